Source: an optimization exercise on an open RTL-to-GDS flow (aim: small area and a short achievable clock period). Production flows keep margins and buffers that such runs may drop. At most, simulation tests tie the RTL to the original design; equivalence was not proved. Runs are listed by start time; runs that overlapped did not see each other's results, and the first one shown may already differ from the original design. Some runs may be left out. An edit can pass the tests and still lose a function that they never use. No functional check of the RTL was part of run 3. Power figures rest on the tool's default switching activity, not on a simulated workload.

--- flow/config.mk ---
export PLATFORM = sky130hd
export DESIGN_NAME = dataPath
export DESIGN_NICKNAME = dataPath
export VERILOG_FILES = /design/flow/design.v
export SDC_FILE = /design/flow/constraint.sdc
export NUM_CORES = 4
export LEC_CHECK = 0
export CAP_MARGIN = 20
export CORE_MARGIN = 2
export CORE_UTILIZATION = 40
export SLEW_MARGIN = 20
--- flow/constraint.sdc ---
create_clock -name core_clock -period 28.0 [get_ports {clk}]
set_input_delay 5.6000 -clock core_clock [delete_from_list [all_inputs] [get_ports {clk}]]
set_output_delay 5.6000 -clock core_clock [all_outputs]
set_load 0.01 [all_outputs]
--- flow/design.v ---
module RegisterFile (
    input  logic clk,         
    input  logic rst,         
    input  logic [3:0] A1,    
    input  logic [3:0] A2,    
    input  logic [3:0] A3,    
    input  logic        WE,   
    input  logic [31:0] WD3,  
    output logic [31:0] RD1,  
    output logic [31:0] RD2   
);
    logic [31:0] registers [0:15];
    always_ff @(posedge clk) begin
        if (rst) begin
            for (int i = 0; i < 16; i++) begin
                registers[i] <= 32'(i);
            end
            RD1 <= 32'h0;
            RD2 <= 32'h0;
        end else begin
            if (WE) begin
                registers[A3] <= WD3;
            end
            RD1 <= registers[A1];
            RD2 <= registers[A2];
        end
    end
endmodule
module fulladder(input logic signed a, b, cin,
				 output logic signed s, cout);
 assign s=a^b^cin;
 assign cout= a&b|b&cin|cin&a;
endmodule
module NbitFulladder (
    input logic [31:0] a, b,
    input logic cin,
    output logic [31:0] s,
    output logic cout
);
   logic [31:0] c;
    genvar i;
    generate
      for (i = 0; i < 32; i++) begin : fulladder_loop
            fulladder fulladder_inst (
                .a(a[i]),
                .b(b[i]),
                .cin(i == 0 ? cin : c[i-1]),
                .s(s[i]),
                .cout(c[i])
            );
        end
    endgenerate
    assign cout = c[31];
endmodule
module mux2(input logic [31:0] d0, d1,
			input logic s,
            output logic [31:0] y);
assign y = s ? d1 : d0;
endmodule
module mux4(input logic [31:0] d0, d1, d2, d3,
			input logic [1:0] s,
            output logic [31:0] y);
  assign y = s[1] ?
  (s[0] ? d3 : d2):
  (s[0] ? d1 : d0);
endmodule
module ALU (
    input logic [31:0] a,
    input logic [31:0] b,
    input logic [1:0] alu_control,
    output logic [31:0] result,
    output logic flag_zero,
    output logic flag_negative,
    output logic flag_carry,
    output logic flag_overflow
);
    logic [31:0] add_result;
    logic [31:0] and_result;
    logic [31:0] or_result;
    logic [31:0] selected_b;
    logic cout;
    NbitFulladder adder (
        .a(a),
        .b(selected_b),
        .cin(alu_control[0]),
        .s(add_result),
        .cout(cout)
    );
    mux2 select_b_mux (
        .d0(b),
        .d1(~b),
        .s(alu_control[0]), 
        .y(selected_b)
    );
    assign and_result = a & b;
    assign or_result = a | b;
    mux4 result_mux (
        .d0(add_result),
        .d1(add_result),
        .d2(and_result),
        .d3(or_result),
        .s(alu_control),
        .y(result)
    );
    assign flag_negative = result[31];
    assign flag_zero = (~|result);
    assign flag_carry = cout & ~alu_control[1];
    assign flag_overflow = ~(alu_control[0] ^ a[31] ^ b[31]) & 
           (a[31] ^ result[31]) & (~alu_control[1]);
endmodule
module dataPath (
  input logic [13:0] instruction,
  input logic clk,
  input logic rst,
  output logic flag_zero,
  output logic flag_negative,
  output logic flag_carry, 
  output logic flag_overflow
);
  logic WE;
  assign WE = 1'b1;
  wire [31:0] rd1, rd2;
  wire [31:0] add_result;
  RegisterFile registerfile (
      .clk(clk),
      .rst(rst),
      .A1(instruction[7:4]),
      .A2(instruction[3:0]),
      .A3(instruction[11:8]),
      .WE(WE),
      .WD3(add_result),
      .RD1(rd1),
      .RD2(rd2)
  );
  ALU alu (
        .a(rd1),
        .b(rd2),
        .alu_control(instruction[13:12]),
        .result(add_result),
        .flag_zero(flag_zero),
        .flag_negative(flag_negative),
        .flag_carry(flag_carry),
        .flag_overflow(flag_overflow)
  );
endmodule
--- flow/run.sh ---
#!/bin/bash
# synth_recipe.tcl (not shown) runs the flow's synth.tcl, then flattens the netlist and writes it again
# the make line also repeats each setting of config.mk as NAME=value (left out here)
make -C /OpenROAD-flow-scripts/flow DESIGN_CONFIG=/design/flow/config.mk WORK_HOME=/design/flow/orfs CLKGATE_MAP_FILE= SYNTH_SCRIPT=/design/flow/synth_recipe.tcl finish
==> results of run 1 <==
[kinds of logic after synthesis]
| kind of cell | after synthesis | share of synthesized area [%] |
|---|---|---|
| mux | 342 | 25.9 |
| xor+xnor | 31 | 0.927 |
| flops | 576 | 56.9 |
| fa+ha+maj | 53 | 2.90 |
| buf+inv | 240 | 3.33 |
| compound gates | 37 | 0.782 |
| simple gates | 649 | 9.23 |
[cell usage in the layout (no fill, tap or decap), types with 29 or more instances in the layout]
| master | count |
|---|---|
| edfxtp_1 | 512 |
| nor2_1 | 487 |
| mux4_2 | 320 |
| nor2b_1 | 69 |
| clkbuf_16 | 69 |
| dfxtp_1 | 64 |
| inv_1 | 63 |
| buf_4 | 56 |
| nand2_1 | 32 |
| fa_1 | 31 |
| xnor2_1 | 29 |
[cells in the mapped netlist, drive strengths merged]
| cell | number |
|---|---|
| xnor2 | 29 |
| o21ai | 19 |
| fa | 31 |
| inv | 64 |
| maj3 | 22 |
| clkbuf | 125 |
| nand3 | 26 |
| nand4b | 1 |
| a21oi | 1 |
| dfxtp | 64 |
| nor3 | 1 |
| and2 | 4 |
| nand2 | 47 |
| nor2 | 487 |
| nand4 | 6 |
| xor2 | 2 |
| a21o | 12 |
| mux4 | 320 |
| nand2b | 2 |
| buf | 51 |
| mux2i | 22 |
| and4 | 1 |
| or2 | 2 |
| or4 | 1 |
| a31o | 1 |
| edfxtp | 512 |
| o21bai | 3 |
| nor2b | 70 |
| o211ai | 1 |
| nor4 | 1 |
[metrics by stage]
step           total power, mW  worst slack [ps]  utilization (%)
6_report                  2.21               669             44.9
5_1_grt                   2.28              44.0             44.9
4_1_cts                   2.21               391             44.8
3_5_place_dp              1.35               412             41.9
3_3_place_gp              1.34               595             41.8
2_1_floorplan             1.24              1850                -
[critical path: cells and delay by family]
family / cells / cell delay [ps]
multiplexers: 1 / 470
buffers and inverters: 5 / 1140
AND/OR/NAND/NOR: 3 / 1270
AO/OA/AOI/OAI: 1 / 290
adder cells (fa/ha/maj): 30 / 12890
[worst max-delay path by stage]
| stage | end | cells past startpoint |
|---|---|---|
| floorplan | flag_zero | 42 |
| global placement | flag_zero | 40 |
| detailed placement | flag_zero | 40 |
| CTS | flag_zero | 40 |
| global route | flag_zero | 40 |
| finish | flag_zero | 40 |
[final cells by class]
| cell class | count | area [µm²] | share of cell area [%] |
|---|---|---|---|
| Clock inverter | 21 | 236 | 0.725 |
| Multi-Input combinational cell | 1112 | 11800 | 36.1 |
| Inverter | 64 | 240 | 0.737 |
| Tap cell | 959 | 1200 | 3.68 |
| Antenna cell | 1 | 2.50 | 0.00767 |
| Timing Repair Buffer | 72 | 577 | 1.77 |
| Sequential cell | 576 | 16700 | 51.1 |
| Clock buffer | 99 | 1920 | 5.89 |
[state kept, by name, indices dropped and copies added (netlist names)]
signal and cells:
registerfile.registers 512, registerfile.RD1 32, registerfile.RD2 32
[layer usage]
layer | global-route usage (%) | wire, µm
met5 | 0 | 0
met4 | 8.51 | 3200
met3 | 5.59 | 8730
met2 | 40.2 | 43900
met1 | 32.7 | 35000
[power by group]
group / total [mW] / leakage, nW / internal [mW] / switching [mW]
logic: 0.327 / 4.30 / 0.125 / 0.201
clock network: 0.875 / 1.05 / 0.520 / 0.355
registers: 1.01 / 5.76 / 0.981 / 0.0240
==> impl_metrics.py, run 1 <==
metrics = {
    "yosys": {
        "synth_area_um2": 29300,
        "syn_inst": 1928,
        "ys_warn_count": 1,
        "ys_seq_area_share_pct": 56.9,
        "synth_cell_types": 38,
        "synthTopCellsByArea": "edfxtp_1 (53%), mux4_2 (25%), nor2_1 (6.2%)",
        "synth_top_area_share_pct": 52.5,
        "yosys.area.top_type": "edfxtp_1",
        "synth_area_per_cell_um2": 15.2,
        "synth_seq_cells": 576,
    },
    "global_route": {
        "grt_pass1_vias": 18700,
        "grt_max_degree": 86,
        "grt_usage_pct": 24.7,
        "grt_overflow": 0,
        "grt_pass1_wl_um": 131000,
        "antenna_found_initial": 0,
    },
    "timing": {
        "relSlewSlack_pct": 27.9,
        "rsz0062_at_grt": "no",
        "finalHoldViolCount": 0,
        "hold-worst-slack_ps": 898,
        "finalSetupViolCount": 0,
        "finalClockSkew_ps": 30.4,
        "fin_tns_setup_ps": 0,
        "fin_crit_sh_pct": 97.6,
        "final-max-slew-violation-count": 0,
        "worstMarginPinSlew_ps": 1080,
        "fmax_mhz": 36.6,
        "fin_crit_ps": 27330,
    },
    "layout": {
        "final_nets": 1939,
        "drive_gt1_share_pct": 27.8,
        "fillCellCount": 6279,
        "finalNonFillerCells": 2904,
        "final_area_um2": 32600,
        "flow.area_growth_from_synthesis_pct": 11.4,
    },
    "route": {
        "wirelength_um": 90800,
        "drtIter0Drc": 2346,
        "ant_nets": 0,
        "via_per_inst": 6.14,
        "dr.pass1.iters": 7,
        "drcViolationCount": 0,
        "via_count": 17800,
        "wl_per_cell_um": 31.3,
    },
    "worst_setup_path": {
        "cp_common_cell": "fa_1",
        "worst_r2r_path_depth": 37,
        "crit_required_ps": 22400,
        "slowest_delay_ps": 650,
        "timing.rr.end": "registerfile.registers[4][31]",
        "r2r-start": "registerfile.RD2[0]",
        "startpoint": "instruction[12]",
        "start_kind": "primary input",
        "worstSetupPathType": "in -> out",
        "cp_slowest_cell": "clkdlybuf4s50_1",
        "r2r_slack_ps": 13070,
        "crit_path_end_kind": "primary output",
        "crit_fanout": 18,
        "cp.arrival_ps": 21730,
    },
    "power": {
        "p_leak_nw": 11.1,
        "ir_drop_mv": 0.0407,
        "powerDensity_nw_per_um2": 67.7,
    },
    "die": {
        "die_area_um2": 75400,
        "ios": 20,
        "die_w_um": 275,
        "coreArea_um2": 72700,
        "start_util_pct": 40.3,
        "row_count": 99,
        "die_y_um": 275,
    },
    "clock_tree": {
        "clk_pin_slew_ps": 60,
        "cts_tree": "built",
        "htree_levels": 3,
        "root_buffer": "clkbuf_16",
        "hold_buffers": 0,
        "cts_setup_buffers": 0,
        "clock_sinks": 576,
        "cts_buffer_depth": 3,
        "insertion_delay_ps": 620,
        "cts_buffers": 66,
        "post_cts_resized": 0,
    },
    "min_path": {
        "min_to": "registerfile.RD2[30]",
        "hold_start": "registerfile.registers[14][30]",
        "hold_class": "reg -> reg",
        "whs_path_depth": 3,
    },
    "place": {
        "place_area_um2": 30400,
        "placedCellCount": 2783,
        "numPortBuffers": 19,
        "dpl.hpwl_um": 47100,
        "place_congestion": 0.789,
    },
    "job": {
        "cap_violations": 0,
    },
    "status": {
        "outcome": "no timing/DRC/antenna violations",
    },
}
==> run 2, diff against run 1 <==
==> flow/design.v (replaced) <==
module dataPath (
  input  logic [13:0] instruction,
  input  logic        clk,
  input  logic        rst,
  output logic        flag_zero,
  output logic        flag_negative,
  output logic        flag_carry,
  output logic        flag_overflow
);
  logic [1:0] op;
  logic [3:0] wa, ra1, ra2;
  assign op  = instruction[13:12];
  assign wa  = instruction[11:8];
  assign ra1 = instruction[7:4];
  assign ra2 = instruction[3:0];
  logic [31:0] R [0:15];
  logic [31:0] a, b;           
  logic [15:0] s1, s2, we;
  always_comb begin
    for (int j = 0; j < 16; j++) begin
      s1[j] = ~rst & (ra1 == 4'(j));
      s2[j] = ~rst & (ra2 == 4'(j));
      we[j] =  rst | (wa  == 4'(j));
    end
  end
  logic [31:0] rd1_n, rd2_n;
  always_comb begin
    rd1_n = '0;
    rd2_n = '0;
    for (int j = 0; j < 16; j++) begin
      rd1_n = rd1_n | ({32{s1[j]}} & R[j]);
      rd2_n = rd2_n | ({32{s2[j]}} & R[j]);
    end
  end
  always_ff @(posedge clk) begin
    a <= rd1_n;
    b <= rd2_n;
  end
  logic [32:0] sum_add, sum_sub;
  assign sum_add = {1'b0, a} + {1'b0, b};
  assign sum_sub = {1'b0, a} + {1'b0, ~b} + 33'd1;
  logic [31:0] and_r, or_r, res;
  assign and_r = a & b;
  assign or_r  = a | b;
  always_comb begin
    case (op)
      2'b00:   res = sum_add[31:0];
      2'b01:   res = sum_sub[31:0];
      2'b10:   res = and_r;
      default: res = or_r;
    endcase
  end
  logic [31:0] p;
  assign p = a ^ b;
  logic z_add, z_sub, z_and, z_or;
  assign z_sub = ~|p;
  assign z_add = ~|(p ^ {or_r[30:0], 1'b0});
  assign z_and = ~|and_r;
  assign z_or  = ~|or_r;
  logic [3:0] fz, fn, fc, fv;
  assign fz = {z_or, z_and, z_sub, z_add};
  assign fn = {or_r[31], and_r[31], sum_sub[31], sum_add[31]};
  assign fc = {1'b0, 1'b0, sum_sub[32], sum_add[32]};
  assign fv = {1'b0, 1'b0,
               (a[31] != b[31]) & (sum_sub[31] != a[31]),
               (a[31] == b[31]) & (sum_add[31] != a[31])};
  assign flag_zero     = fz[op];
  assign flag_negative = fn[op];
  assign flag_carry    = fc[op];
  assign flag_overflow = fv[op];
  logic [31:0] wd_lo, wd_hi;    
  assign wd_lo = res & {32{~rst}};
  assign wd_hi = res | {32{rst}};
  always_ff @(posedge clk) begin
    for (int r = 0; r < 16; r++) begin
      logic [31:0] wd;
      for (int k = 0; k < 32; k++)
        wd[k] = (k < 4 && r[k]) ? wd_hi[k] : wd_lo[k];
      R[r] <= ({32{we[r]}} & wd) | ({32{~we[r]}} & R[r]);
    end
  end
endmodule
==> run 2 against run 1 <==
Effect of this change:
- utilization is 0.46 points higher
- highest routed layer is now met5
- critical endpoint unchanged
- largest cell class unchanged
- synthesized area is 5.0% lower
- critical path depth is 35 lower
- synthesized cell count is 13% higher
- register-to-register slack better by 10000 ps
- still clean
- routed wire length is 19% higher
- die area is 4.9% lower
- first-iteration DRC count is 41% higher
- non-clock buffer count is 12 higher
==> impl_metrics.py, run 2 <==
metrics = {
    "status": {
        "outcome": "no timing/DRC/antenna violations",
    },
    "global_route": {
        "grt_pass1_wl_um": 152000,
        "antenna_found_initial": 3,
        "grt_usage_pct": 29.5,
        "grt_max_degree": 79,
        "grt_overflow": 0,
        "grt_pass1_vias": 21700,
    },
    "clock_tree": {
        "cts_buffer_depth": 3,
        "clock_sinks": 576,
        "root_buffer": "clkbuf_16",
        "hold_buffers": 0,
        "post_cts_resized": 0,
        "cts_setup_buffers": 0,
        "clk_pin_slew_ps": 60,
        "cts_tree": "built",
        "insertion_delay_ps": 600,
        "cts_buffers": 55,
        "htree_levels": 2,
    },
    "power": {
        "powerDensity_nw_per_um2": 75.2,
        "p_leak_nw": 10.8,
        "p_total_mw": 2.34,
        "ir_drop_mv": 0.0509,
    },
    "layout": {
        "final_nets": 2287,
        "layout_common_cells": "edfxtp_1 (512), a221oi_1 (260), a22o_1 (258), inv_1 (100), ha_1 (96)",
        "fillCellCount": 6157,
        "flow.area_growth_from_synthesis_pct": 11.9,
        "drive_gt1_share_pct": 10.5,
        "diodes": 0,
        "final_common_cell": "edfxtp_1",
    },
    "route": {
        "ant_nets": 0,
        "drcViolationCount": 0,
        "wirelength_um": 108000,
        "wl_per_cell_um": 34.3,
        "dr.pass1.iters": 9,
        "via_count": 22100,
        "via_per_inst": 7.01,
        "drtIter0Drc": 3317,
    },
    "worst_setup_path": {
        "worstSetupPathType": "in -> out",
        "crit_fanout": 29,
        "r2r_slack_ps": 23190,
        "crit_required_ps": 22400,
        "start_kind": "primary input",
        "cp.arrival_ps": 8560,
        "crit_path_end_kind": "primary output",
    },
    "yosys": {
        "ys_async_sr_fraction_pct": 0,
        "synth.mux.area_fraction_pct": 0.418,
        "synth_cell_types": 74,
        "synth_area_um2": 27800,
        "syn_inst": 2186,
        "synth_xor_xnor_area_share_pct": 1.76,
        "yosys.area.top_type": "edfxtp_1",
        "synthFlopType": "edfxtp_1",
        "ys_seq_area_share_pct": 59.9,
        "synth_area_per_cell_um2": 12.7,
        "synth_most_common_cell": "edfxtp_1",
        "synthSimpleGateAreaFrac_pct": 7.20,
        "synth_top_area_share_pct": 55.3,
        "synthTopCellsByArea": "edfxtp_1 (55%), a221oi_1 (8.2%), a22o_1 (8.1%)",
        "synth_top_family_by_area": "compound AO/OA/AOI/OAI gates",
        "synth-compound-area-share_pct": 22.7,
        "synth_edf_count": 512,
        "ys_warn_count": 2,
        "ys_top_cells_by_count": "edfxtp_1 (512), a221oi_1 (260), a22o_1 (258)",
        "synth_adder_area_share_pct": 4.46,
        "synth_seq_cells": 576,
    },
    "die": {
        "row_count": 96,
        "die_area_um2": 71700,
        "die_y_um": 268,
        "ios": 20,
        "die_w_um": 268,
        "start_util_pct": 40.5,
        "coreArea_um2": 68700,
    },
    "timing": {
        "fin_crit_sh_pct": 50.6,
        "rsz0062_at_grt": "no",
        "final-max-slew-violation-count": 0,
        "worstMarginPinSlew_ps": 1020,
        "fin_tns_setup_ps": 0,
        "finalClockSkew_ps": 18.6,
        "relSlewSlack_pct": 32.1,
        "fmax_mhz": 70.6,
        "fin_crit_ps": 14160,
        "finalHoldViolCount": 0,
        "finalSetupViolCount": 0,
    },
    "place": {
        "dpl.hpwl_um": 59700,
        "place_congestion": 0.926,
        "numPortBuffers": 19,
    },
    "job": {
        "cap_violations": 0,
    },
    "min_path": {
        "hold_class": "reg -> reg",
    },
}
-- run 2: where the power goes --
group / switching [mW] / internal, mW / leakage, nW
logic: 0.310 / 0.134 / 4.19
clock network: 0.322 / 0.422 / 0.874
registers: 0.0697 / 1.08 / 5.76
total: 0.701 / 1.64 / 10.8
-- run 2: per-stage QoR --
step	hold WS [ps]	cell area, µm²	util (%)	std cells	worst slack (ps)
after floorplan	473	27800	-	2186	15420
after CTS	507	31100	45.3	3145	13920
after global routing	530	31100	45.3	3147	13740
final	504	31100	45.3	3147	13840
after global placement	494	29300	42.7	3045	13930
after detailed placement	492	29300	42.7	3045	13920
-- run 2: path summary, 6_finish.rpt --
check,startpoint,to,cells after the start
worst max-delay path,instruction[12],flag_zero,5
worst min-delay path,register,b[12],2
worst max register to register,a[9],register,11
worst min register to register,register,b[12],2
-- run 2: final cells by class --
cell class,instances,area (µm²),share of cell area [%]
multi-input combinational,1355,10500,33.6
clock buffer,74,1540,4.94
tap,931,1160,3.74
timing repair buffer,84,666,2.14
sequential,576,16700,53.5
clock inverter,26,254,0.816
inverter,101,379,1.22
-- run 2: logic make-up (layout without fill, tap and decap cells) --
kind of cell | after synthesis | after routing
AOI/OAI and AO/OA | 784 | 784
DFF | 576 | 576
xor gates and xnor gates | 56 | 56
adders and majority gates | 98 | 98
muxes | 11 | 11
buffers and inverters | 255 | 285
and+or+nand+nor | 406 | 406
-- run 2: worst max-delay path, stage by stage --
cell	delay [ps]
buf_4	270
clkinv_1	790
or4_1	750
o311ai_0	480
clkdlybuf4s50_1	640
-- run 2: routing by layer --
metal	track usage, %	share of wire, %
met1	38.4	36
met2	44.7	43
met3	8.26	14
met4	16.1	6.4
met5	0	0.020
==> run 3, diff against run 2 <==
==> flow/design.v (replaced) <==
module dataPath (
  input  logic [13:0] instruction,
  input  logic        clk,
  input  logic        rst,
  output logic        flag_zero,
  output logic        flag_negative,
  output logic        flag_carry,
  output logic        flag_overflow
);
  logic [1:0] op;
  logic [3:0] wa, ra1, ra2;
  assign op  = instruction[13:12];
  assign wa  = instruction[11:8];
  assign ra1 = instruction[7:4];
  assign ra2 = instruction[3:0];
  logic [31:0] R [0:15];
  logic [31:0] a, b;           
  logic [15:0] s1, s2, we;
  always_comb begin
    for (int j = 0; j < 16; j++) begin
      s1[j] = ~rst & (ra1 == 4'(j));
      s2[j] = ~rst & (ra2 == 4'(j));
      we[j] =  rst | (wa  == 4'(j));
    end
  end
  logic [31:0] rd1_n, rd2_n;
  always_comb begin
    rd1_n = '0;
    rd2_n = '0;
    for (int j = 0; j < 16; j++) begin
      rd1_n = rd1_n | ({32{s1[j]}} & R[j]);
      rd2_n = rd2_n | ({32{s2[j]}} & R[j]);
    end
  end
  always_ff @(posedge clk) begin
    a <= rd1_n;
    b <= rd2_n;
  end
  logic [31:0] p, g, o;
  assign p = a ^ b;
  assign g = a & b;
  assign o = a | b;
  logic [7:0] ga, pa, gs, ps;    
  always_comb begin
    for (int k = 0; k < 8; k++) begin
      logic ca, cs;
      ca = 1'b0;    
      cs = 1'b0;    
      for (int i = 4*k; i < 4*k + 4; i++) begin
        ca = p[i] ? ca : a[i];
        cs = p[i] ? a[i] : cs;
      end
      ga[k] = ca;
      gs[k] = cs;
      pa[k] = &p[4*k +: 4];
      ps[k] = ~|p[4*k +: 4];
    end
  end
  logic [8:0] CA, CS;
  always_comb begin
    CA[0] = 1'b0;
    CS[0] = 1'b1;
    for (int k = 0; k < 8; k++) begin
      CA[k+1] = ga[k] | (pa[k] & CA[k]);
      CS[k+1] = gs[k] | (ps[k] & CS[k]);
    end
  end
  logic [32:0] ca_b, cs_b;
  logic [31:0] sa, ss;
  always_comb begin
    for (int k = 0; k < 8; k++) begin
      ca_b[4*k] = CA[k];
      cs_b[4*k] = CS[k];
      for (int i = 4*k; i < 4*k + 4; i++) begin
        if (i % 4 != 3) begin
          ca_b[i+1] = p[i] ? ca_b[i] : a[i];
          cs_b[i+1] = p[i] ? a[i] : cs_b[i];
        end
      end
    end
    ca_b[32] = CA[8];
    cs_b[32] = CS[8];
    sa = p ^ ca_b[31:0];
    ss = ~p ^ cs_b[31:0];
  end
  logic z_add, z_sub, z_and, z_or;
  assign z_add = ~|sa;
  assign z_sub = ~|p;
  assign z_and = ~|g;
  assign z_or  = ~|o;
  logic [3:0] fz, fn;
  logic [1:0] fc, fv;
  assign fz = {z_or, z_and, z_sub, z_add};
  assign fn = {o[31], g[31], ss[31], sa[31]};
  assign fc = {cs_b[32], ca_b[32]};
  assign fv = {cs_b[32] ^ cs_b[31], ca_b[32] ^ ca_b[31]};
  flag_sel u_flag_sel (
    .op(op), .fz(fz), .fn(fn), .fc(fc), .fv(fv),
    .flag_zero(flag_zero), .flag_negative(flag_negative),
    .flag_carry(flag_carry), .flag_overflow(flag_overflow)
  );
  logic [3:0] os;     
  assign os[0] = ~rst & (op == 2'd0);
  assign os[1] = ~rst & (op == 2'd1);
  assign os[2] = ~rst & (op == 2'd2);
  assign os[3] = ~rst & (op == 2'd3);
  logic [31:0] wd_lo, wd_hi;    
  assign wd_lo = ({32{os[0]}} & sa) | ({32{os[1]}} & ss) |
                 ({32{os[2]}} & g)  | ({32{os[3]}} & o);
  assign wd_hi = wd_lo | {32{rst}};
  always_ff @(posedge clk) begin
    for (int r = 0; r < 16; r++) begin
      logic [31:0] wd;
      for (int k = 0; k < 32; k++)
        wd[k] = (k < 4 && r[k]) ? wd_hi[k] : wd_lo[k];
      R[r] <= ({32{we[r]}} & wd) | ({32{~we[r]}} & R[r]);
    end
  end
endmodule
module flag_sel (
  input  logic [1:0] op,
  input  logic [3:0] fz,
  input  logic [3:0] fn,
  input  logic [1:0] fc,
  input  logic [1:0] fv,
  output logic       flag_zero,
  output logic       flag_negative,
  output logic       flag_carry,
  output logic       flag_overflow
);
  assign flag_zero     = fz[op];
  assign flag_negative = fn[op];
  assign flag_carry    = ~op[1] & fc[op[0]];
  assign flag_overflow = ~op[1] & fv[op[0]];
endmodule
--- a/flow/config.mk
+++ b/flow/config.mk
@@ -8,4 +8,8 @@
 export CAP_MARGIN = 20
 export CORE_MARGIN = 2
-export CORE_UTILIZATION = 40
+export CORE_UTILIZATION = 60
+export CTS_BUF_LIST = sky130_fd_sc_hd__clkbuf_4 sky130_fd_sc_hd__clkbuf_8
+export CTS_CLUSTER_SIZE = 24
 export SLEW_MARGIN = 20
+export SYNTH_HIERARCHICAL = 1
+export SYNTH_MINIMUM_KEEP_SIZE = 0
==> run 3 against run 2 <==
Effect of this change:
- utilization up 22 points
- largest power group unchanged
- routed wire length fell by 6.0%
- global-route usage is 13 points higher
- still clean
- highest routed layer unchanged
==> impl_metrics.py, run 3 <==
metrics = {
    "clock_tree": {
        "cts_buffer_depth": 3,
        "post_cts_resized": 0,
        "hold_buffers": 0,
        "insertion_delay_ps": 690,
        "root_buffer": "clkbuf_8",
        "cts_buffers": 89,
        "htree_levels": 3,
        "clock_sinks": 576,
        "cts_tree": "built",
        "clk_pin_slew_ps": 60,
        "cts_setup_buffers": 0,
    },
    "yosys": {
        "synth_most_common_cell": "edfxtp_1",
        "synthFlopType": "edfxtp_1",
        "synth_area_per_cell_um2": 12.8,
        "synthTopCellsByArea": "edfxtp_1 (56%), a221oi_1 (6.1%), a22o_1 (5.8%)",
        "yosys.area.top_type": "edfxtp_1",
        "synth_edf_count": 512,
        "synth_area_um2": 27500,
        "synth_seq_cells": 576,
        "ys_warn_count": 8,
        "syn_inst": 2143,
        "ys_seq_area_share_pct": 60.5,
        "synth_top_area_share_pct": 55.9,
        "ys_async_sr_fraction_pct": 0,
        "ys_top_cells_by_count": "edfxtp_1 (512), a221oi_1 (191), a22o_1 (182)",
        "synth_cell_types": 79,
    },
    "global_route": {
        "grt_overflow": 0,
        "grt_pass1_vias": 21200,
        "grt_pass1_wl_um": 144000,
        "grt_max_degree": 84,
        "antenna_found_initial": 3,
        "grt_usage_pct": 42.6,
    },
    "layout": {
        "finalNonFillerCells": 2845,
        "drive_gt1_share_pct": 14.4,
        "final_common_cell": "edfxtp_1",
        "final_area_um2": 30500,
        "final_nets": 2263,
        "flow.area_growth_from_synthesis_pct": 10.8,
        "layout_common_cells": "edfxtp_1 (512), a221oi_1 (191), a22o_1 (182), nor2_1 (102), clkbuf_8 (96)",
        "fillCellCount": 3334,
    },
    "place": {
        "dpl.hpwl_um": 56200,
        "placedCellCount": 2676,
        "place_congestion": 0.918,
        "place_area_um2": 28600,
        "numPortBuffers": 19,
        "dp_slack_ps": 14890,
    },
    "timing": {
        "fmax_mhz": 76.3,
        "relSlewSlack_pct": 16.3,
        "fin_crit_ps": 13110,
        "finalClockSkew_ps": 35.2,
        "fin_ws_ps": 14890,
        "fin_crit_sh_pct": 46.8,
        "final-max-slew-violation-count": 0,
        "rsz0062_at_grt": "no",
        "fin_tns_setup_ps": 0,
        "finalHoldViolCount": 0,
        "finalSetupViolCount": 0,
        "hold-worst-slack_ps": 516,
        "worstMarginPinSlew_ps": 1250,
    },
    "worst_setup_path": {
        "crit_fanout": 83,
        "crit_required_ps": 22400,
        "worstSetupPathType": "in -> out",
        "cp.arrival_ps": 7510,
        "start_kind": "primary input",
        "crit_path_end_kind": "primary output",
    },
    "die": {
        "coreArea_um2": 45300,
        "row_count": 78,
        "ios": 20,
        "die_w_um": 218,
        "die_y_um": 218,
        "die_area_um2": 47600,
        "start_util_pct": 60.8,
    },
    "route": {
        "via_per_inst": 7.67,
        "drtIter0Drc": 3877,
        "dr.pass1.iters": 10,
        "via_count": 21800,
        "wl_per_cell_um": 35.7,
        "wirelength_um": 101000,
        "drcViolationCount": 0,
        "ant_nets": 0,
    },
    "power": {
        "power_frac_seq_pct": 50.0,
        "ir_drop_mv": 0.0560,
        "p_int_mw": 1.65,
        "powerDensity_nw_per_um2": 78.0,
        "combPwrFrac_pct": 19.9,
        "switching_power_uw": 727,
        "switching_share_pct": 30.6,
        "p_leak_nw": 10.9,
        "power_frac_clock_pct": 30.1,
    },
    "job": {
        "cap_violations": 0,
    },
    "min_path": {
        "hold_class": "reg -> reg",
    },
    "status": {
        "outcome": "no timing/DRC/antenna violations",
    },
}
==> run 3: cell types whose count changed after synthesis, moves of 34 or more <==
cell / before / now
a21oi_1: 93 / 57
mux2i_1: 9 / 43
a22oi_1: 2 / 43
a221oi_1: 260 / 191
a222oi_1: 0 / 46
a22o_1: 258 / 182
==> run 3: Yosys stat by module (local to each module, per instance) <==
module    cells  area (µm²)  copies in the design  flops+latches
flag_sel      6        80.1                     1              0
dataPath   2137       27400                     1            576
==> run 3: metrics by stage <==
step	total power [mW]	utilization, %
3_5_place_dp	1.65	63.2
3_3_place_gp	1.64	63.2
4_1_cts	2.36	67.3
2_1_floorplan	1.47	-
5_1_grt	2.46	67.3
6_report	2.38	67.3
==> run 3: cells by family (layout without fill, tap and decap cells) <==
family	after synthesis	in the layout	synth area share (%)
AOI/OAI and AO/OA	715	715	20.9
muxes	55	55	2.25
DFF	576	576	60.5
adders and majority gates	80	80	3.64
and+or+nand+nor	433	433	7.97
other	0	2	0
buffers and inverters	243	343	3.41
xor gates and xnor gates	41	41	1.30
==> run 3: per-layer routing <==
metal | track usage [%] | vias up | share of wire [%]
met5 | 0 | - | 0.15
met2 | 61.7 | 2038 | 42
met3 | 15.8 | 514 | 17
met4 | 22.4 | 4 | 6.1
met1 | 56.1 | 10400 | 35
li1 | - | 8826 | -
==> run 3: power groups by stage <==
stage               clock network [mW]  registers, mW  logic (mW)
floorplan                            0           1.17       0.302
global placement                     0           1.20       0.446
detailed placement                   0           1.20       0.453
CTS                              0.719           1.18       0.455
global route                     0.759           1.20       0.505
finish                           0.717           1.19       0.473
==> run 3: final cells by class <==
cell class	count	area, µm²	area share, %
repair buffers	94	733	2.40
inverters	82	308	1.01
diodes	2	5.00	0.0164
clock inverters	24	158	0.517
multi-input cells	1324	10200	33.5
flip-flops and latches	576	16700	54.6
clock buffers	143	1670	5.49
well taps	600	751	2.46
==> run 3: path summary, 6_finish.rpt <==
check	start	to	slack (ps)	depth (start not counted)
max	instruction[12]	flag_negative	14890	4
min	register	b[18]	520	2
max reg2reg	a[5]	register	23350	11
min reg2reg	register	b[18]	520	2
==> run 3: worst max-delay path: stages <==
cell	delay (ps)
buf_2	80
buf_4	660
mux4_1	660
clkdlybuf4s50_1	490
==> run 4, diff against run 3 <==
--- a/flow/design.v
+++ b/flow/design.v
@@ -41,47 +41,15 @@
   assign g = a & b;
   assign o = a | b;
-  logic [7:0] ga, pa, gs, ps;    
+  logic [32:0] ca_b, cs_b;
   always_comb begin
-    for (int k = 0; k < 8; k++) begin
-      logic ca, cs;
-      ca = 1'b0;    
-      cs = 1'b0;    
-      for (int i = 4*k; i < 4*k + 4; i++) begin
-        ca = p[i] ? ca : a[i];
-        cs = p[i] ? a[i] : cs;
-      end
-      ga[k] = ca;
-      gs[k] = cs;
-      pa[k] = &p[4*k +: 4];
-      ps[k] = ~|p[4*k +: 4];
+    ca_b[0] = 1'b0; cs_b[0] = 1'b1;
+    for (int i = 0; i < 32; i++) begin
+      ca_b[i+1] = p[i] ? ca_b[i] : a[i];
+      cs_b[i+1] = p[i] ? a[i] : cs_b[i];
     end
   end
-  logic [8:0] CA, CS;
-  always_comb begin
-    CA[0] = 1'b0;
-    CS[0] = 1'b1;
-    for (int k = 0; k < 8; k++) begin
-      CA[k+1] = ga[k] | (pa[k] & CA[k]);
-      CS[k+1] = gs[k] | (ps[k] & CS[k]);
-    end
-  end
-  logic [32:0] ca_b, cs_b;
   logic [31:0] sa, ss;
-  always_comb begin
-    for (int k = 0; k < 8; k++) begin
-      ca_b[4*k] = CA[k];
-      cs_b[4*k] = CS[k];
-      for (int i = 4*k; i < 4*k + 4; i++) begin
-        if (i % 4 != 3) begin
-          ca_b[i+1] = p[i] ? ca_b[i] : a[i];
-          cs_b[i+1] = p[i] ? a[i] : cs_b[i];
-        end
-      end
-    end
-    ca_b[32] = CA[8];
-    cs_b[32] = CS[8];
-    sa = p ^ ca_b[31:0];
-    ss = ~p ^ cs_b[31:0];
-  end
+  assign sa = p ^ ca_b[31:0];
+  assign ss = ~p ^ cs_b[31:0];
   logic z_add, z_sub, z_and, z_or;
   assign z_add = ~|sa;
@@ -101,8 +69,5 @@
   );
   logic [3:0] os;     
-  assign os[0] = ~rst & (op == 2'd0);
-  assign os[1] = ~rst & (op == 2'd1);
-  assign os[2] = ~rst & (op == 2'd2);
-  assign os[3] = ~rst & (op == 2'd3);
+  op_decode u_op_decode (.op(op), .rst(rst), .os(os));
   logic [31:0] wd_lo, wd_hi;    
   assign wd_lo = ({32{os[0]}} & sa) | ({32{os[1]}} & ss) |
@@ -129,7 +94,28 @@
   output logic       flag_overflow
 );
-  assign flag_zero     = fz[op];
-  assign flag_negative = fn[op];
-  assign flag_carry    = ~op[1] & fc[op[0]];
-  assign flag_overflow = ~op[1] & fv[op[0]];
+  logic [3:0] s;
+  op_onehot u_dec (.op(op), .s(s));
+  sel4 u_z (.s(s), .d(fz), .y(flag_zero));
+  sel4 u_n (.s(s), .d(fn), .y(flag_negative));
+  sel4 u_c (.s(s), .d({2'b00, fc}), .y(flag_carry));
+  sel4 u_v (.s(s), .d({2'b00, fv}), .y(flag_overflow));
 endmodule
+module op_onehot (input logic [1:0] op, output logic [3:0] s);
+  assign s[0] = (op == 2'd0);
+  assign s[1] = (op == 2'd1);
+  assign s[2] = (op == 2'd2);
+  assign s[3] = (op == 2'd3);
+endmodule
+module sel4 (input logic [3:0] s, input logic [3:0] d, output logic y);
+  assign y = |(s & d);
+endmodule
+module op_decode (
+  input  logic [1:0] op,
+  input  logic       rst,
+  output logic [3:0] os
+);
+  assign os[0] = ~rst & (op == 2'd0);
+  assign os[1] = ~rst & (op == 2'd1);
+  assign os[2] = ~rst & (op == 2'd2);
+  assign os[3] = ~rst & (op == 2'd3);
+endmodule
==> flow/flow/run.sh (new file) <==
#!/bin/bash
# Layout flow: the standard ORFS flow (standard.sh, synthesis unchanged)
# with two changes to how the layout is made:
#  - the port buffers that buffer_ports inserts on every input and output
#    are sky130_fd_sc_hd__buf_2 cells rather than the tool's default pick;
#  - clock tree synthesis runs without dummy loads.
# Each tool's full output stays in orfs/logs/; make's output goes to
# standard.log in this folder.
set -euo pipefail
export BUFFER_PORTS_ARGS="-buffer_cell sky130_fd_sc_hd__buf_2"
export CTS_ARGS="-sink_clustering_enable -repair_clock_nets -sink_clustering_size 30 -sink_clustering_max_diameter 60 -dont_use_dummy_load"
bash standard.sh > standard.log 2>&1
==> flow/standard.sh (new file) <==
#!/bin/bash
# synth_recipe.tcl (not shown) runs the flow's synth.tcl, then flattens the netlist and writes it again
# the make line also repeats each setting of config.mk as NAME=value (left out here)
make -C /OpenROAD-flow-scripts/flow DESIGN_CONFIG=/design/flow/config.mk WORK_HOME=/design/flow/orfs CLKGATE_MAP_FILE= SYNTH_SCRIPT=/design/flow/synth_recipe.tcl "${@:-finish}"
--- a/flow/config.mk
+++ b/flow/config.mk
@@ -8,7 +8,7 @@
 export CAP_MARGIN = 20
 export CORE_MARGIN = 2
-export CORE_UTILIZATION = 60
-export CTS_BUF_LIST = sky130_fd_sc_hd__clkbuf_4 sky130_fd_sc_hd__clkbuf_8
-export CTS_CLUSTER_SIZE = 24
+export CORE_UTILIZATION = 50
+export CTS_CLUSTER_DIAMETER = 100
+export CTS_CLUSTER_SIZE = 40
 export SLEW_MARGIN = 20
 export SYNTH_HIERARCHICAL = 1
removed: flow/run.sh
==> run 4 against run 3 <==
Effect of this change:
- clock-buffer cell count down 96
- clock power down 19%
- clock skew up 32 ps
- critical path depth up 1
- critical endpoint is now flag_zero
- highest routed layer is now met4
==> impl_metrics.py, run 4 <==
metrics = {
    "route": {
        "drcViolationCount": 0,
        "via_count": 20800,
        "via_per_inst": 7.60,
        "drtIter0Drc": 3314,
        "ant_nets": 0,
        "wl_per_cell_um": 36.8,
        "dr.pass1.iters": 9,
        "wirelength_um": 101000,
    },
    "layout": {
        "layout_common_cells": "edfxtp_1 (512), a221oi_1 (192), a22o_1 (190), a22oi_1 (124), nand2_1 (88)",
        "flow.area_growth_from_synthesis_pct": 8.46,
        "diodes": 0,
        "drive_gt1_share_pct": 11.6,
        "finalNonFillerCells": 2737,
        "final_common_cell": "edfxtp_1",
        "final_nets": 2125,
    },
    "die": {
        "die_w_um": 237,
        "row_count": 85,
        "die_area_um2": 56200,
        "die_y_um": 237,
        "start_util_pct": 50.5,
        "ios": 20,
        "coreArea_um2": 53700,
    },
    "power": {
        "power_frac_seq_pct": 53.4,
        "p_leak_nw": 10.1,
        "powerDensity_nw_per_um2": 78.9,
        "switching_share_pct": 30.4,
        "power_frac_clock_pct": 25.1,
        "switching_power_uw": 706,
        "combPwrFrac_pct": 21.5,
        "p_int_mw": 1.62,
        "ir_drop_mv": 0.0455,
    },
    "yosys": {
        "ys_warn_count": 8,
        "synth_edf_count": 512,
        "synth_top_area_share_pct": 56.6,
        "ys_async_sr_fraction_pct": 0,
        "yosys.area.top_type": "edfxtp_1",
        "synth_area_per_cell_um2": 13.2,
        "syn_inst": 2050,
        "ys_seq_area_share_pct": 61.4,
        "synthFlopType": "edfxtp_1",
        "synth_most_common_cell": "edfxtp_1",
        "synth_seq_cells": 576,
        "ys_top_cells_by_count": "edfxtp_1 (512), a221oi_1 (192), a22o_1 (190)",
        "synth_area_um2": 27100,
        "synth_cell_types": 90,
        "synthTopCellsByArea": "edfxtp_1 (57%), a221oi_1 (6.2%), a22o_1 (6.1%)",
    },
    "timing": {
        "fin_tns_setup_ps": 0,
        "finalClockSkew_ps": 67.2,
        "rsz0062_at_grt": "no",
        "fin_ws_ps": 15960,
        "worstMarginPinSlew_ps": 1100,
        "fin_crit_sh_pct": 43.0,
        "hold-worst-slack_ps": 492,
        "finalHoldViolCount": 0,
        "relSlewSlack_pct": 26.0,
        "fmax_mhz": 83.1,
        "fin_crit_ps": 12040,
        "finalSetupViolCount": 0,
        "final-max-slew-violation-count": 0,
    },
    "worst_setup_path": {
        "cp_num_buf_inv": 2,
        "start_kind": "primary input",
        "cp_slowest_cell": "nor2b_1",
        "path_cells": "buf_2 > nor2b_1 > a22oi_1 > nand2_1 > buf_2",
        "crit_path_end_kind": "primary output",
        "worstSetupPathType": "in -> out",
        "cp_common_cell": "buf_2",
        "cp.arrival_ps": 6440,
        "slowest_delay_ps": 300,
        "crit_family": "simple AND/OR/NAND/NOR gates",
        "crit_required_ps": 22400,
        "crit_fanout": 8,
    },
    "place": {
        "dp_slack_ps": 15970,
        "place_congestion": 0.947,
        "placedCellCount": 2687,
        "dpl.hpwl_um": 53000,
        "numPortBuffers": 19,
    },
    "clock_tree": {
        "cts_tree": "built",
        "cts_buffer_depth": 3,
        "clk_pin_slew_ps": 100,
        "cts_setup_buffers": 0,
        "htree_levels": 2,
        "insertion_delay_ps": 620,
        "hold_buffers": 0,
        "cts_buffers": 47,
        "root_buffer": "clkbuf_16",
        "clock_sinks": 576,
        "post_cts_resized": 0,
    },
    "global_route": {
        "grt_max_degree": 34,
        "grt_pass1_wl_um": 141000,
        "grt_pass1_vias": 19900,
        "grt_overflow": 0,
        "grt_usage_pct": 35.4,
        "antenna_found_initial": 2,
    },
    "job": {
        "cap_violations": 0,
    },
    "min_path": {
        "hold_class": "reg -> reg",
    },
    "status": {
        "outcome": "no timing/DRC/antenna violations",
    },
}
-- run 4: cell count changes after synthesis, moves of 14 or more --
| cell | previous run | this run |
|---|---|---|
| a22oi_1 | 43 | 124 |
| nor2_1 | 118 | 64 |
| a222oi_1 | 46 | 7 |
| a211oi_1 | 30 | 2 |
| mux2i_1 | 43 | 21 |
| xnor2_1 | 22 | 41 |
| a21oi_1 | 57 | 42 |
| and3_1 | 16 | 31 |
| clkbuf_1 | 132 | 117 |
| ha_1 | 80 | 66 |
-- run 4: layer usage --
layer	up-vias	share of wire [%]	global-route usage, %
met5	-	0	0
met1	10200	37	47.4
met3	411	14	10.4
met4	0	5.9	17.6
li1	8347	-	-
met2	1791	43	52.7
-- run 4: layout make-up --
cell class,count,area [µm²]
clock buffers,47,1180
flip-flops and latches,576,16700
inverters,73,288
repair buffers,84,583
multi-input cells,1261,9860
fillers,4363,24300
well taps,696,871
-- run 4: logic make-up (layout without fill, tap and decap cells) --
group                      count (synthesis)  count (layout)  share of synthesized area (%)
AOI/OAI and AO/OA                        723             723                           21.4
xor gates and xnor gates                  70              70                           2.33
adders and majority gates                 66              66                           3.04
buffers and inverters                    216             204                           3.38
DFF                                      576             576                           61.4
muxes                                     26              26                           1.05
other                                      1               4                         0.0138
and+or+nand+nor                          372             372                           7.37
-- run 4: tightest hold or removal path, stage by stage, from the launching register on --
cell and delay (ps):
edfxtp_1 350, a221oi_1 90, nand4_1 80
-- run 4: through the flow --
stage	utilization, %	instance area (µm²)	power (mW)
floorplan	-	27200	1.57
global placement	52.5	28200	1.73
detailed placement	52.5	28200	1.74
CTS	54.7	29400	2.31
global route	54.8	29400	2.41
finish	54.8	29400	2.32
-- run 4: power groups by stage --
stage          clock, mW  combinational [mW]  sequential [mW]
2_1_floorplan          0               0.351             1.22
3_3_place_gp           0               0.480             1.25
3_5_place_dp           0               0.485             1.25
4_1_cts            0.582               0.487             1.24
5_1_grt            0.614               0.540             1.26
6_report           0.583               0.500             1.24
-- run 4: final timing paths --
path / from / to / slack (ps) / cells after the start
max: instruction[12] / flag_zero / 15960 / 5
min: register / b[11] / 490 / 2
min reg2reg: register / b[11] / 490 / 2
max reg2reg: a[3] / register / 23780 / 12
-- run 4: per-module statistics from Yosys (local to each module, per instance) --
| module | cells inside | flip-flops and latches |
|---|---|---|
| dataPath | 2029 | 576 |
| op_decode | 4 | 0 |
| op_onehot | 4 | 0 |
| sel4 | 3 | 0 |
| flag_sel | 1 | 0 |
==> run 5, diff against run 4 <==
--- a/flow/flow/run.sh
+++ b/flow/flow/run.sh
@@ -9,4 +9,4 @@
 set -euo pipefail
 export BUFFER_PORTS_ARGS="-buffer_cell sky130_fd_sc_hd__buf_2"
-export CTS_ARGS="-sink_clustering_enable -repair_clock_nets -sink_clustering_size 30 -sink_clustering_max_diameter 60 -dont_use_dummy_load"
+export CTS_ARGS="-sink_clustering_enable -repair_clock_nets -sink_clustering_size 24 -sink_clustering_max_diameter 80 -dont_use_dummy_load"
 bash standard.sh > standard.log 2>&1
==> run 5 against run 4 <==
Effect of this change:
- still clean on timing, DRC and antenna
- clock-buffer cell count decreased by 13
- clock skew fell by 22 ps
- synthesized cell count is the same
- utilization shrank 0.60 points
==> impl_metrics.py, run 5 <==
metrics = {
    "status": {
        "outcome": "no timing/DRC/antenna violations",
    },
    "power": {
        "ir_drop_mv": 0.0452,
        "p_leak_nw": 9.96,
        "powerDensity_nw_per_um2": 76.5,
    },
    "yosys": {
        "syn_inst": 2050,
        "synth_top_area_share_pct": 56.6,
        "synth_area_per_cell_um2": 13.2,
        "ys_seq_area_share_pct": 61.4,
        "synth_area_um2": 27100,
        "synth_seq_cells": 576,
        "ys_warn_count": 8,
        "yosys.area.top_type": "edfxtp_1",
        "synth_edf_count": 512,
        "synthFlopType": "edfxtp_1",
        "ys_top_cells_by_count": "edfxtp_1 (512), a221oi_1 (192), a22o_1 (190)",
        "synthTopCellsByArea": "edfxtp_1 (57%), a221oi_1 (6.2%), a22o_1 (6.1%)",
        "ys_async_sr_fraction_pct": 0,
        "synth_cell_types": 90,
        "synth_most_common_cell": "edfxtp_1",
    },
    "worst_setup_path": {
        "slowest_delay_ps": 300,
        "crit_path_end_kind": "primary output",
        "crit_required_ps": 22400,
        "r2r-start": "a[3]",
        "cp.arrival_ps": 6430,
        "crit_fanout": 8,
        "cp_common_cell": "buf_2",
        "worst_r2r_path_depth": 12,
        "start_kind": "primary input",
        "path_cells": "buf_2 > nor2b_1 > a22oi_1 > nand2_1 > buf_2",
        "crit_family": "simple AND/OR/NAND/NOR gates",
        "cp_num_buf_inv": 2,
        "worstSetupPathType": "in -> out",
        "cp_slowest_cell": "nor2b_1",
        "r2r_slack_ps": 23790,
    },
    "timing": {
        "fin_ws_ps": 15970,
        "worstMarginPinSlew_ps": 991,
        "finalSetupViolCount": 0,
        "fin_crit_ps": 12030,
        "finalHoldViolCount": 0,
        "final-max-slew-violation-count": 0,
        "rsz0062_at_grt": "no",
        "finalClockSkew_ps": 45.3,
        "relSlewSlack_pct": 33.5,
        "fin_tns_setup_ps": 0,
        "fin_crit_sh_pct": 43.0,
        "fmax_mhz": 83.1,
    },
    "clock_tree": {
        "hold_buffers": 0,
        "clock_sinks": 576,
        "cts_buffer_depth": 3,
        "insertion_delay_ps": 580,
        "cts_buffers": 34,
        "cts_setup_buffers": 0,
        "htree_levels": 2,
        "post_cts_resized": 0,
        "clk_pin_slew_ps": 90,
        "root_buffer": "clkbuf_16",
        "cts_tree": "built",
    },
    "layout": {
        "drive_gt1_share_pct": 11.0,
        "fillCellCount": 4398,
        "finalNonFillerCells": 2725,
        "flow.area_growth_from_synthesis_pct": 7.28,
        "final_nets": 2113,
        "diodes": 0,
        "layout_common_cells": "edfxtp_1 (512), a221oi_1 (192), a22o_1 (190), a22oi_1 (124), nand2_1 (88)",
        "final_area_um2": 29100,
        "final_common_cell": "edfxtp_1",
    },
    "die": {
        "start_util_pct": 50.5,
        "row_count": 85,
        "die_area_um2": 56200,
        "coreArea_um2": 53700,
        "die_w_um": 237,
        "die_y_um": 237,
        "ios": 20,
    },
    "global_route": {
        "grt_pass1_vias": 19900,
        "grt_max_degree": 34,
        "grt_use_met1_pct": 47.4,
        "grt_usage_pct": 35.3,
        "grt_use_met2_pct": 52.7,
        "grt_pass1_wl_um": 141000,
        "antenna_found_initial": 2,
        "grt_overflow": 0,
        "grt_util_met3_pct": 10.4,
        "top_usage_layer": "met2",
    },
    "route": {
        "drtIter0Drc": 3460,
        "wl_per_cell_um": 36.9,
        "ant_nets": 0,
        "via_per_inst": 7.59,
        "dr.pass1.iters": 9,
        "drcViolationCount": 0,
        "via_count": 20700,
        "wirelength_um": 101000,
    },
    "min_path": {
        "min_to": "a[31]",
        "hold_class": "reg -> reg",
        "whs_path_depth": 2,
    },
    "job": {
        "cap_violations": 0,
    },
    "place": {
        "numPortBuffers": 19,
        "dpl.hpwl_um": 53000,
        "dp_slack_ps": 15970,
        "place_congestion": 0.947,
        "placedCellCount": 2687,
        "place_area_um2": 28200,
    },
}
run 5: routing by layer:
layer  part of all wire (%)  vias up
met3                     14      411
met1                     37    10100
met4                    5.8        2
li1                       -     8319
met2                     43     1843
met5                  0.012        -
run 5: through the flow:
| stage | power, mW | util, % | hold WS, ps |
|---|---|---|---|
| after global routing | 2.31 | 54.2 | 502 |
| after global placement | 1.73 | 52.5 | 498 |
| after detailed placement | 1.74 | 52.5 | 502 |
| after CTS | 2.21 | 54.1 | 495 |
| after floorplan | 1.57 | - | 445 |
| final | 2.23 | 54.2 | 508 |
run 5: cell families after synthesis:
group | Yosys count | share of synthesized area, %
compound gates | 723 | 21.4
flops | 576 | 61.4
other cells | 1 | 0.0138
buf+inv | 216 | 3.38
xor+xnor | 70 | 2.33
mux | 26 | 1.05
simple gates | 372 | 7.37
fa+ha+maj | 66 | 3.04
run 5: per-module statistics from Yosys (local to each module, per instance):
| module | copies in the design | flops+latches | cells |
|---|---|---|---|
| op_onehot | 1 | 0 | 4 |
| op_decode | 1 | 0 | 4 |
| dataPath | 1 | 576 | 2029 |
| sel4 | 4 | 0 | 3 |
| flag_sel | 1 | 0 | 1 |
run 5: worst max-delay path by stage:
stage / depth (start not counted) / end / start
3_3_place_gp: 5 / flag_negative / instruction[12]
3_5_place_dp: 5 / flag_zero / instruction[12]
5_1_grt: 5 / flag_zero / instruction[12]
6_report: 5 / flag_zero / instruction[12]
4_1_cts: 5 / flag_zero / instruction[12]
2_1_floorplan: 3 / flag_negative / instruction[12]
run 5: final cells by class:
type                            count  area (µm²)  share of cell area, %
Tap cell                          696         871                   2.99
Inverter                           73         288                  0.988
Sequential cell                   576       16700                   57.2
Timing Repair Buffer               85         591                   2.03
Clock buffer                       34         851                   2.92
Multi-Input combinational cell   1261        9860                   33.9
run 5: where the power goes:
| part | total [mW] | internal, mW | switching [mW] |
|---|---|---|---|
| clock | 0.487 | 0.217 | 0.270 |
| combinational | 0.500 | 0.176 | 0.324 |
| sequential | 1.24 | 1.15 | 0.0933 |
| total | 2.23 | 1.54 | 0.688 |
run 5: worst reg2reg max path, cell delays in order, from the launching register on:
cell       delay [ps]
dfxtp_1           440
bufinv_8          220
ha_1              500
nor2_1            280
o211ai_1          130
a22o_1            290
o2bb2ai_1         160
buf_4             180
a31o_2            290
o31a_1            310
a31oi_2           310
xor2_1            300
a221o_1           530
==> run 6, diff against run 5 <==
--- a/flow/design.v
+++ b/flow/design.v
@@ -94,19 +94,21 @@
   output logic       flag_overflow
 );
-  logic [3:0] s;
-  op_onehot u_dec (.op(op), .s(s));
-  sel4 u_z (.s(s), .d(fz), .y(flag_zero));
-  sel4 u_n (.s(s), .d(fn), .y(flag_negative));
-  sel4 u_c (.s(s), .d({2'b00, fc}), .y(flag_carry));
-  sel4 u_v (.s(s), .d({2'b00, fv}), .y(flag_overflow));
+  logic z_lo_n, z_hi_n, n_lo_n, n_hi_n, c_lo_n, v_lo_n;
+  mux2_n u_z0 (.s(op[0]), .a(fz[0]), .b(fz[1]), .y(z_lo_n));
+  mux2_n u_z1 (.s(op[0]), .a(fz[2]), .b(fz[3]), .y(z_hi_n));
+  mux2_n u_z  (.s(op[1]), .a(z_lo_n), .b(z_hi_n), .y(flag_zero));
+  mux2_n u_n0 (.s(op[0]), .a(fn[0]), .b(fn[1]), .y(n_lo_n));
+  mux2_n u_n1 (.s(op[0]), .a(fn[2]), .b(fn[3]), .y(n_hi_n));
+  mux2_n u_n  (.s(op[1]), .a(n_lo_n), .b(n_hi_n), .y(flag_negative));
+  mux2_n u_c0 (.s(op[0]), .a(fc[0]), .b(fc[1]), .y(c_lo_n));
+  mux2_n u_v0 (.s(op[0]), .a(fv[0]), .b(fv[1]), .y(v_lo_n));
+  nor2_k u_c (.a(op[1]), .b(c_lo_n), .y(flag_carry));
+  nor2_k u_v (.a(op[1]), .b(v_lo_n), .y(flag_overflow));
 endmodule
-module op_onehot (input logic [1:0] op, output logic [3:0] s);
-  assign s[0] = (op == 2'd0);
-  assign s[1] = (op == 2'd1);
-  assign s[2] = (op == 2'd2);
-  assign s[3] = (op == 2'd3);
+module mux2_n (input logic s, a, b, output logic y);
+  assign y = ~(s ? b : a);
 endmodule
-module sel4 (input logic [3:0] s, input logic [3:0] d, output logic y);
-  assign y = |(s & d);
+module nor2_k (input logic a, b, output logic y);
+  assign y = ~(a | b);
 endmodule
 module op_decode (
==> flow/flow/run.sh (replaced) <==
#!/bin/bash
# Layout flow: the standard ORFS flow (standard.sh, synthesis unchanged)
# with these changes to how the layout is made:
#  - the port buffers that buffer_ports inserts on every input and output
#    are sky130_fd_sc_hd__buf_2 cells rather than the tool's default pick;
#  - clock tree synthesis uses larger sink clusters and no dummy loads;
#  - before global routing, flow/tighten.tcl runs one more setup repair
#    pass with a larger setup margin.
# Each tool's full output stays in orfs/logs/ (one log per step); make's
# output goes to standard.log in this folder.
set -euo pipefail
here=$(pwd)
export BUFFER_PORTS_ARGS="-buffer_cell sky130_fd_sc_hd__buf_2"
export CTS_ARGS="-sink_clustering_enable -repair_clock_nets -sink_clustering_size 24 -sink_clustering_max_diameter 80 -dont_use_dummy_load"
export PRE_GLOBAL_ROUTE_TCL="$here/flow/tighten.tcl"
bash standard.sh > standard.log 2>&1
==> flow/flow/tighten.tcl (new file) <==
# Sourced by ORFS's global_route step (PRE_GLOBAL_ROUTE_TCL) before global
# routing: one more setup repair pass on the placed, clock-tree-synthesized
# design, asking for extra slack on the input-to-output flag paths so the
# resizer sizes their few cells up. The SDC is unchanged.
estimate_parasitics -placement
repair_timing -setup -setup_margin 16.8 -match_cell_footprint -verbose
detailed_placement
check_placement -verbose
estimate_parasitics -placement
report_checks -path_delay max -format end -group_path_count 4
==> run 6 against run 5 <==
Effect of this change:
- routed wire length fell by 0.99%
- setup slack better by 260 ps
- global-route usage shrank 0.29 points
- utilization decreased by 0.14 points
- clock power is 6.0% lower
- clock-buffer cell count down 3
- synthesized area about the same
- critical endpoint unchanged
- largest power group unchanged
- highest routed layer unchanged
==> impl_metrics.py, run 6 <==
metrics = {
    "status": {
        "outcome": "no timing/DRC/antenna violations",
    },
    "worst_setup_path": {
        "cp_common_cell": "mux2i_1",
        "slowest_delay_ps": 170,
        "crit_fanout": 7,
        "r2r_slack_ps": 23850,
        "path_cells": "buf_12 > mux2i_1 > mux2i_1 > buf_2",
        "worstSetupPathType": "in -> out",
        "crit_required_ps": 22400,
        "cp.arrival_ps": 6170,
        "start_kind": "primary input",
        "cp_slowest_cell": "mux2i_1",
        "crit_path_end_kind": "primary output",
    },
    "yosys": {
        "synth_seq_cells": 576,
        "synth_area_um2": 27100,
        "ys_top_cells_by_count": "edfxtp_1 (512), a221oi_1 (192), a22o_1 (190)",
        "syn_inst": 2043,
        "synthFlopType": "edfxtp_1",
        "synth_edf_count": 512,
        "ys_seq_area_share_pct": 61.4,
        "synth_cell_types": 88,
        "ys_async_sr_fraction_pct": 0,
        "synth_area_per_cell_um2": 13.3,
        "yosys.area.top_type": "edfxtp_1",
        "synth_top_area_share_pct": 56.7,
        "ys_warn_count": 8,
        "synth_most_common_cell": "edfxtp_1",
        "synthTopCellsByArea": "edfxtp_1 (57%), a221oi_1 (6.2%), a22o_1 (6.1%)",
    },
    "global_route": {
        "antenna_found_initial": 5,
        "grt_pass1_vias": 20000,
        "grt_max_degree": 34,
        "grt_overflow": 0,
        "grt_usage_pct": 35.0,
        "grt_pass1_wl_um": 141000,
    },
    "timing": {
        "rsz0062_at_grt": "yes",
        "fmax_mhz": 85.0,
        "final-max-slew-violation-count": 0,
        "finalHoldViolCount": 0,
        "relSlewSlack_pct": 33.5,
        "finalSetupViolCount": 0,
        "fin_tns_setup_ps": 0,
        "finalClockSkew_ps": 70.7,
        "hold-worst-slack_ps": 506,
        "fin_crit_ps": 11770,
        "fin_crit_sh_pct": 42.0,
        "worstMarginPinSlew_ps": 987,
    },
    "layout": {
        "final_common_cell": "edfxtp_1",
        "final_nets": 2103,
        "drive_gt1_share_pct": 10.9,
        "flow.area_growth_from_synthesis_pct": 7.08,
        "layout_common_cells": "edfxtp_1 (512), a221oi_1 (192), a22o_1 (190), a22oi_1 (116), nand2_1 (84)",
    },
    "clock_tree": {
        "insertion_delay_ps": 660,
        "cts_tree": "built",
        "clk_pin_slew_ps": 90,
        "root_buffer": "clkbuf_16",
        "htree_levels": 1,
        "cts_buffers": 31,
        "clock_sinks": 576,
        "hold_buffers": 0,
        "cts_buffer_depth": 3,
    },
    "route": {
        "wirelength_um": 99500,
        "ant_nets": 0,
        "dr.pass1.iters": 6,
        "drcViolationCount": 0,
        "via_per_inst": 7.58,
        "via_count": 20600,
        "drtIter0Drc": 3139,
        "wl_per_cell_um": 36.6,
    },
    "die": {
        "coreArea_um2": 53700,
        "die_y_um": 237,
        "die_w_um": 237,
        "start_util_pct": 50.5,
        "ios": 20,
        "row_count": 85,
        "die_area_um2": 56100,
    },
    "power": {
        "ir_drop_mv": 0.0481,
        "power_frac_seq_pct": 56.2,
        "power_frac_clock_pct": 20.7,
        "powerDensity_nw_per_um2": 76.0,
        "p_leak_nw": 9.93,
        "switching_power_uw": 691,
        "combPwrFrac_pct": 23.0,
        "p_int_mw": 1.52,
        "switching_share_pct": 31.3,
    },
    "place": {
        "dpl.hpwl_um": 54000,
        "numPortBuffers": 19,
        "place_congestion": 0.938,
    },
    "min_path": {
        "hold_class": "reg -> reg",
    },
    "job": {
        "cap_violations": 0,
    },
}
## run 6: through the flow
stage	util [%]	setup slack, ps	power (mW)	area (µm²)	std cells
4_1_cts	54.0	16070	2.20	29000	2714
2_1_floorplan	-	16480	1.57	27100	2043
3_3_place_gp	52.5	16110	1.74	28200	2683
3_5_place_dp	52.5	16070	1.75	28200	2683
6_report	54.1	16230	2.21	29000	2716
5_1_grt	54.1	16210	2.30	29000	2716
## run 6: cell type report
type | instances | area [µm²]
fill | 4432 | 24700
sequential | 576 | 16700
multi-input combinational | 1251 | 9820
tap | 696 | 871
clock buffer | 31 | 776
timing repair buffer | 88 | 631
inverter | 73 | 288
antenna | 1 | 2.50
## run 6: path summary, 6_finish.rpt
check                        from        end  cells past startpoint
setup / recovery  instruction[12]  flag_zero                      4
hold / removal           register      b[22]                      1
setup reg to reg             a[3]   register                     11
hold reg to reg          register      b[22]                      1
## run 6: per-module statistics from Yosys (local to each module, per instance), a selection
module | flops+latches | cells
op_decode | 0 | 4
nor2_k | 0 | 1
mux2_n | 0 | 1
dataPath | 576 | 2029
## run 6: cells by family after synthesis
kind of cell | Yosys count | share of synthesized area, %
AO/OA/AOI/OAI | 715 | 21.2
flip-flops | 576 | 61.4
AND/OR/NAND/NOR | 366 | 7.25
buffers and inverters | 216 | 3.39
XOR/XNOR | 70 | 2.33
adder cells (fa/ha/maj) | 66 | 3.04
multiplexers | 34 | 1.35
## run 6: worst max-delay path, delay by kind of cell
kind / cells / cell delay, ps
muxes: 2 / 300
buffers and inverters: 2 / 280
## run 6: metal layers
| layer | part of all wire [%] | wire length, µm | up-vias | global-route usage, % |
|---|---|---|---|---|
| met5 | 0.040 | 40 | - | 0 |
| met4 | 4.0 | 4030 | 6 | 12.8 |
| met3 | 15 | 14800 | 327 | 9.69 |
| met2 | 43 | 42400 | 1747 | 51.8 |
| met1 | 39 | 38300 | 10200 | 49.5 |
| li1 | - | - | 8310 | - |
## run 6: repair_timing
action                     in CTS  in global routing
buffers inserted                0                  1
setup endpoints to repair       0                  4
resized for setup               0                  5
## run 6: power groups by stage
stage	Clock [mW]	Combinational, mW	Sequential (mW)
3_3_place_gp	0	0.489	1.25
6_report	0.458	0.508	1.24
4_1_cts	0.460	0.496	1.24
5_1_grt	0.490	0.548	1.26
2_1_floorplan	0	0.352	1.22
3_5_place_dp	0	0.495	1.26
==> run 7, diff against run 6 <==
==> flow/config.mk (replaced) <==
export PLATFORM = sky130hd
export DESIGN_NAME = dataPath
export DESIGN_NICKNAME = dataPath
export VERILOG_FILES = /design/flow/design.v
export SDC_FILE = /design/flow/constraint.sdc
export NUM_CORES = 4
export LEC_CHECK = 0
export CAP_MARGIN = 5
export CORE_MARGIN = 2
export CORE_UTILIZATION = 60
export CTS_CLUSTER_DIAMETER = 80
export CTS_CLUSTER_SIZE = 24
export SLEW_MARGIN = 5
export SYNTH_HIERARCHICAL = 1
export SYNTH_MINIMUM_KEEP_SIZE = 0
==> run 7 against run 6 <==
Effect of this change:
- still clean
- critical path depth unchanged
- flip-flop and latch count unchanged
- register-to-register slack got worse by 200 ps
- critical endpoint unchanged
- largest cell class unchanged
- highest routed layer unchanged
==> impl_metrics.py, run 7 <==
metrics = {
    "power": {
        "power_frac_clock_pct": 20.5,
        "switching_power_uw": 683,
        "p_leak_nw": 9.91,
        "combPwrFrac_pct": 23.0,
        "p_int_mw": 1.51,
        "powerDensity_nw_per_um2": 76.0,
        "ir_drop_mv": 0.0651,
        "power_frac_seq_pct": 56.5,
        "switching_share_pct": 31.1,
    },
    "global_route": {
        "grt_max_degree": 34,
        "grt_pass1_vias": 19700,
        "grt_usage_pct": 40.8,
        "grt_overflow": 0,
        "antenna_found_initial": 2,
        "grt_pass1_wl_um": 137000,
    },
    "route": {
        "wirelength_um": 97400,
        "drcViolationCount": 0,
        "dr.pass1.iters": 6,
        "wl_per_cell_um": 37.3,
        "via_per_inst": 7.94,
        "drtIter0Drc": 3772,
        "ant_nets": 0,
        "via_count": 20700,
    },
    "yosys": {
        "ys_seq_area_share_pct": 61.4,
        "synth_area_per_cell_um2": 13.3,
        "ys_warn_count": 8,
        "syn_inst": 2043,
        "synth_most_common_cell": "edfxtp_1",
        "ys_top_cells_by_count": "edfxtp_1 (512), a221oi_1 (192), a22o_1 (190)",
        "synth_cell_types": 88,
        "synth_area_um2": 27100,
        "ys_async_sr_fraction_pct": 0,
        "synthTopCellsByArea": "edfxtp_1 (57%), a221oi_1 (6.2%), a22o_1 (6.1%)",
        "synthFlopType": "edfxtp_1",
        "yosys.area.top_type": "edfxtp_1",
        "synth_edf_count": 512,
        "synth_seq_cells": 576,
        "synth_top_area_share_pct": 56.7,
    },
    "clock_tree": {
        "cts_buffer_depth": 3,
        "htree_levels": 1,
        "root_buffer": "clkbuf_16",
        "insertion_delay_ps": 650,
        "clk_pin_slew_ps": 90,
        "cts_tree": "built",
        "hold_buffers": 0,
        "cts_buffers": 30,
        "clock_sinks": 576,
    },
    "worst_setup_path": {
        "cp.arrival_ps": 6140,
        "crit_required_ps": 22400,
        "start_kind": "primary input",
        "crit_path_end_kind": "primary output",
        "worstSetupPathType": "in -> out",
        "crit_fanout": 7,
    },
    "place": {
        "place_congestion": 0.984,
        "placedCellCount": 2579,
        "numPortBuffers": 19,
        "place_area_um2": 28100,
        "dpl.hpwl_um": 51600,
    },
    "status": {
        "outcome": "no timing/DRC/antenna violations",
    },
    "timing": {
        "fin_tns_setup_ps": 0,
        "rsz0062_at_grt": "yes",
        "fin_crit_sh_pct": 41.9,
        "finalClockSkew_ps": 92.5,
        "fin_crit_ps": 11740,
        "finalHoldViolCount": 0,
        "final-max-slew-violation-count": 0,
        "fmax_mhz": 85.2,
        "relSlewSlack_pct": 20.0,
        "finalSetupViolCount": 0,
        "worstMarginPinSlew_ps": 1190,
    },
    "die": {
        "die_area_um2": 46900,
        "die_y_um": 217,
        "die_w_um": 217,
        "start_util_pct": 61.1,
        "row_count": 77,
        "ios": 20,
        "coreArea_um2": 44400,
    },
    "layout": {
        "multi_input_area_um2": 9800,
        "layout_common_cells": "edfxtp_1 (512), a221oi_1 (192), a22o_1 (190), a22oi_1 (116), nand2_1 (84)",
        "final_area_um2": 28900,
        "flow.area_growth_from_synthesis_pct": 6.44,
        "finalNonFillerCells": 2612,
        "final_common_cell": "edfxtp_1",
        "fillCellCount": 3293,
        "regArea_um2": 16700,
        "drive_gt1_share_pct": 10.7,
        "final_nets": 2102,
    },
    "job": {
        "cap_violations": 0,
    },
    "min_path": {
        "hold_class": "reg -> reg",
    },
}
## run 7: repair_timing
action	in CTS	in global routing
setup endpoints to repair	0	4
gates resized for setup	0	5
setup buffers	0	1
## run 7: kinds of logic after synthesis
group	Yosys count	share of synthesized area (%)
AOI/OAI and AO/OA	715	21.2
xor gates and xnor gates	70	2.33
adders and majority gates	66	3.04
buffers and inverters	216	3.39
DFF	576	61.4
muxes	34	1.35
and+or+nand+nor	366	7.25
## run 7: worst paths after layout
path	cells past startpoint	slack (ps)	startpoint	endpoint
max	4	16260	instruction[12]	flag_zero
min	2	520	register	b[11]
max reg2reg	11	23650	a[3]	register
min reg2reg	2	520	register	b[11]
## run 7: critical path: stages
cell and delay (ps):
buf_12 100, mux2i_1 210, mux2i_1 90, buf_2 140
## run 7: routing by layer
| metal | wire, µm | vias to the layer above | track usage (%) | part of all wire, % |
|---|---|---|---|---|
| met5 | 13 | - | 0 | 0.013 |
| met4 | 5510 | 2 | 17.2 | 5.7 |
| met3 | 16000 | 454 | 13.8 | 16 |
| met2 | 40900 | 1945 | 59.7 | 42 |
| met1 | 35000 | 10000 | 56.1 | 36 |
| li1 | - | 8287 | - | - |
## run 7: modules after synthesis, one instance, submodules excluded, a selection
module     cells inside  times used
nor2_k                1           2
dataPath           2029           1
mux2_n                1           8
op_decode             4           1
## run 7: stage by stage
| step | hold slack [ps] | worst slack [ps] | util, % | total power, mW |
|---|---|---|---|---|
| final | 523 | 16260 | 65.0 | 2.20 |
| after global routing | 545 | 16220 | 65.0 | 2.27 |
| after CTS | 520 | 16090 | 64.9 | 2.17 |
| after detailed placement | 483 | 16090 | 63.2 | 1.74 |
| after global placement | 487 | 16130 | 63.2 | 1.74 |
| after floorplan | 445 | 16480 | - | 1.57 |
## run 7: final cells by class
type / count / area share (%)
Antenna cell: 2 / 0.0173
Clock buffer: 30 / 2.60
Inverter: 73 / 0.997
Multi-Input combinational cell: 1251 / 33.9
Sequential cell: 576 / 57.7
Tap cell: 592 / 2.57
Timing Repair Buffer: 88 / 2.18
## run 7: power groups by stage
stage	clock network (mW)	logic, mW	registers (mW)
final	0.449	0.505	1.24
after global routing	0.474	0.539	1.26
after CTS	0.446	0.492	1.24
after detailed placement	0	0.489	1.26
after global placement	0	0.484	1.25
after floorplan	0	0.352	1.22
==> run 8, diff against run 7 <==
--- a/flow/config.mk
+++ b/flow/config.mk
@@ -8,5 +8,5 @@
 export CAP_MARGIN = 5
 export CORE_MARGIN = 2
-export CORE_UTILIZATION = 60
+export CORE_UTILIZATION = 50
 export CTS_CLUSTER_DIAMETER = 80
 export CTS_CLUSTER_SIZE = 24
==> run 8 against run 7 <==
Effect of this change:
- still clean on timing, DRC and antenna
- critical path type unchanged
- via count decreased by 1.0%
- flip-flop and latch count unchanged
- final cell count grew 4.0%
==> impl_metrics.py, run 8 <==
metrics = {
    "route": {
        "ant_nets": 0,
        "drtIter0Drc": 3242,
        "wl_per_cell_um": 36.6,
        "via_count": 20500,
        "wirelength_um": 99500,
        "drcViolationCount": 0,
        "via_per_inst": 7.56,
        "dr.pass1.iters": 6,
    },
    "global_route": {
        "grt_max_degree": 34,
        "grt_pass1_wl_um": 141000,
        "antenna_found_initial": 5,
        "grt_overflow": 0,
        "grt_pass1_vias": 20000,
        "grt_usage_pct": 35.0,
    },
    "yosys": {
        "synth_area_um2": 27100,
        "synth_edf_count": 512,
        "ys_seq_area_share_pct": 61.4,
        "synth.mux.area_fraction_pct": 1.35,
        "synth_cell_types": 88,
        "ys_top_cells_by_count": "edfxtp_1 (512), a221oi_1 (192), a22o_1 (190)",
        "yosys.area.top_type": "edfxtp_1",
        "synth_most_common_cell": "edfxtp_1",
        "synth_adder_area_share_pct": 3.04,
        "synth-compound-area-share_pct": 21.2,
        "synth_xor_xnor_area_share_pct": 2.33,
        "synthFlopType": "edfxtp_1",
        "synth_top_area_share_pct": 56.7,
        "ys_warn_count": 8,
        "synth_area_per_cell_um2": 13.3,
        "syn_inst": 2043,
        "synth_seq_cells": 576,
        "ys_async_sr_fraction_pct": 0,
        "synthTopCellsByArea": "edfxtp_1 (57%), a221oi_1 (6.2%), a22o_1 (6.1%)",
        "synthSimpleGateAreaFrac_pct": 7.25,
        "synth_top_family_by_area": "compound AO/OA/AOI/OAI gates",
    },
    "worst_setup_path": {
        "crit_fanout": 7,
        "crit_family": "multiplexers",
        "worstSetupPathType": "in -> out",
        "cp.arrival_ps": 6170,
        "cp_slowest_cell": "mux2i_1",
        "start_kind": "primary input",
        "crit_required_ps": 22400,
        "cp_num_buf_inv": 2,
        "crit_path_end_kind": "primary output",
        "slowest_delay_ps": 170,
        "cp_common_cell": "mux2i_1",
        "path_cells": "buf_12 > mux2i_1 > mux2i_1 > buf_2",
    },
    "clock_tree": {
        "clk_pin_slew_ps": 100,
        "cts_buffers": 31,
        "htree_levels": 1,
        "clock_sinks": 576,
        "root_buffer": "clkbuf_16",
        "cts_buffer_depth": 3,
        "hold_buffers": 0,
        "cts_tree": "built",
        "insertion_delay_ps": 660,
    },
    "timing": {
        "rsz0062_at_grt": "yes",
        "fin_tns_setup_ps": 0,
        "worstMarginPinSlew_ps": 1190,
        "fmax_mhz": 85.0,
        "relSlewSlack_pct": 20.0,
        "fin_crit_ps": 11770,
        "final-max-slew-violation-count": 0,
        "finalClockSkew_ps": 75.4,
        "finalSetupViolCount": 0,
        "finalHoldViolCount": 0,
        "fin_crit_sh_pct": 42.0,
    },
    "layout": {
        "layout_common_cells": "edfxtp_1 (512), a221oi_1 (192), a22o_1 (190), a22oi_1 (116), nand2_1 (84)",
        "drive_gt1_share_pct": 10.7,
        "final_common_cell": "edfxtp_1",
        "flow.area_growth_from_synthesis_pct": 7.02,
        "final_nets": 2103,
        "finalNonFillerCells": 2717,
        "fin_util_pct": 54.0,
    },
    "die": {
        "ios": 20,
        "die_w_um": 237,
        "die_y_um": 237,
        "die_area_um2": 56100,
        "row_count": 85,
        "start_util_pct": 50.5,
        "coreArea_um2": 53700,
    },
    "power": {
        "powerDensity_nw_per_um2": 76.0,
        "ir_drop_mv": 0.0484,
        "p_leak_nw": 9.92,
    },
    "place": {
        "placedCellCount": 2683,
        "dpl.hpwl_um": 54000,
        "numPortBuffers": 19,
        "place_congestion": 0.938,
    },
    "job": {
        "cap_violations": 0,
    },
    "status": {
        "outcome": "no timing/DRC/antenna violations",
    },
    "min_path": {
        "hold_class": "reg -> reg",
    },
}
==> run 8: cells by family after synthesis <==
group                      after synthesis
and+or+nand+nor                        366
xor gates and xnor gates                70
DFF                                    576
muxes                                   34
AOI/OAI and AO/OA                      715
adders and majority gates               66
buffers and inverters                  216
==> run 8: layer usage <==
layer	vias to the layer above	GRT usage [%]	routed length, µm
met4	6	12.8	4050
met1	10200	49.5	38400
met2	1693	51.8	42300
li1	8302	-	-
met5	-	0	40
met3	326	9.69	14800
==> run 8: path summary, 6_finish.rpt <==
| path | startpoint | to | slack (ps) | depth (start not counted) |
|---|---|---|---|---|
| max | instruction[12] | flag_zero | 16230 | 4 |
| min | register | b[14] | 500 | 2 |
| max reg2reg | a[3] | register | 23760 | 11 |
| min reg2reg | register | b[14] | 500 | 2 |
==> run 8: cell type report <==
cell class	count	area, µm²
diodes	2	5.00
clock buffers	31	776
fillers	4436	24700
inverters	73	288
multi-input cells	1251	9800
flip-flops and latches	576	16700
well taps	696	871
repair buffers	88	631
==> run 8: per-module statistics from Yosys (local to each module, per instance), a selection <==
| module | cells | times used | flops+latches | area, µm² |
|---|---|---|---|---|
| mux2_n | 1 | 8 | 0 | 10.0 |
| nor2_k | 1 | 2 | 0 | 3.75 |
| op_decode | 4 | 1 | 0 | 30.0 |
| dataPath | 2029 | 1 | 576 | 27000 |
==> run 8: report_power, final <==
group / internal, mW / switching (mW) / leakage, nW
combinational: 0.176 / 0.330 / 3.74
clock: 0.196 / 0.263 / 0.382
sequential: 1.15 / 0.0965 / 5.80
total: 1.52 / 0.690 / 9.92
==> run 8: tightest hold or removal path: stages, from the launching register on <==
cell and delay [ps]:
edfxtp_1 350, a22oi_1 70, nand4_1 100
==> run 8: metrics by stage <==
| stage | hold slack [ps] | power, mW | cell area (µm²) | setup slack (ps) |
|---|---|---|---|---|
| 2_1_floorplan | 445 | 1.57 | 27100 | 16480 |
| 3_3_place_gp | 469 | 1.74 | 28200 | 16110 |
| 3_5_place_dp | 468 | 1.75 | 28200 | 16070 |
| 4_1_cts | 488 | 2.20 | 29000 | 16070 |
| 5_1_grt | 524 | 2.29 | 29000 | 16210 |
| 6_report | 499 | 2.21 | 29000 | 16230 |
==> run 8: repair_timing <==
action                                  CTS  global route
buffers inserted                          0             1
hold endpoints to repair                  0             0
endpoints found under the setup margin    0             4
resized for setup                         0             5
==> run 9, diff against run 8 <==
--- a/flow/design.v
+++ b/flow/design.v
@@ -25,12 +25,9 @@
   end
   logic [31:0] rd1_n, rd2_n;
-  always_comb begin
-    rd1_n = '0;
-    rd2_n = '0;
-    for (int j = 0; j < 16; j++) begin
-      rd1_n = rd1_n | ({32{s1[j]}} & R[j]);
-      rd2_n = rd2_n | ({32{s2[j]}} & R[j]);
-    end
-  end
+  logic [511:0] R_flat;
+  always_comb
+    for (int j = 0; j < 16; j++) R_flat[32*j +: 32] = R[j];
+  read_sel u_rs1 (.s(s1), .Rf(R_flat), .q(rd1_n));
+  read_sel u_rs2 (.s(s2), .Rf(R_flat), .q(rd2_n));
   always_ff @(posedge clk) begin
     a <= rd1_n;
@@ -122,2 +119,24 @@
   assign os[3] = ~rst & (op == 2'd3);
 endmodule
+module read_sel (
+  input  logic [15:0] s,
+  input  logic [511:0] Rf,
+  output logic [31:0] q
+);
+  for (genvar k = 0; k < 32; k++) begin : g_bit
+    logic [5:0] n;
+    aoi222 u0 (.a1(s[0]),  .a2(Rf[0*32+k]),  .b1(s[1]),  .b2(Rf[1*32+k]),  .c1(s[2]),  .c2(Rf[2*32+k]),  .y(n[0]));
+    aoi222 u1 (.a1(s[3]),  .a2(Rf[3*32+k]),  .b1(s[4]),  .b2(Rf[4*32+k]),  .c1(s[5]),  .c2(Rf[5*32+k]),  .y(n[1]));
+    aoi222 u2 (.a1(s[6]),  .a2(Rf[6*32+k]),  .b1(s[7]),  .b2(Rf[7*32+k]),  .c1(s[8]),  .c2(Rf[8*32+k]),  .y(n[2]));
+    aoi222 u3 (.a1(s[9]),  .a2(Rf[9*32+k]),  .b1(s[10]), .b2(Rf[10*32+k]), .c1(s[11]), .c2(Rf[11*32+k]), .y(n[3]));
+    aoi222 u4 (.a1(s[12]), .a2(Rf[12*32+k]), .b1(s[13]), .b2(Rf[13*32+k]), .c1(s[14]), .c2(Rf[14*32+k]), .y(n[4]));
+    nand2_k u5 (.a(s[15]), .b(Rf[15*32+k]), .y(n[5]));
+    assign q[k] = ~&n;
+  end
+endmodule
+module aoi222 (input logic a1, a2, b1, b2, c1, c2, output logic y);
+  assign y = ~((a1 & a2) | (b1 & b2) | (c1 & c2));
+endmodule
+module nand2_k (input logic a, b, output logic y);
+  assign y = ~(a & b);
+endmodule
==> run 9 against run 8 <==
Effect of this change:
- still clean on timing, DRC and antenna
- via count decreased by 4.3%
- final cell count decreased by 4.5%
- die area decreased by 3.6%
- synthesized cell count decreased by 9.6%
- register-to-register slack got worse by 450 ps
- largest power group unchanged
==> impl_metrics.py, run 9 <==
metrics = {
    "layout": {
        "final_common_cell": "edfxtp_1",
        "multi_input_area_um2": 9180,
        "fin_util_pct": 55.0,
        "drive_gt1_share_pct": 10.9,
        "final_area_um2": 28400,
        "layout_common_cells": "edfxtp_1 (512), a222oi_1 (320), nand2_1 (142), inv_1 (71), nand3_1 (71)",
        "final_nets": 1999,
        "regArea_um2": 16700,
        "flow.area_growth_from_synthesis_pct": 8.56,
        "fillCellCount": 4258,
    },
    "die": {
        "die_y_um": 233,
        "coreArea_um2": 51500,
        "row_count": 83,
        "ios": 20,
        "die_w_um": 233,
        "die_area_um2": 54100,
        "start_util_pct": 50.7,
    },
    "power": {
        "p_leak_nw": 9.45,
        "ir_drop_mv": 0.0485,
        "powerDensity_nw_per_um2": 76.5,
    },
    "global_route": {
        "grt_overflow": 0,
        "grt_usage_pct": 33.4,
        "grt_pass1_wl_um": 130000,
        "grt_pass1_vias": 18700,
        "grt_max_degree": 33,
        "antenna_found_initial": 0,
    },
    "timing": {
        "fin_crit_ps": 11750,
        "worstMarginPinSlew_ps": 1230,
        "fin_tns_setup_ps": 0,
        "rsz0062_at_grt": "yes",
        "relSlewSlack_pct": 17.8,
        "fmax_mhz": 85.1,
        "final-max-slew-violation-count": 0,
        "finalHoldViolCount": 0,
        "finalSetupViolCount": 0,
        "fin_crit_sh_pct": 42.0,
        "finalClockSkew_ps": 45.4,
    },
    "worst_setup_path": {
        "cp.arrival_ps": 6150,
        "cp_slowest_cell": "mux2i_1",
        "cp_num_buf_inv": 2,
        "cp_common_cell": "mux2i_1",
        "crit_path_end_kind": "primary output",
        "slowest_delay_ps": 170,
        "crit_family": "multiplexers",
        "worstSetupPathType": "in -> out",
        "start_kind": "primary input",
        "path_cells": "buf_12 > mux2i_1 > mux2i_1 > buf_2",
        "r2r_slack_ps": 23310,
        "crit_required_ps": 22400,
        "path_depth": 4,
        "crit_fanout": 5,
        "r2r-start": "a[3]",
        "worst_r2r_path_depth": 11,
    },
    "route": {
        "drtIter0Drc": 3877,
        "wirelength_um": 91300,
        "via_count": 19600,
        "drcViolationCount": 0,
        "via_per_inst": 7.56,
        "dr.pass1.iters": 14,
        "wl_per_cell_um": 35.2,
        "ant_nets": 0,
    },
    "yosys": {
        "ys_async_sr_fraction_pct": 0,
        "synth_area_per_cell_um2": 14.1,
        "synthTopCellsByArea": "edfxtp_1 (59%), a222oi_1 (12%), dfxtp_1 (4.9%)",
        "ys_top_cells_by_count": "edfxtp_1 (512), a222oi_1 (320), nand2_1 (142)",
        "synth_area_um2": 26100,
        "synth_seq_cells": 576,
        "syn_inst": 1846,
        "synth_cell_types": 87,
        "synth_most_common_cell": "edfxtp_1",
        "synth_edf_count": 512,
        "ys_seq_area_share_pct": 63.8,
        "yosys.area.top_type": "edfxtp_1",
        "ys_warn_count": 8,
        "synthFlopType": "edfxtp_1",
        "synth_top_area_share_pct": 58.9,
    },
    "place": {
        "place_congestion": 0.919,
        "dpl.hpwl_um": 47400,
        "place_area_um2": 27500,
        "numPortBuffers": 19,
    },
    "min_path": {
        "min_to": "b[8]",
        "hold_class": "reg -> reg",
        "whs_path_depth": 2,
    },
    "clock_tree": {
        "htree_levels": 1,
        "cts_tree": "built",
        "cts_buffers": 30,
        "hold_buffers": 0,
        "cts_buffer_depth": 3,
        "clock_sinks": 576,
        "insertion_delay_ps": 620,
        "root_buffer": "clkbuf_16",
        "clk_pin_slew_ps": 80,
    },
    "job": {
        "cap_violations": 0,
    },
    "status": {
        "outcome": "no timing/DRC/antenna violations",
    },
}
run 9: cell types whose count changed in the layout (fill, tap and decap cells not counted), moves of 58 or more:
cell | before | now
a222oi_1 | 7 | 320
a22o_1 | 190 | 3
and4_1 | 0 | 64
nand3_1 | 9 | 71
a221oi_1 | 192 | 1
nand2_1 | 84 | 142
nand4_1 | 74 | 11
a22oi_1 | 116 | 1
run 9: logic make-up (layout without fill, tap and decap cells):
kind of cell    after synthesis  count (layout)  synth area share [%]
compound gates              527             527                  17.8
other cells                   0               1                     0
simple gates                459             459                  9.46
flops                       576             576                  63.8
mux                          30              30                  1.25
buf+inv                     118             187                  2.11
xor+xnor                     70              70                  2.42
fa+ha+maj                    66              66                  3.16
run 9: report_power, final:
| group | switching [mW] | internal, mW |
|---|---|---|
| clock | 0.261 | 0.190 |
| sequential | 0.0834 | 1.14 |
| combinational | 0.313 | 0.176 |
run 9: cell type report:
| class | instances | share of cell area (%) |
|---|---|---|
| Timing Repair Buffer | 85 | 2.22 |
| Sequential cell | 576 | 58.7 |
| Multi-Input combinational cell | 1152 | 32.4 |
| Clock buffer | 30 | 2.65 |
| Inverter | 72 | 1.00 |
| Tap cell | 680 | 3.00 |
| Antenna cell | 1 | 0.00883 |
run 9: modules after synthesis, one instance, submodules excluded, a selection:
module,flip-flops and latches,cells
op_decode,0,4
mux2_n,0,1
aoi222,0,1
read_sel,0,64
dataPath,576,1320
nand2_k,0,1
nor2_k,0,1
run 9: tightest hold or removal path: cells and delay by family, from the launching register on:
kind / cells / cell delay, ps
DFF: 1 / 350
and+or+nand+nor: 1 / 70
AOI/OAI and AO/OA: 1 / 60
run 9: worst max path at each step:
| stage | startpoint | end | slack, ps |
|---|---|---|---|
| 2_1_floorplan | instruction[12] | flag_zero | 16480 |
| 3_3_place_gp | instruction[12] | flag_zero | 16140 |
| 3_5_place_dp | instruction[12] | flag_zero | 16080 |
| 4_1_cts | instruction[12] | flag_zero | 16080 |
| 5_1_grt | instruction[12] | flag_zero | 16190 |
| 6_report | instruction[12] | flag_zero | 16250 |
run 9: metrics by stage:
| step | cells | hold WS (ps) | worst slack (ps) | power (mW) |
|---|---|---|---|---|
| after global placement | 2562 | 488 | 16140 | 1.71 |
| after floorplan | 1846 | 468 | 16480 | 1.57 |
| final | 2596 | 511 | 16250 | 2.17 |
| after detailed placement | 2562 | 490 | 16080 | 1.72 |
| after CTS | 2592 | 512 | 16080 | 2.15 |
| after global routing | 2595 | 535 | 16190 | 2.25 |
run 9: per-layer routing:
| metal | routed length, µm | track usage (%) |
|---|---|---|
| met4 | 4160 | 13.8 |
| met2 | 40500 | 52.0 |
| met1 | 33800 | 44.9 |
| met5 | 0 | 0 |
| met3 | 12800 | 8.32 |
run 9: timing repair:
action	CTS	global route
buffers inserted	0	1
gates resized for setup	0	6
setup endpoints to repair	0	4
==> run 10, diff against run 9 <==
--- a/flow/design.v
+++ b/flow/design.v
@@ -71,11 +71,18 @@
                  ({32{os[2]}} & g)  | ({32{os[3]}} & o);
   assign wd_hi = wd_lo | {32{rst}};
+  logic [15:0] wen;
+  assign wen = ~we;
+  logic [31:0] R_n [0:15];
+  for (genvar r = 0; r < 16; r++) begin : g_row
+    for (genvar k = 0; k < 32; k++) begin : g_bit
+      if (k < 4 && r[k]) begin : g_hi
+        hold_sel u_h (.we(we[r]), .wen(wen[r]), .d(wd_hi[k]), .q(R[r][k]), .y(R_n[r][k]));
+      end else begin : g_lo
+        hold_sel u_h (.we(we[r]), .wen(wen[r]), .d(wd_lo[k]), .q(R[r][k]), .y(R_n[r][k]));
+      end
+    end
+  end
   always_ff @(posedge clk) begin
-    for (int r = 0; r < 16; r++) begin
-      logic [31:0] wd;
-      for (int k = 0; k < 32; k++)
-        wd[k] = (k < 4 && r[k]) ? wd_hi[k] : wd_lo[k];
-      R[r] <= ({32{we[r]}} & wd) | ({32{~we[r]}} & R[r]);
-    end
+    for (int r = 0; r < 16; r++) R[r] <= R_n[r];
   end
 endmodule
@@ -141,2 +148,5 @@
   assign y = ~(a & b);
 endmodule
+module hold_sel (input logic we, wen, d, q, output logic y);
+  assign y = (we & d) | (wen & q);
+endmodule
==> run 10 against run 9 <==
Effect of this change:
- final area shrank 2.8%
- sequential power grew 16%
- maximum frequency is essentially flat
- total power grew 39%
- synthesized area shrank 3.5%
- clock skew grew 36 ps
- combinational power grew 130%
- largest power group unchanged
- critical endpoint unchanged
- final cell count grew 20%
==> impl_metrics.py, run 10 <==
metrics = {
    "status": {
        "outcome": "no timing/DRC/antenna violations",
    },
    "layout": {
        "reg.largest.list": "R (512), a (32), b (32)",
        "fillCellCount": 4395,
        "largest_reg_flops": 512,
        "layout_common_cells": "dfxtp_1 (576), a22o_1 (512), a222oi_1 (321), nand2_1 (137), inv_1 (89)",
        "drive_gt1_share_pct": 8.54,
        "regArea_um2": 11500,
        "flow.area_growth_from_synthesis_pct": 9.36,
        "regMostFlops": "R",
        "final_common_cell": "dfxtp_1",
        "final_nets": 2519,
        "multi_input_area_um2": 13400,
    },
    "yosys": {
        "synth_most_common_cell": "dfxtp_1",
        "synth_cell_types": 77,
        "synth_adder_area_share_pct": 3.28,
        "synth_xor_xnor_area_share_pct": 2.05,
        "synth.mux.area_fraction_pct": 1.24,
        "synth_area_per_cell_um2": 10.7,
        "synth_top_family_by_area": "compound AO/OA/AOI/OAI gates",
        "synth_top_area_share_pct": 45.8,
        "synth-compound-area-share_pct": 36.0,
        "synth_area_um2": 25200,
        "ys_async_sr_fraction_pct": 0,
        "yosys.area.top_type": "dfxtp_1",
        "syn_inst": 2351,
        "synth_seq_cells": 576,
        "ys_top_cells_by_count": "dfxtp_1 (576), a22o_1 (512), a222oi_1 (321)",
        "ys_seq_area_share_pct": 45.8,
        "synth_edf_count": 0,
        "ys_warn_count": 10,
        "synthFlopType": "dfxtp_1",
        "synthTopCellsByArea": "dfxtp_1 (46%), a22o_1 (18%), a222oi_1 (13%)",
        "synthSimpleGateAreaFrac_pct": 9.59,
    },
    "place": {
        "dpl.hpwl_um": 60700,
        "numPortBuffers": 19,
        "place_congestion": 0.936,
        "dp_slack_ps": 16060,
    },
    "clock_tree": {
        "cts_tree": "built",
        "root_buffer": "clkbuf_16",
        "clock_sinks": 576,
        "hold_buffers": 0,
        "htree_levels": 1,
        "cts_buffer_depth": 3,
        "cts_buffers": 30,
        "clk_pin_slew_ps": 90,
        "insertion_delay_ps": 640,
    },
    "die": {
        "start_util_pct": 50.4,
        "row_count": 82,
        "die_w_um": 228,
        "coreArea_um2": 50000,
        "die_y_um": 228,
        "ios": 20,
        "die_area_um2": 52200,
    },
    "route": {
        "via_count": 24100,
        "drcViolationCount": 0,
        "via_per_inst": 7.77,
        "drtIter0Drc": 4747,
        "ant_nets": 0,
        "dr.pass1.iters": 11,
        "wirelength_um": 104000,
        "wl_per_cell_um": 33.4,
    },
    "power": {
        "powerDensity_nw_per_um2": 110,
        "ir_drop_mv": 0.0606,
        "p_leak_nw": 10.1,
    },
    "worst_setup_path": {
        "startpoint": "instruction[12]",
        "worstSetupPathType": "in -> out",
        "r2r-start": "a[3]",
        "cp_common_cell": "mux2i_1",
        "start_kind": "primary input",
        "slowest_delay_ps": 220,
        "crit_required_ps": 22400,
        "crit_family": "multiplexers",
        "crit_path_end_kind": "primary output",
        "cp_num_buf_inv": 2,
        "cp.arrival_ps": 6150,
        "cp_slowest_cell": "mux2i_1",
        "crit_fanout": 7,
        "path_cells": "buf_12 > mux2i_1 > mux2i_1 > buf_2",
    },
    "timing": {
        "final-max-slew-violation-count": 0,
        "rsz0062_at_grt": "yes",
        "fin_tns_setup_ps": 0,
        "fmax_mhz": 85.1,
        "finalSetupViolCount": 0,
        "fin_crit_ps": 11750,
        "relSlewSlack_pct": 11.2,
        "fin_ws_ps": 16250,
        "finalHoldViolCount": 0,
        "fin_crit_sh_pct": 42.0,
        "worstMarginPinSlew_ps": 1330,
        "finalClockSkew_ps": 81.0,
    },
    "global_route": {
        "grt_pass1_wl_um": 151000,
        "grt_use_met2_pct": 56.2,
        "grt_max_degree": 34,
        "grt_usage_pct": 37.8,
        "grt_util_met3_pct": 12.3,
        "grt_use_met1_pct": 50.4,
        "grt_pass1_vias": 23100,
        "antenna_found_initial": 4,
        "top_usage_layer": "met2",
        "grt_overflow": 0,
    },
    "min_path": {
        "hold_start": "R[4][26]",
        "hold_class": "reg -> reg",
    },
    "job": {
        "cap_violations": 0,
    },
}
## run 10: cell types whose count changed after synthesis, sizes merged, moves of 4 or more
cell    previous run  this run
a211o              5         0
a22o               3       512
buf               23        11
clkbuf            23        32
dfxtp             64       576
edfxtp           512         0
inv               71        92
nand2            142       137
nand3b             9         4
nor2              70        64
nor2b             11        15
nor3              17        21
xnor2             42        31
## run 10: through the flow
stage	cell area (µm²)	cells	power [mW]	hold slack, ps	util, %
global route	27600	3107	3.17	516	55.1
finish	27600	3108	3.02	503	55.2
CTS	27500	3106	2.98	502	55.1
detailed placement	26800	3076	2.53	476	53.6
global placement	26800	3076	2.49	473	53.6
floorplan	25200	2351	2.16	460	-
## run 10: logic make-up (layout without fill, tap and decap cells)
family | count (synthesis) | in the layout
and+or+nand+nor | 452 | 452
adders and majority gates | 66 | 66
xor gates and xnor gates | 59 | 59
muxes | 29 | 29
AOI/OAI and AO/OA | 1033 | 1033
buffers and inverters | 136 | 220
DFF | 576 | 576
other | 0 | 1
## run 10: cell type report
| type | count | area share (%) |
|---|---|---|
| multi-input combinational | 1639 | 48.6 |
| sequential | 576 | 41.8 |
| tap | 672 | 3.05 |
| clock buffer | 30 | 2.72 |
| timing repair buffer | 97 | 2.53 |
| inverter | 93 | 1.27 |
| antenna | 1 | 0.00908 |
## run 10: final timing paths
check         endpoint  slack (ps)  cells past startpoint
max          flag_zero       16250                      4
min           R[4][26]         500                      1
max reg2reg   R[5][31]       23460                     13
min reg2reg   R[4][26]         500                      1
## run 10: per-layer routing
metal | part of all wire (%) | wire, µm
met1 | 39 | 40700
met5 | 0.026 | 27
met3 | 14 | 14900
met4 | 4.3 | 4440
met2 | 42 | 43600
## run 10: power breakdown
group	switching, mW	internal [mW]
logic	0.641	0.497
registers	0.270	1.16
clock network	0.265	0.190
total	1.18	1.84
## run 10: worst register-to-register path, cell delays in order (launching register included)
cell and delay, ps:
dfxtp_1 470, inv_1 80, ha_1 520, or2_1 210, o22a_1 170, nor3b_1 530
o21ai_1 220, a31o_2 330, a21oi_1 280, o21a_1 210, o211ai_1 140, and3_1 250
o31ai_4 800, a22o_1 290
## run 10: modules after synthesis, one instance, submodules excluded, a selection
module / cells / times used
nor2_k: 1 / 2
op_decode: 4 / 1
aoi222: 1 / 320
hold_sel: 1 / 512
dataPath: 1313 / 1
nand2_k: 1 / 64
## run 10: timing repair
action / 4_1_cts / 5_1_grt
endpoints found under the setup margin: 0 / 4
resized for setup: 0 / 5
setup buffers: 0 / 1
==> run 11, diff against run 10 <==
--- a/flow/flow/run.sh
+++ b/flow/flow/run.sh
@@ -12,5 +12,5 @@
 here=$(pwd)
 export BUFFER_PORTS_ARGS="-buffer_cell sky130_fd_sc_hd__buf_2"
-export CTS_ARGS="-sink_clustering_enable -repair_clock_nets -sink_clustering_size 24 -sink_clustering_max_diameter 80 -dont_use_dummy_load"
+export CTS_ARGS="-sink_clustering_enable -repair_clock_nets -sink_clustering_size 32 -sink_clustering_max_diameter 70 -dont_use_dummy_load"
 export PRE_GLOBAL_ROUTE_TCL="$here/flow/tighten.tcl"
 bash standard.sh > standard.log 2>&1
--- a/flow/config.mk
+++ b/flow/config.mk
@@ -9,6 +9,6 @@
 export CORE_MARGIN = 2
 export CORE_UTILIZATION = 50
-export CTS_CLUSTER_DIAMETER = 80
-export CTS_CLUSTER_SIZE = 24
+export CTS_CLUSTER_DIAMETER = 70
+export CTS_CLUSTER_SIZE = 32
 export SLEW_MARGIN = 5
 export SYNTH_HIERARCHICAL = 1
==> run 11 against run 10 <==
Effect of this change:
- final cell count about the same
- flip-flop and latch count unchanged
- register-to-register slack got worse by 40 ps
- first-iteration DRC count decreased by 6.1%
- critical path type unchanged
- largest cell class unchanged
==> impl_metrics.py, run 11 <==
metrics = {
    "layout": {
        "final_area_um2": 27600,
        "final_nets": 2520,
        "largest_reg_flops": 512,
        "reg.largest.list": "R (512), a (32), b (32)",
        "finalNonFillerCells": 3109,
        "fillCellCount": 4395,
        "layout_common_cells": "dfxtp_1 (576), a22o_1 (512), a222oi_1 (321), nand2_1 (137), inv_1 (89)",
        "regMostFlops": "R",
        "drive_gt1_share_pct": 8.58,
        "fin_util_pct": 55.2,
        "flow.area_growth_from_synthesis_pct": 9.46,
        "final_common_cell": "dfxtp_1",
    },
    "worst_setup_path": {
        "start_kind": "primary input",
        "r2r-start": "a[3]",
        "worstSetupPathType": "in -> out",
        "cp.arrival_ps": 6150,
        "crit_path_end_kind": "primary output",
        "startpoint": "instruction[12]",
        "crit_required_ps": 22400,
        "crit_fanout": 7,
    },
    "route": {
        "wirelength_um": 104000,
        "wl_met2_um": 43500,
        "drtIter0Drc": 4459,
        "drcViolationCount": 0,
        "route.met3.wl_um": 15100,
        "via_count": 24100,
        "wl_per_cell_um": 33.3,
        "dr.pass1.iters": 9,
        "top_layer": "met5",
        "ant_nets": 0,
        "met1_length_um": 40700,
        "via_per_inst": 7.74,
    },
    "clock_tree": {
        "htree_levels": 1,
        "hold_buffers": 0,
        "cts_buffers": 31,
        "insertion_delay_ps": 670,
        "cts_buffer_depth": 3,
        "root_buffer": "clkbuf_16",
        "cts_tree": "built",
        "clock_sinks": 576,
        "clk_pin_slew_ps": 80,
    },
    "job": {
        "cap_violations": 0,
    },
    "global_route": {
        "grt_usage_pct": 37.8,
        "grt_pass1_vias": 23100,
        "grt_pass1_wl_um": 150000,
        "grt_max_degree": 34,
        "antenna_found_initial": 3,
        "grt_overflow": 0,
    },
    "die": {
        "coreArea_um2": 50000,
        "die_y_um": 228,
        "start_util_pct": 50.4,
        "die_w_um": 228,
        "row_count": 82,
        "ios": 20,
        "die_area_um2": 52200,
    },
    "power": {
        "powerDensity_nw_per_um2": 110,
        "p_leak_nw": 10.1,
        "ir_drop_mv": 0.0587,
    },
    "status": {
        "outcome": "no timing/DRC/antenna violations",
    },
    "timing": {
        "hold-worst-slack_ps": 501,
        "finalClockSkew_ps": 115,
        "rsz0062_at_grt": "yes",
        "fin_crit_ps": 11750,
        "finalHoldViolCount": 0,
        "fin_tns_setup_ps": 0,
        "worstMarginPinSlew_ps": 1340,
        "relSlewSlack_pct": 10.3,
        "final-max-slew-violation-count": 0,
        "finalSetupViolCount": 0,
        "fmax_mhz": 85.1,
        "fin_crit_sh_pct": 42.0,
    },
    "yosys": {
        "syn_inst": 2351,
        "yosys.area.top_type": "dfxtp_1",
        "ys_top_cells_by_count": "dfxtp_1 (576), a22o_1 (512), a222oi_1 (321)",
        "synth_top_area_share_pct": 45.8,
        "ys_seq_area_share_pct": 45.8,
        "ys_warn_count": 10,
        "synth_cell_types": 77,
        "synthTopCellsByArea": "dfxtp_1 (46%), a22o_1 (18%), a222oi_1 (13%)",
        "synth_most_common_cell": "dfxtp_1",
        "synth_edf_count": 0,
        "synth_seq_cells": 576,
        "ys_async_sr_fraction_pct": 0,
        "synth_area_um2": 25200,
        "synthFlopType": "dfxtp_1",
        "synth_area_per_cell_um2": 10.7,
    },
    "min_path": {
        "hold_start": "R[13][24]",
        "hold_class": "reg -> reg",
    },
    "place": {
        "dpl.hpwl_um": 60700,
        "place_congestion": 0.936,
        "placedCellCount": 3076,
        "place_area_um2": 26800,
        "numPortBuffers": 19,
    },
}
-- run 11: cell counts after synthesis --
No cell type changed its count.
-- run 11: power by group --
part	internal [mW]	leakage, nW	switching [mW]
sequential	1.16	4.73	0.270
clock	0.196	0.382	0.266
combinational	0.497	5.04	0.641
total	1.85	10.1	1.18
-- run 11: per-layer routing --
layer | vias to the layer above | track usage [%]
li1 | 10100 | -
met1 | 11800 | 50.1
met2 | 1830 | 56.1
met3 | 333 | 12.8
met4 | 2 | 15.8
met5 | - | 0
-- run 11: logic make-up after synthesis --
kind of cell	count (synthesis)	synth area share [%]
compound gates	1033	36.0
flops	576	45.8
simple gates	452	9.59
buf+inv	136	2.11
fa+ha+maj	66	3.28
xor+xnor	59	2.05
mux	29	1.24
-- run 11: worst paths after layout --
kind,depth (start not counted),slack (ps),to
setup / recovery,4,16250,flag_zero
hold / removal,1,500,R[13][24]
setup reg to reg,13,23420,R[5][31]
hold reg to reg,1,500,R[13][24]
-- run 11: stage by stage --
| step | power, mW | worst slack (ps) |
|---|---|---|
| after floorplan | 2.16 | 16480 |
| after global placement | 2.49 | 16120 |
| after detailed placement | 2.53 | 16060 |
| after CTS | 2.98 | 16070 |
| after global routing | 3.18 | 16180 |
| final | 3.03 | 16250 |
-- run 11: what timing repair did --
| action | 4_1_cts | 5_1_grt |
|---|---|---|
| setup buffers | 0 | 1 |
| setup endpoints to repair | 0 | 4 |
| resized for setup | 0 | 5 |
| hold endpoints to repair | 0 | 0 |
-- run 11: layout make-up --
class                   count  area, µm²  share of cell area [%]
clock buffers              31        776                    2.81
multi-input cells        1639      13400                    48.5
diodes                      1       2.50                 0.00907
flip-flops and latches    576      11500                    41.8
inverters                  93        349                    1.27
well taps                 672        841                    3.05
repair buffers             97        698                    2.53
-- run 11: Yosys stat by module, one instance, submodules excluded, excerpt --
| module | area [µm²] | flip-flops and latches |
|---|---|---|
| aoi222 | 10.0 | 0 |
| dataPath | 16300 | 576 |
| hold_sel | 8.76 | 0 |
| mux2_n | 10.0 | 0 |
| nand2_k | 3.75 | 0 |
| nor2_k | 3.75 | 0 |
| op_decode | 30.0 | 0 |
| read_sel | 440 | 0 |
-- run 11: critical path, stage by stage --
cell and delay (ps):
buf_12 100, mux2i_1 210, mux2i_1 90, buf_2 140
==> run 12, diff against run 11 <==
--- a/flow/flow/run.sh
+++ b/flow/flow/run.sh
@@ -12,5 +12,5 @@
 here=$(pwd)
 export BUFFER_PORTS_ARGS="-buffer_cell sky130_fd_sc_hd__buf_2"
-export CTS_ARGS="-sink_clustering_enable -repair_clock_nets -sink_clustering_size 32 -sink_clustering_max_diameter 70 -dont_use_dummy_load"
+export CTS_ARGS="-sink_clustering_enable -repair_clock_nets -sink_clustering_size 36 -sink_clustering_max_diameter 60 -dont_use_dummy_load"
 export PRE_GLOBAL_ROUTE_TCL="$here/flow/tighten.tcl"
 bash standard.sh > standard.log 2>&1
--- a/flow/config.mk
+++ b/flow/config.mk
@@ -9,6 +9,6 @@
 export CORE_MARGIN = 2
 export CORE_UTILIZATION = 50
-export CTS_CLUSTER_DIAMETER = 70
-export CTS_CLUSTER_SIZE = 32
+export CTS_CLUSTER_DIAMETER = 60
+export CTS_CLUSTER_SIZE = 36
 export SLEW_MARGIN = 5
 export SYNTH_HIERARCHICAL = 1
==> run 12 against run 11 <==
Effect of this change:
- setup slack better by 1.3 ps
- still clean on timing, DRC and antenna
- sequential share of layout area down 0.26 points
- die area unchanged
- global-route usage up 0.20 points
- critical endpoint unchanged
- critical path type unchanged
- highest routed layer unchanged
==> impl_metrics.py, run 12 <==
metrics = {
    "status": {
        "outcome": "no timing/DRC/antenna violations",
    },
    "power": {
        "power_frac_clock_pct": 16.8,
        "combPwrFrac_pct": 37.0,
        "switching_power_mw": 1.19,
        "ir_drop_mv": 0.0517,
        "powerDensity_nw_per_um2": 111,
        "p_leak_nw": 10.2,
        "p_total_mw": 3.08,
        "p_int_mw": 1.89,
        "power_frac_seq_pct": 46.3,
        "switching_share_pct": 38.5,
    },
    "clock_tree": {
        "cts_tree": "built",
        "htree_levels": 2,
        "insertion_delay_ps": 620,
        "cts_buffers": 38,
        "cts_buffer_depth": 3,
        "root_buffer": "clkbuf_16",
        "clock_sinks": 576,
        "hold_buffers": 0,
        "clk_pin_slew_ps": 70,
    },
    "yosys": {
        "synthTopCellsByArea": "dfxtp_1 (46%), a22o_1 (18%), a222oi_1 (13%)",
        "yosys.area.top_type": "dfxtp_1",
        "synth_cell_types": 77,
        "synth_area_per_cell_um2": 10.7,
        "synth_edf_count": 0,
        "synth_seq_cells": 576,
        "ys_warn_count": 10,
        "ys_seq_area_share_pct": 45.8,
        "syn_inst": 2351,
        "synth_top_area_share_pct": 45.8,
        "synthFlopType": "dfxtp_1",
        "ys_top_cells_by_count": "dfxtp_1 (576), a22o_1 (512), a222oi_1 (321)",
        "ys_async_sr_fraction_pct": 0,
        "synth_area_um2": 25200,
        "synth_most_common_cell": "dfxtp_1",
    },
    "global_route": {
        "antenna_found_initial": 3,
        "grt_usage_pct": 38.0,
        "grt_pass1_wl_um": 151000,
        "grt_overflow": 0,
        "grt_max_degree": 34,
        "grt_pass1_vias": 23200,
    },
    "route": {
        "via_count": 24100,
        "drcViolationCount": 0,
        "ant_nets": 0,
        "wirelength_um": 104000,
        "wl_per_cell_um": 33.4,
        "drtIter0Drc": 4381,
        "via_per_inst": 7.73,
        "dr.pass1.iters": 10,
    },
    "die": {
        "die_w_um": 228,
        "coreArea_um2": 50000,
        "row_count": 82,
        "ios": 20,
        "start_util_pct": 50.4,
        "die_y_um": 228,
        "die_area_um2": 52200,
    },
    "timing": {
        "final-max-slew-violation-count": 0,
        "worstMarginPinSlew_ps": 1320,
        "fin_crit_ps": 11750,
        "rsz0062_at_grt": "yes",
        "fin_tns_setup_ps": 0,
        "finalSetupViolCount": 0,
        "relSlewSlack_pct": 12.0,
        "fin_crit_sh_pct": 42.0,
        "fmax_mhz": 85.1,
        "finalHoldViolCount": 0,
        "finalClockSkew_ps": 101,
    },
    "worst_setup_path": {
        "start_kind": "primary input",
        "r2r-start": "a[3]",
        "crit_fanout": 7,
        "cp.arrival_ps": 6150,
        "crit_path_end_kind": "primary output",
        "crit_required_ps": 22400,
        "startpoint": "instruction[12]",
        "worstSetupPathType": "in -> out",
    },
    "place": {
        "placedCellCount": 3076,
        "place_area_um2": 26800,
        "dpl.hpwl_um": 60700,
        "numPortBuffers": 19,
        "place_congestion": 0.936,
    },
    "layout": {
        "layout_common_cells": "dfxtp_1 (576), a22o_1 (512), a222oi_1 (321), nand2_1 (137), inv_1 (89)",
        "drive_gt1_share_pct": 8.84,
        "largest_reg_flops": 512,
        "final_nets": 2527,
        "final_common_cell": "dfxtp_1",
        "fillCellCount": 4357,
        "regMostFlops": "R",
        "reg.largest.list": "R (512), a (32), b (32)",
        "finalNonFillerCells": 3116,
        "flow.area_growth_from_synthesis_pct": 10.2,
        "final_area_um2": 27800,
    },
    "min_path": {
        "hold_start": "R[13][8]",
        "hold_class": "reg -> reg",
    },
    "job": {
        "cap_violations": 0,
    },
}
==> run 12: cell type report <==
class | count | area (µm²) | area share (%)
diodes | 1 | 2.50 | 0.00902
clock buffers | 38 | 951 | 3.43
inverters | 93 | 349 | 1.26
multi-input cells | 1639 | 13400 | 48.2
flip-flops and latches | 576 | 11500 | 41.5
well taps | 672 | 841 | 3.03
repair buffers | 97 | 698 | 2.52
==> run 12: per-layer routing <==
layer	up-vias	track usage (%)	wire length, µm
li1	10100	-	-
met1	11800	50.2	40900
met2	1810	56.3	43600
met3	345	12.4	14900
met4	2	17.2	4520
met5	-	0	13
==> run 12: logic make-up after synthesis <==
logic type               after synthesis  share of synthesized area [%]
XOR/XNOR                              59                           2.05
adder cells (fa/ha/maj)               66                           3.28
flip-flops                           576                           45.8
buffers and inverters                136                           2.11
multiplexers                          29                           1.24
AND/OR/NAND/NOR                      452                           9.59
AO/OA/AOI/OAI                       1033                           36.0
==> run 12: repair_timing <==
| action | 4_1_cts | 5_1_grt |
|---|---|---|
| buffers inserted | 0 | 1 |
| endpoints found under the setup margin | 0 | 4 |
| gates resized for setup | 0 | 5 |
==> run 12: final timing paths <==
path,end,slack [ps],cells past startpoint
setup / recovery,flag_zero,16250,4
hold / removal,R[13][8],500,1
setup reg to reg,R[1][31],23430,13
hold reg to reg,R[13][8],500,1
==> run 12: through the flow <==
step | hold slack [ps] | worst slack [ps] | utilization, %
4_1_cts | 497 | 16070 | 55.5
3_3_place_gp | 473 | 16120 | 53.6
2_1_floorplan | 460 | 16480 | -
3_5_place_dp | 476 | 16060 | 53.6
5_1_grt | 512 | 16180 | 55.5
6_report | 501 | 16250 | 55.6
==> run 12: power groups by stage <==
stage                     Clock, mW  Sequential [mW]  Combinational (mW)
final                         0.517             1.43                1.14
after detailed placement          0             1.42                1.11
after floorplan                   0             1.36               0.804
after global placement            0             1.41                1.08
after CTS                     0.518             1.41                1.11
after global routing          0.546             1.46                1.22
==> run 12: Yosys stat by module, one instance, submodules excluded, a selection <==
module	copies in the design	flip-flops and latches	cells inside
aoi222	320	0	1
dataPath	1	576	1313
hold_sel	512	0	1
mux2_n	8	0	1
nand2_k	64	0	1
nor2_k	2	0	1
op_decode	1	0	4
read_sel	2	0	64
==> run 12: worst max-delay path, stage by stage <==
cell and delay (ps):
buf_12 100, mux2i_1 210, mux2i_1 90, buf_2 140
==> run 13, diff against run 12 <==
--- a/flow/flow/run.sh
+++ b/flow/flow/run.sh
@@ -12,5 +12,5 @@
 here=$(pwd)
 export BUFFER_PORTS_ARGS="-buffer_cell sky130_fd_sc_hd__buf_2"
-export CTS_ARGS="-sink_clustering_enable -repair_clock_nets -sink_clustering_size 36 -sink_clustering_max_diameter 60 -dont_use_dummy_load"
+export CTS_ARGS="-sink_clustering_enable -repair_clock_nets -sink_clustering_size 24 -sink_clustering_max_diameter 80 -dont_use_dummy_load"
 export PRE_GLOBAL_ROUTE_TCL="$here/flow/tighten.tcl"
 bash standard.sh > standard.log 2>&1
--- a/flow/config.mk
+++ b/flow/config.mk
@@ -9,6 +9,7 @@
 export CORE_MARGIN = 2
 export CORE_UTILIZATION = 50
-export CTS_CLUSTER_DIAMETER = 60
-export CTS_CLUSTER_SIZE = 36
+export CTS_CLUSTER_DIAMETER = 80
+export CTS_CLUSTER_SIZE = 24
+export GPL_TIMING_DRIVEN = 0
 export SLEW_MARGIN = 5
 export SYNTH_HIERARCHICAL = 1
==> run 13 against run 12 <==
Effect of this change:
- setup slack worse by 7.6 ps
- flip-flop and latch count stayed put
- maximum frequency hardly changed
- largest power group unchanged
- first-iteration DRC count is 6.0% higher
- synthesized cell count stayed put
- routed wire length is 1.9% higher
- critical endpoint unchanged
- combinational power hardly changed
- critical path depth stayed put
- total power is 1.1% lower
- final cell count is 0.80% higher
- worst hold slack worse by 2.4 ps
==> impl_metrics.py, run 13 <==
metrics = {
    "power": {
        "powerDensity_nw_per_um2": 107,
        "power_frac_seq_pct": 46.7,
        "p_int_mw": 1.85,
        "ir_drop_mv": 0.0599,
        "switching_share_pct": 39.3,
        "p_leak_nw": 10.4,
        "p_total_mw": 3.05,
        "combPwrFrac_pct": 37.9,
        "power_frac_clock_pct": 15.3,
        "switching_power_mw": 1.20,
    },
    "timing": {
        "hold-worst-slack_ps": 499,
        "rsz0062_at_grt": "yes",
        "fmax_mhz": 85.1,
        "worstMarginPinSlew_ps": 1350,
        "finalSetupViolCount": 0,
        "finalHoldViolCount": 0,
        "fin_crit_ps": 11760,
        "fin_tns_setup_ps": 0,
        "relSlewSlack_pct": 10.1,
        "finalClockSkew_ps": 90.1,
        "final-max-slew-violation-count": 0,
        "fin_crit_sh_pct": 42.0,
    },
    "global_route": {
        "grt_usage_pct": 38.9,
        "grt_use_met1_pct": 51.0,
        "grt_pass1_vias": 23500,
        "grt_max_degree": 34,
        "grt_pass1_wl_um": 154000,
        "top_usage_layer": "met2",
        "antenna_found_initial": 2,
        "grt_overflow": 0,
        "grt_util_met3_pct": 10.9,
        "grt_use_met2_pct": 58.7,
    },
    "yosys": {
        "synth_area_um2": 25200,
        "ys_seq_area_share_pct": 45.8,
        "synth_top_area_share_pct": 45.8,
        "synth_most_common_cell": "dfxtp_1",
        "yosys.area.top_type": "dfxtp_1",
        "ys_warn_count": 10,
        "ys_top_cells_by_count": "dfxtp_1 (576), a22o_1 (512), a222oi_1 (321)",
        "synthTopCellsByArea": "dfxtp_1 (46%), a22o_1 (18%), a222oi_1 (13%)",
        "synth_area_per_cell_um2": 10.7,
        "synth_seq_cells": 576,
        "synth_edf_count": 0,
        "syn_inst": 2351,
        "ys_async_sr_fraction_pct": 0,
        "synthFlopType": "dfxtp_1",
        "synth_cell_types": 77,
    },
    "layout": {
        "final_nets": 2553,
        "final_area_um2": 28400,
        "diodes": 0,
        "flow.area_growth_from_synthesis_pct": 12.8,
        "reg.largest.list": "R (512), a (32), b (32)",
        "layout_common_cells": "dfxtp_1 (576), a22o_1 (512), a222oi_1 (321), nand2_1 (137), inv_1 (76)",
        "drive_gt1_share_pct": 9.72,
        "largest_reg_flops": 512,
        "regMostFlops": "R",
        "fillCellCount": 4318,
        "final_common_cell": "dfxtp_1",
    },
    "worst_setup_path": {
        "crit_family": "multiplexers",
        "slowest_delay_ps": 210,
        "cp_num_buf_inv": 2,
        "crit_fanout": 7,
        "path_cells": "buf_12 > mux2i_1 > mux2i_1 > buf_2",
        "worstSetupPathType": "in -> out",
        "path_depth": 4,
        "crit_path_end_kind": "primary output",
        "cp_common_cell": "mux2i_1",
        "cp.arrival_ps": 6160,
        "cp_slowest_cell": "mux2i_1",
        "crit_required_ps": 22400,
        "worst_r2r_path_depth": 14,
        "start_kind": "primary input",
    },
    "clock_tree": {
        "insertion_delay_ps": 660,
        "htree_levels": 1,
        "root_buffer": "clkbuf_16",
        "cts_buffer_depth": 3,
        "cts_tree": "built",
        "clock_sinks": 576,
        "clk_pin_slew_ps": 60,
        "cts_buffers": 31,
        "hold_buffers": 0,
    },
    "die": {
        "coreArea_um2": 50000,
        "die_y_um": 228,
        "die_w_um": 228,
        "ios": 20,
        "row_count": 82,
        "die_area_um2": 52200,
        "start_util_pct": 50.4,
    },
    "route": {
        "via_count": 24400,
        "via_per_inst": 7.77,
        "wl_per_cell_um": 33.7,
        "dr.pass1.iters": 11,
        "wirelength_um": 106000,
        "ant_nets": 0,
        "drtIter0Drc": 4643,
        "drcViolationCount": 0,
    },
    "place": {
        "place_congestion": 0.959,
        "place_area_um2": 27600,
        "numPortBuffers": 19,
        "dpl.hpwl_um": 68900,
    },
    "min_path": {
        "whs_path_depth": 1,
        "hold_class": "reg -> reg",
    },
    "job": {
        "cap_violations": 0,
    },
    "status": {
        "outcome": "no timing/DRC/antenna violations",
    },
}
-- run 13: cell counts after synthesis --
No cell type changed its count.
-- run 13: worst paths after layout --
check | slack [ps] | start | to
min | 500 | R[9][4] | R[9][4]
min reg2reg | 500 | R[9][4] | R[9][4]
max reg2reg | 23060 | a[9] | R[4][31]
max | 16240 | instruction[12] | flag_zero
-- run 13: stage by stage --
| stage | util, % | setup slack [ps] | instances |
|---|---|---|---|
| 2_1_floorplan | - | 16480 | 2351 |
| 3_3_place_gp | 52.3 | 16120 | 3042 |
| 3_5_place_dp | 55.3 | 16070 | 3109 |
| 4_1_cts | 56.8 | 16070 | 3140 |
| 5_1_grt | 56.9 | 16220 | 3141 |
| 6_report | 56.9 | 16240 | 3141 |
-- run 13: power groups by stage --
| stage | Combinational, mW | Clock (mW) | Sequential [mW] |
|---|---|---|---|
| 2_1_floorplan | 0.804 | 0 | 1.36 |
| 3_3_place_gp | 1.07 | 0 | 1.40 |
| 3_5_place_dp | 1.12 | 0 | 1.42 |
| 4_1_cts | 1.13 | 0.469 | 1.41 |
| 5_1_grt | 1.24 | 0.497 | 1.46 |
| 6_report | 1.16 | 0.468 | 1.42 |
-- run 13: per-module statistics from Yosys, one instance, submodules excluded, a selection --
module     cells inside  times used  flip-flops and latches  area [µm²]
mux2_n                1           8                       0        10.0
nor2_k                1           2                       0        3.75
aoi222                1         320                       0        10.0
op_decode             4           1                       0        30.0
hold_sel              1         512                       0        8.76
dataPath           1313           1                     576       16300
read_sel             64           2                       0         440
nand2_k               1          64                       0        3.75
-- run 13: logic make-up after synthesis --
logic type	count (synthesis)	share of synthesized area (%)
muxes	29	1.24
xor gates and xnor gates	59	2.05
AOI/OAI and AO/OA	1033	36.0
adders and majority gates	66	3.28
DFF	576	45.8
buffers and inverters	136	2.11
and+or+nand+nor	452	9.59
-- run 13: final cells by class --
cell class                      count  area [µm²]  share of cell area, %
Inverter                           93         349                   1.23
Timing Repair Buffer               87        1280                   4.51
Sequential cell                   576       11500                   40.6
Buffer                             43         181                  0.638
Tap cell                          672         841                   2.96
Clock buffer                       31         776                   2.73
Multi-Input combinational cell   1639       13500                   47.4
-- run 13: what timing repair did --
action	4_1_cts	5_1_grt
resized for setup	0	5
endpoints found under the setup margin	0	4
buffers inserted	0	1
-- run 13: per-layer routing --
metal	wire, µm	vias up
li1	-	10200
met1	41100	12000
met2	45200	1814
met3	13800	410
met4	5660	6
met5	191	-
==> run 14, diff against run 13 <==
--- a/flow/flow/run.sh
+++ b/flow/flow/run.sh
@@ -12,5 +12,5 @@
 here=$(pwd)
 export BUFFER_PORTS_ARGS="-buffer_cell sky130_fd_sc_hd__buf_2"
-export CTS_ARGS="-sink_clustering_enable -repair_clock_nets -sink_clustering_size 24 -sink_clustering_max_diameter 80 -dont_use_dummy_load"
+export CTS_ARGS="-sink_clustering_enable -repair_clock_nets -sink_clustering_size 28 -sink_clustering_max_diameter 100 -dont_use_dummy_load"
 export PRE_GLOBAL_ROUTE_TCL="$here/flow/tighten.tcl"
 bash standard.sh > standard.log 2>&1
--- a/flow/config.mk
+++ b/flow/config.mk
@@ -9,7 +9,6 @@
 export CORE_MARGIN = 2
 export CORE_UTILIZATION = 50
-export CTS_CLUSTER_DIAMETER = 80
-export CTS_CLUSTER_SIZE = 24
-export GPL_TIMING_DRIVEN = 0
+export CTS_CLUSTER_DIAMETER = 100
+export CTS_CLUSTER_SIZE = 28
 export SLEW_MARGIN = 5
 export SYNTH_HIERARCHICAL = 1
==> run 14 against run 13 <==
Effect of this change:
- flip-flop and latch count stayed put
- first-iteration DRC count is essentially flat
- clock-buffer cell count is 6 lower
- global-route usage down 1.1 points
- largest cell class unchanged
- utilization decreased by 2.0 points
- highest routed layer unchanged
- maximum frequency hardly changed
- sequential share of layout area up 1.5 points
- via count shrank 1.6%
- register-to-register slack better by 330 ps
==> impl_metrics.py, run 14 <==
metrics = {
    "die": {
        "die_area_um2": 52200,
        "start_util_pct": 50.4,
        "row_count": 82,
        "coreArea_um2": 50000,
        "die_y_um": 228,
        "ios": 20,
        "die_w_um": 228,
    },
    "timing": {
        "final-max-slew-violation-count": 0,
        "fin_crit_sh_pct": 42.0,
        "finalClockSkew_ps": 82.7,
        "fin_ws_ps": 16250,
        "fin_tns_setup_ps": 0,
        "fmax_mhz": 85.1,
        "fin_crit_ps": 11750,
        "rsz0062_at_grt": "yes",
        "finalHoldViolCount": 0,
        "relSlewSlack_pct": 11.5,
        "worstMarginPinSlew_ps": 1320,
        "finalSetupViolCount": 0,
    },
    "status": {
        "outcome": "no timing/DRC/antenna violations",
    },
    "worst_setup_path": {
        "cp.arrival_ps": 6150,
        "r2r_slack_ps": 23390,
        "crit_path_end_kind": "primary output",
        "cp_common_cell": "mux2i_1",
        "slowest_delay_ps": 210,
        "cp_num_buf_inv": 2,
        "crit_family": "multiplexers",
        "crit_fanout": 7,
        "start_kind": "primary input",
        "path_cells": "buf_12 > mux2i_1 > mux2i_1 > buf_2",
        "crit_required_ps": 22400,
        "cp_slowest_cell": "mux2i_1",
        "worstSetupPathType": "in -> out",
    },
    "layout": {
        "fillCellCount": 4393,
        "final_nets": 2514,
        "drive_gt1_share_pct": 8.35,
        "final_area_um2": 27400,
        "flow.area_growth_from_synthesis_pct": 8.86,
        "final_common_cell": "dfxtp_1",
        "reg.largest.list": "R (512), a (32), b (32)",
        "regMostFlops": "R",
        "layout_common_cells": "dfxtp_1 (576), a22o_1 (512), a222oi_1 (321), nand2_1 (137), inv_1 (89)",
        "fin_util_pct": 54.9,
        "largest_reg_flops": 512,
    },
    "global_route": {
        "grt_overflow": 0,
        "antenna_found_initial": 4,
        "grt_max_degree": 34,
        "grt_pass1_vias": 23100,
        "grt_usage_pct": 37.8,
        "grt_pass1_wl_um": 151000,
    },
    "power": {
        "powerDensity_nw_per_um2": 109,
        "p_leak_nw": 10.1,
        "ir_drop_mv": 0.0611,
        "power_frac_seq_pct": 47.8,
        "p_int_mw": 1.81,
        "combPwrFrac_pct": 38.2,
        "switching_share_pct": 39.2,
        "switching_power_mw": 1.17,
        "p_total_mw": 2.98,
        "power_frac_clock_pct": 14.0,
    },
    "yosys": {
        "synth_top_family_by_area": "compound AO/OA/AOI/OAI gates",
        "synth_adder_area_share_pct": 3.28,
        "synth_area_per_cell_um2": 10.7,
        "ys_warn_count": 10,
        "synth-compound-area-share_pct": 36.0,
        "synth.mux.area_fraction_pct": 1.24,
        "synthTopCellsByArea": "dfxtp_1 (46%), a22o_1 (18%), a222oi_1 (13%)",
        "synth_xor_xnor_area_share_pct": 2.05,
        "synth_top_area_share_pct": 45.8,
        "synth_area_um2": 25200,
        "synth_most_common_cell": "dfxtp_1",
        "syn_inst": 2351,
        "synthFlopType": "dfxtp_1",
        "synth_cell_types": 77,
        "synthSimpleGateAreaFrac_pct": 9.59,
        "ys_seq_area_share_pct": 45.8,
        "synth_edf_count": 0,
        "yosys.area.top_type": "dfxtp_1",
        "synth_seq_cells": 576,
        "ys_async_sr_fraction_pct": 0,
        "ys_top_cells_by_count": "dfxtp_1 (576), a22o_1 (512), a222oi_1 (321)",
    },
    "job": {
        "cap_violations": 0,
    },
    "place": {
        "place_area_um2": 26800,
        "dp_slack_ps": 16060,
        "dpl.hpwl_um": 60700,
        "place_congestion": 0.936,
        "numPortBuffers": 19,
    },
    "clock_tree": {
        "root_buffer": "clkbuf_16",
        "clock_sinks": 576,
        "insertion_delay_ps": 620,
        "cts_tree": "built",
        "clk_pin_slew_ps": 70,
        "hold_buffers": 0,
        "htree_levels": 1,
        "cts_buffer_depth": 3,
        "cts_buffers": 25,
    },
    "route": {
        "wirelength_um": 104000,
        "dr.pass1.iters": 13,
        "via_per_inst": 7.74,
        "wl_per_cell_um": 33.4,
        "ant_nets": 0,
        "drcViolationCount": 0,
        "drtIter0Drc": 4644,
        "via_count": 24000,
    },
    "min_path": {
        "hold_class": "reg -> reg",
    },
}
run 14: per-module statistics from Yosys (local to each module, per instance), excerpt:
module     flops+latches  times used
aoi222                 0         320
dataPath             576           1
hold_sel               0         512
mux2_n                 0           8
nand2_k                0          64
nor2_k                 0           2
op_decode              0           1
read_sel               0           2
run 14: cell type report:
| cell class | instances | area, µm² | share of cell area [%] |
|---|---|---|---|
| diodes | 1 | 2.50 | 0.00912 |
| repair buffers | 97 | 698 | 2.55 |
| multi-input cells | 1639 | 13400 | 48.8 |
| inverters | 93 | 349 | 1.27 |
| clock buffers | 25 | 626 | 2.28 |
| flip-flops and latches | 576 | 11500 | 42.0 |
| well taps | 672 | 841 | 3.06 |
run 14: worst paths after layout:
kind | start | to | cells past startpoint
max | instruction[12] | flag_zero | 4
min | R[7][12] | R[7][12] | 1
max reg2reg | a[3] | R[9][31] | 13
min reg2reg | R[7][12] | R[7][12] | 1
run 14: cells by family after synthesis:
group,after synthesis
AO/OA/AOI/OAI,1033
XOR/XNOR,59
adder cells (fa/ha/maj),66
buffers and inverters,136
flip-flops,576
multiplexers,29
AND/OR/NAND/NOR,452
run 14: repair_timing:
| item | 4_1_cts | 5_1_grt |
|---|---|---|
| gates resized for setup | 0 | 5 |
| setup endpoints to repair | 0 | 4 |
| setup buffers | 0 | 1 |
run 14: layer usage:
metal	up-vias	part of all wire [%]	GRT usage [%]
met5	-	0.026	0
met4	4	4.1	15.9
met1	11800	40	50.7
met2	1803	42	56.3
met3	316	14	11.6
li1	10100	-	-
run 14: stage by stage:
step	cells	hold slack, ps
after floorplan	2351	460
final	3103	503
after CTS	3101	500
after detailed placement	3076	476
after global routing	3102	519
after global placement	3076	473
run 14: power by group through the flow:
stage | logic, mW | registers [mW] | clock network (mW)
after floorplan | 0.804 | 1.36 | 0
after global placement | 1.08 | 1.41 | 0
after detailed placement | 1.11 | 1.42 | 0
after CTS | 1.11 | 1.41 | 0.418
after global routing | 1.22 | 1.46 | 0.449
final | 1.14 | 1.42 | 0.418
run 14: worst reg2reg max path, stage by stage, from the launching register on:
cell      delay [ps]
dfxtp_1          480
inv_1             90
ha_1             520
or2_1            220
o22a_1           170
nor3b_1          550
o21ai_1          230
a31o_2           330
a21oi_1          280
o21a_1           210
o211ai_1         140
and3_1           250
o31ai_4          790
a22o_1           290

==> re-timing with driven ports <==
The results above use ideal ports. As a check the final layouts listed here were re-extracted and re-timed, cells and wires unchanged.
Step 1, drivers: a clkbuf_16 drives clk and a buf_2 each remaining input, both assumed.
Step 2 adds t to the input delays and takes it off the output delays; t is the mean of the earliest and latest rising clock arrival at the registers after step 1. Input paths then give back, and output paths get back, about the clock's delay inside the block.
Three values: ideal ports, drivers, drivers and shift; two values: the first two.
run | t (ns) | slack for setup (ns) | worst register clock-pin slew, ns | worst data-port slew with drivers (ns)
run 1 | 0.669 | 0.669 / 0.625 / 0.625 | 0.06 / 0.06 | 0.04
run 2 | 0.655 | 13.837 / 13.810 / 13.810 | 0.07 / 0.07 | 0.05
run 3 | 0.722 | 14.889 / 14.867 / 14.867 | 0.07 / 0.07 | 0.08
run 4 | 0.647 | 15.961 / 15.935 / 15.935 | 0.10 / 0.10 | 0.06
run 5 | 0.611 | 15.965 / 15.940 / 15.940 | 0.10 / 0.10 | 0.06
run 6 | 0.679 | 16.230 / 16.162 / 16.162 | 0.10 / 0.10 | 0.10
run 7 | 0.664 | 16.262 / 16.177 / 16.177 | 0.10 / 0.10 | 0.08
run 8 | 0.681 | 16.229 / 16.161 / 16.161 | 0.10 / 0.10 | 0.10
run 9 | 0.658 | 16.250 / 16.120 / 16.120 | 0.10 / 0.10 | 0.15
run 10 | 0.665 | 16.246 / 16.180 / 16.180 | 0.10 / 0.10 | 0.06
run 11 | 0.681 | 16.249 / 16.183 / 16.183 | 0.11 / 0.11 | 0.06
run 12 | 0.631 | 16.250 / 16.184 / 16.184 | 0.10 / 0.10 | 0.06
run 13 | 0.677 | 16.243 / 16.175 / 16.175 | 0.10 / 0.10 | 0.06
run 14 | 0.639 | 16.248 / 16.182 / 16.182 | 0.12 / 0.12 | 0.06
After both steps setup and hold are still met in every run listed. For run 9, which loses most, drivers alone change the setup slack by -0.130 ns; drivers and shift together by -0.130 ns.
